Context: an optimization exercise on an open-source flow, tuned for small area, a short achievable clock period and few clock cycles per item. The choices shown serve that exercise and are no tape-out recipe. At most, simulation tests tie the RTL to the original design; equivalence was not proved. The runs stand in the order in which they began. Some may have run side by side, so a run need not build on the results above it, and the first need not be the original design. The series may have gaps, and a smaller design here may also do less where the tests do not look. The RTL of runs 1, 7 and 11 was laid out without a check of its function. No activity file was given, so power comes from the tool's default toggle rates.

==> flow/design.v <==
module alu_top (
    input wire clk,
    input wire rst,
    input wire in_valid,
    output wire in_ready,
    input wire [2:0] opcode,
    input wire [31:0] a,
    input wire [31:0] b,
    output reg out_valid,
    output reg [31:0] result
);
    localparam K = 4;           
    localparam NCH = 32 / K;    
    localparam ADD = 3'd0, MUL = 3'd1, SUB = 3'd2, DIV = 3'd3,
               SHR = 3'd4, SHL = 3'd5, NOR = 3'd6, XOR = 3'd7;
    reg [31:0] A, B;
    reg [2:0]  op;
    reg        full;        
    reg        first;       
    reg        ready_q;     
    reg [3:0]  cnt;         
    assign in_ready = ready_q;
    function [3:0] nchunks(input [31:0] v);
        integer j;
        begin
            nchunks = 4'd0;
            for (j = 0; j < NCH; j = j + 1)
                if (|v[K*j +: K]) nchunks = j + 1;
        end
    endfunction
    wire is_mul = (op == MUL);
    wire is_div = (op == DIV);
    wire is_md  = is_mul | is_div;
    wire [3:0] cha = nchunks(A);
    wire [3:0] chb = nchunks(B);
    wire       b_zero = (chb == 4'd0);
    wire       swp   = first & is_mul & (chb < cha);
    wire [3:0] n_mul = swp ? chb : cha;
    wire [4:0] n_div = {1'b0, cha} - {1'b0, chb} + 5'd1;
    wire       div_short = n_div[4] | (n_div == 5'd0);    
    wire [3:0] n = is_mul ? n_mul : n_div[3:0];
    wire md_zero = is_mul ? (n_mul == 4'd0) : (is_div & ~b_zero & div_short);
    wire md_ones = is_div & b_zero;
    wire md_const = md_zero | md_ones;
    wire [5:0] r = is_md ? (n * K) :
                   (op == SHL) ? (6'd32 - {1'b0, B[4:0]}) : {1'b0, B[4:0]};
    wire [5:0] m = 6'd32 - r;
    wire [31:0] rin = swp ? B : A;
    wire [63:0] rr = {rin, rin} >> r[4:0];
    wire [31:0] rot = rr[31:0];
    reg  [31:0] low;
    integer i;
    always @(*) begin
        for (i = 0; i < 32; i = i + 1)
            low[i] = (i < m);
    end
    wire big = |B[31:5];
    wire [31:0] rot_lo = rot & low;
    wire [31:0] rot_hi = rot & ~low;
    wire [31:0] R0 = first ? rot_lo : result;
    wire [31:0] Q0 = first ? rot_hi : A;
    wire [31:0] D  = swp ? A : B;
    reg  [31:0] Rs, Qs;
    reg  [32:0] r2, y;
    reg  [33:0] s;
    integer k;
    always @(*) begin
        Rs = R0;
        Qs = Q0;
        for (k = 0; k < K; k = k + 1) begin
            r2 = {Rs, is_div & Qs[31]};
            y  = is_div ? {1'b1, ~D} : (Qs[31] ? {1'b0, D} : 33'd0);
            s  = {1'b0, r2} + {1'b0, y} + {33'd0, is_div};
            if (is_div) begin
                Rs = s[33] ? s[31:0] : r2[31:0];
                Qs = {Qs[30:0], s[33]};
            end else begin
                Rs = s[31:0];
                Qs = {Qs[30:0], 1'b0};
            end
        end
    end
    reg [31:0] simple;
    always @(*) begin
        case (op)
            ADD: simple = A + B;
            SUB: simple = A - B;
            SHR: simple = big ? 32'd0 : rot_lo;
            SHL: simple = big ? 32'd0 : rot_hi;
            NOR: simple = ~(A | B);
            default: simple = A ^ B;
        endcase
    end
    wire fin_first = ~is_md | md_const | (n == 4'd1);
    wire fin = full & (first ? fin_first : (cnt == 4'd0));
    wire fin_next = first ? (n == 4'd2) : (cnt == 4'd1);
    always @(posedge clk) begin
        if (ready_q) begin
            A  <= a;
            B  <= b;
            op <= opcode;
        end else begin
            A <= Qs;
            if (first & swp) B <= A;
        end
        if (full & ~first & is_md | full & first & is_md & ~md_const)
            result <= (fin & is_div) ? Qs : Rs;
        if (full & first & ~is_md)
            result <= simple;
        if (full & first & md_const)
            result <= md_ones ? 32'hFFFFFFFF : 32'd0;
        if (first) cnt <= n - 4'd2;
        else       cnt <= cnt - 4'd1;
        if (rst) begin
            full <= 1'b0;
            first <= 1'b0;
            ready_q <= 1'b1;
            out_valid <= 1'b0;
        end else begin
            out_valid <= fin;
            if (ready_q) begin
                full <= in_valid;
                first <= in_valid;
                ready_q <= ~in_valid | (opcode != MUL && opcode != DIV);
            end else begin
                full <= ~fin;
                first <= 1'b0;
                ready_q <= fin | fin_next;
            end
        end
    end
endmodule
==> flow/run.sh <==
#!/bin/bash
# synth_recipe.tcl (not shown) runs the flow's synth.tcl, then flattens the netlist and writes it again
# the make line also repeats each setting of config.mk as NAME=value (left out here)
make -C /OpenROAD-flow-scripts/flow DESIGN_CONFIG=/design/flow/config.mk WORK_HOME=/design/flow/orfs CLKGATE_MAP_FILE= SYNTH_SCRIPT=/design/flow/synth_recipe.tcl finish
==> flow/config.mk <==
export PLATFORM = sky130hd
export DESIGN_NAME = alu_top
export DESIGN_NICKNAME = alu_top
export VERILOG_FILES = /design/flow/design.v
export SDC_FILE = /design/flow/constraint.sdc
export NUM_CORES = 4
export LEC_CHECK = 0
export CAP_MARGIN = 20
export CORE_MARGIN = 2
export CORE_UTILIZATION = 40
export SLEW_MARGIN = 20
==> flow/constraint.sdc <==
create_clock -name core_clock -period 100.0 [get_ports {clk}]
set_input_delay 20.0000 -clock core_clock [delete_from_list [all_inputs] [get_ports {clk}]]
set_output_delay 20.0000 -clock core_clock [all_outputs]
set_load 0.01 [all_outputs]
==> results.cfg, run 1 <==
[cells_and_area]
syn2layout_area_growth_pct = 8.80
final_net_count = 3453
drive_gt1_frac = 0.0682
fillers = 5905
fin_cells = 3930
utilization = 0.439
mostFrequentLayoutCells = o21ai_0 (330), nand2_1 (287), a21oi_1 (282), nor2_1 (248), ha_1 (209)
mostFrequentLayoutCell = o21ai_0

[setup_path]
cp-startpoint = A[18]
cp_max_fo = 25
crit_slowest_cell = nor4_2
end_kind = register
path_common_cell = a21oi_1
start_kind = register
worstReg2RegStart = A[18]
required_ns = 100.14
worstPathArrival_ns = 23.57
crit_type = reg -> reg
crit_path_max_incr_delay_ns = 0.83

[clock_tree]
clk-insertion-delay-late_ns = 0.40
cts_root_buf = clkbuf_16
ctsHoldBuffers = 0
cts.sinks = 107
cts_resized = 0
htreeDepth = 3
cts.clk_slew.worst_paths_ns = 0.08
numCtsBuffers = 9
post_cts_buffers = 0
clock_path_buffers = 2
cts_tree = yes

[synth]
synthArstFlopShare = 0
ys_warn_count = 1
netlist_instances = 3192
ys_seq_elements = 107
syn_area_um2 = 22600
syn-num-nets = 3481
ys_seq_area_frac = 0.124
ys_types = 111
synth_enable_flop_cells = 67
synth_top_flop_cell = edfxtp_1
synth_area_per_cell_um2 = 7.09

[sta]
clock.fmax_mhz = 42.7
holdWs_ns = 0.516
tns_ns = 0
period_share = 0.234
rsz0062_at_grt = no
relSlewSlack = 0.108
skew_ns = 0.0121
worst_pin_slew_ns = 1.33
fin_ws_ns = 76.57
maxSlewViolCount = 0
min_period_ns = 23.43
setup_viol = 0
hold_viol = 0

[placed_design]
port-buffer-count = 103
dp_slack_ns = 77.34
place_hpwl_um = 87700
place_congestion = 1.03
dpl.cell_count = 3908

[grt]
grt_pass1_wl_um = 161000
grt_use_total = 0.363
overflow = 0
grt_pass1_vias = 24500
grt_max_degree = 68
grt_antenna_before_repair = 3

[flow_run]
maxCapViolCount = 0

[worst_hold_path]
min_path_type = reg -> reg
hold_start = cnt[0]

[die]
core_um2 = 56200
rows = 87
die_area_um2 = 58500
io_pins = 104
die_w_um = 242
die_h_um = 242
initial_core_util = 0.403

[power_and_ir_drop]
p_per_area_nw_per_um2 = 43.3
leakagePower_nw = 10.6
ir_drop_mv = 0.0432

[detailed_routing]
wl_per_cell_um = 28.0
vias_per_cell = 6.60
drtIter0Drc = 3347
vias = 25900
dr.pass1.iters = 6
drt_wl_total_um = 110000
route.detailed.drc = 0
antenna_left = 0

[outcome]
status = timing/DRC/antenna clean
==> report_power, final <==
group | leakage [nW] | switching [W] | total, W | internal [W]
Sequential | 0.999 | 0.0000185 | 0.0000941 | 0.0000756
Clock | 0.146 | 0.0000204 | 0.0000383 | 0.0000179
Combinational | 9.43 | 0.000549 | 0.000934 | 0.000385
==> synthesized netlist by cell type, drive strengths merged, types with 46 or more instances <==
cell,n,share of area
a31oi,46,0.014
edfxtp,67,0.089
nand2,290,0.049
inv,208,0.034
xnor2,138,0.053
buf,60,0.013
nor3,108,0.025
ha,209,0.12
nand3,62,0.014
mux2,46,0.023
mux2i,145,0.065
o21ai,354,0.079
clkbuf,145,0.024
a21oi,286,0.064
nor2,251,0.042
nand2b,48,0.013
a21o,75,0.025
o22ai,70,0.020
==> path summary, 6_finish.rpt <==
check	slack [ns]	endpoint	cells past startpoint
setup / recovery	76.57	result[19]	83
hold / removal	0.52	cnt[0]	1
setup reg to reg	76.57	result[19]	83
hold reg to reg	0.52	cnt[0]	1
==> worst max-delay path, delay by kind of cell, from the launching register on <==
| family | cells | cell delay, ns |
|---|---|---|
| compound gates | 49 | 13.40 |
| simple gates | 17 | 4.41 |
| fa+ha+maj | 6 | 2.01 |
| buf+inv | 8 | 1.80 |
| mux | 2 | 0.79 |
| flops | 1 | 0.47 |
| xor+xnor | 1 | 0.22 |
==> cells by family (layout without fill, tap and decap cells) <==
group,after synthesis,in the layout,share of synthesized area
AO/OA/AOI/OAI,1139,1139,0.314
flip-flops,107,107,0.124
AND/OR/NAND/NOR,927,927,0.193
multiplexers,206,206,0.103
adder cells (fa/ha/maj),221,221,0.125
buffers and inverters,414,391,0.0713
other,0,5,0
XOR/XNOR,178,178,0.0688
==> per-layer routing <==
metal  GRT usage  part of all wire  vias up
met3      0.0724              0.10      330
met4       0.200             0.063        2
li1            -                 -    11600
met1       0.481              0.41    12300
met2       0.554              0.43     1695
met5           0           0.00016        -
==> cell type report <==
class | instances | area [um^2] | share of cell area
diodes | 5 | 12.5 | 0.000508
inverters | 209 | 785 | 0.0318
multi-input cells | 2671 | 18300 | 0.742
clock buffers | 10 | 239 | 0.00970
well taps | 756 | 946 | 0.0384
clock inverters | 6 | 45.0 | 0.00183
flip-flops and latches | 107 | 2820 | 0.114
repair buffers | 166 | 1500 | 0.0609
==> per-stage QoR <==
stage	total power (W)	cell area [um^2]
final	0.00107	24600
after global routing	0.00115	24600
after CTS	0.00105	24600
after detailed placement	0.00100	24300
after global placement	0.000992	24300
after floorplan	0.000766	22600
==> registers in the layout (all words and copies together), names as in the netlist <==
register   count
A             32
B             32
cnt            4
first          1
full           1
op             3
out_valid      1
ready_q        1
result        32
==> inputs of run 2 (changes only) <==
--- a/flow/design.v
+++ b/flow/design.v
@@ -18,12 +18,12 @@
     reg        full;        
     reg        first;       
     reg        ready_q;     
-    reg [3:0]  cnt;         
+    reg [5:0]  cnt;         
     assign in_ready = ready_q;
-    function [3:0] nchunks(input [31:0] v);
+    function [5:0] nchunks(input [31:0] v);
         integer j;
         begin
-            nchunks = 4'd0;
+            nchunks = 6'd0;
             for (j = 0; j < NCH; j = j + 1)
                 if (|v[K*j +: K]) nchunks = j + 1;
         end
@@ -31,15 +31,15 @@
     wire is_mul = (op == MUL);
     wire is_div = (op == DIV);
     wire is_md  = is_mul | is_div;
-    wire [3:0] cha = nchunks(A);
-    wire [3:0] chb = nchunks(B);
-    wire       b_zero = (chb == 4'd0);
+    wire [5:0] cha = nchunks(A);
+    wire [5:0] chb = nchunks(B);
+    wire       b_zero = (chb == 6'd0);
     wire       swp   = first & is_mul & (chb < cha);
-    wire [3:0] n_mul = swp ? chb : cha;
-    wire [4:0] n_div = {1'b0, cha} - {1'b0, chb} + 5'd1;
-    wire       div_short = n_div[4] | (n_div == 5'd0);    
-    wire [3:0] n = is_mul ? n_mul : n_div[3:0];
-    wire md_zero = is_mul ? (n_mul == 4'd0) : (is_div & ~b_zero & div_short);
+    wire [5:0] n_mul = swp ? chb : cha;
+    wire [6:0] n_div = {1'b0, cha} - {1'b0, chb} + 7'd1;
+    wire       div_short = n_div[6] | (n_div == 7'd0);    
+    wire [5:0] n = is_mul ? n_mul : n_div[5:0];
+    wire md_zero = is_mul ? (n_mul == 6'd0) : (is_div & ~b_zero & div_short);
     wire md_ones = is_div & b_zero;
     wire md_const = md_zero | md_ones;
     wire [5:0] r = is_md ? (n * K) :
@@ -91,9 +91,9 @@
             default: simple = A ^ B;
         endcase
     end
-    wire fin_first = ~is_md | md_const | (n == 4'd1);
-    wire fin = full & (first ? fin_first : (cnt == 4'd0));
-    wire fin_next = first ? (n == 4'd2) : (cnt == 4'd1);
+    wire fin_first = ~is_md | md_const | (n == 6'd1);
+    wire fin = full & (first ? fin_first : (cnt == 6'd0));
+    wire fin_next = first ? (n == 6'd2) : (cnt == 6'd1);
     always @(posedge clk) begin
         if (ready_q) begin
             A  <= a;
@@ -109,8 +109,8 @@
             result <= simple;
         if (full & first & md_const)
             result <= md_ones ? 32'hFFFFFFFF : 32'd0;
-        if (first) cnt <= n - 4'd2;
-        else       cnt <= cnt - 4'd1;
+        if (first) cnt <= n - 6'd2;
+        else       cnt <= cnt - 6'd1;
         if (rst) begin
             full <= 1'b0;
             first <= 1'b0;
==> results.cfg, run 2 <==
[outcome]
status = timing/DRC/antenna clean

[cells_and_area]
final_net_count = 3461
mostFrequentLayoutCells = o21ai_0 (340), nand2_1 (336), nor2_1 (250), a21oi_1 (244), ha_1 (209)
antenna_cells = 0
fillers = 5924
multi_input_area_um2 = 18900
final_cell_area_um2 = 25100
largestRegisters = A: 32 flops, B: 32 flops, result: 32 flops
syn2layout_area_growth_pct = 8.82
drive_gt1_frac = 0.0866
regArea_um2 = 2860
mostFrequentLayoutCell = o21ai_0

[grt]
grt_pass1_vias = 25200
grt_pass1_wl_um = 170000
grt_antenna_before_repair = 2
overflow = 0
grt_use_total = 0.382
grt_max_degree = 68

[clock_tree]
numCtsBuffers = 9
cts_resized = 0
cts_tree = yes
htreeDepth = 3
post_cts_buffers = 0
ctsHoldBuffers = 0
cts_root_buf = clkbuf_16
cts.sinks = 109
clock_path_buffers = 2
cts.clk_slew.worst_paths_ns = 0.09
clk-insertion-delay-late_ns = 0.41

[synth]
synth_area_leader_cell = ha_1
ys_warn_count = 1
synth_enable_flop_cells = 67
synth_area_per_cell_um2 = 7.25
netlist_instances = 3186
synth_top_flop_cell = edfxtp_1
syn-num-nets = 3476
ys_seq_elements = 109
ys_types = 112
ys_seq_area_frac = 0.124
synth_most_common_cell = o21ai_0
synth_top_area_share = 0.113
synthTopCellsByCount = o21ai_0 (340), nand2_1 (338), nor2_1 (254), a21oi_1 (244), ha_1 (209)
synthTopCellsByArea = ha_1 (11%), edfxtp_1 (8.7%), o21ai_0 (7.4%)
synthArstFlopShare = 0
syn_area_um2 = 23100

[setup_path]
worstReg2RegStart = B[0]
rrSetupSlack_ns = 76.10
crit_path_max_incr_delay_ns = 0.82
timing.rr.end = result[22]
worstPathArrival_ns = 24.17
required_ns = 100.28
start_kind = register
end_kind = register
crit_slowest_cell = nor2_1
rr_worst_depth = 89
crit_type = reg -> reg
cp_max_fo = 62

[die]
io_pins = 104
initial_core_util = 0.403
die_w_um = 244
die_area_um2 = 59700
core_um2 = 57400
die_h_um = 244
rows = 88

[detailed_routing]
antenna_left = 0
vias = 26700
dr.pass1.iters = 8
wl_per_cell_um = 29.8
route.detailed.drc = 0
vias_per_cell = 6.77
drtIter0Drc = 3868
drt_wl_total_um = 117000

[worst_hold_path]
min_path_type = reg -> reg
min_delay_path_depth = 1
hold_start = cnt[0]
min_to = cnt[0]

[sta]
rsz0062_at_grt = no
min_period_ns = 23.90
period_share = 0.239
maxSlewViolCount = 0
clock.fmax_mhz = 41.8
relSlewSlack = 0.214
hold_viol = 0
worst_pin_slew_ns = 1.16
tns_ns = 0
setup_viol = 0
skew_ns = 0.0150

[power_and_ir_drop]
leakagePower_nw = 10.6
p_per_area_nw_per_um2 = 47.3
ir_drop_mv = 0.0359

[flow_run]
maxCapViolCount = 0

[placed_design]
place_hpwl_um = 92000
place_congestion = 1.06
port-buffer-count = 103
placed_cell_area_um2 = 24900
==> run 2: cell types whose count changed after synthesis, sizes merged, moves of 11 or more <==
cell	before	now
mux4	15	27
mux2i	145	104
a21oi	286	246
o21a	26	39
a22oi	24	13
nand2	290	339
xor2	40	56
a221o	13	0
or3	13	24
inv	208	144
mux2	46	61
a31oi	46	35
==> run 2: area by class of cell <==
class | count | share of cell area
inverters | 149 | 0.0223
well taps | 765 | 0.0381
clock inverters | 7 | 0.00189
flip-flops and latches | 109 | 0.114
repair buffers | 173 | 0.0619
clock buffers | 9 | 0.00896
multi-input cells | 2729 | 0.753
==> run 2: metal layers <==
layer  GRT usage  wire length (um)  vias up  part of all wire
li1            -                 -    11700                 -
met1       0.507             47600    12700              0.41
met2       0.567             48700     1880              0.41
met3      0.0953             13900      337              0.12
met4       0.202              7200        2             0.061
met5           0                11        -          0.000094
==> run 2: power by group <==
group	switching [W]	internal, W	total (W)
clock	0.0000215	0.0000171	0.0000386
combinational	0.000635	0.000418	0.00105
sequential	0.0000184	0.0000771	0.0000955
total	0.000675	0.000513	0.00119
==> run 2: cell families after synthesis <==
family,Yosys count,synth area share
AOI/OAI and AO/OA,1115,0.310
xor gates and xnor gates,195,0.0749
adders and majority gates,224,0.124
buffers and inverters,348,0.0597
DFF,109,0.124
muxes,192,0.103
and+or+nand+nor,1003,0.204
==> run 2: how the worst max path moves through the flow <==
stage	startpoint	cells after the start	end	slack, ns
after floorplan	rst	2	ready_q	79.48
after global placement	B[0]	87	result[15]	77.47
after detailed placement	B[0]	87	result[23]	77.08
after CTS	B[0]	89	result[22]	76.96
after global routing	B[0]	89	result[23]	74.52
final	B[0]	89	result[22]	76.10
==> run 2: stage by stage <==
step           hold WS, ns  instances  worst slack, ns  utilization  total power [W]
6_report             0.521       3941            76.10        0.438          0.00119
5_1_grt              0.539       3941            74.52        0.438          0.00126
4_1_cts              0.516       3941            76.96        0.438          0.00115
3_5_place_dp         0.487       3925            77.08        0.433          0.00111
3_3_place_gp         0.467       3925            77.47        0.433          0.00110
2_1_floorplan        0.453       3186            79.48            -         0.000819
==> run 2: worst max-delay path: cells and delay by family, from the launching register on <==
| family | cells | cell delay, ns |
|---|---|---|
| AO/OA/AOI/OAI | 53 | 13.26 |
| buffers and inverters | 9 | 1.97 |
| multiplexers | 4 | 1.07 |
| XOR/XNOR | 1 | 0.16 |
| adder cells (fa/ha/maj) | 8 | 2.82 |
| AND/OR/NAND/NOR | 14 | 3.90 |
| flip-flops | 1 | 0.52 |
Testbench counts for the RTL of run 2, summed over its fixed seeds: cycles 98,907, ops 64,000.
==> inputs of run 3 (changes only) <==
==> flow/design.v (replaced) <==
module alu_top (
    input wire clk,
    input wire rst,
    input wire in_valid,
    output wire in_ready,
    input wire [2:0] opcode,
    input wire [31:0] a,
    input wire [31:0] b,
    output reg out_valid,
    output reg [31:0] result
);
    localparam K = 4;           
    localparam NCH = 32 / K;    
    localparam ADD = 3'd0, MUL = 3'd1, SUB = 3'd2, DIV = 3'd3,
               SHR = 3'd4, SHL = 3'd5, NOR = 3'd6, XOR = 3'd7;
    reg [31:0] A, B;
    reg [2:0]  op;
    reg        full;        
    reg        first;       
    reg        ready_q;     
    reg [5:0]  cnt;         
    assign in_ready = ready_q;
    function [5:0] nchunks(input [31:0] v);
        integer j;
        begin
            nchunks = 6'd0;
            for (j = 0; j < NCH; j = j + 1)
                if (|v[K*j +: K]) nchunks = j + 1;
        end
    endfunction
    function [33:0] add33(input [32:0] x, input [32:0] y, input ci);
        integer i, l;
        reg [33:0] g, p, g2, p2;
        begin
            g = {x & y, ci};
            p = {x ^ y, 1'b0};
            for (l = 1; l < 34; l = l * 2) begin
                g2 = g;
                p2 = p;
                for (i = 0; i < 34; i = i + 1)
                    if ((i / l) % 2 == 1) begin
                        g2[i] = g[i] | (p[i] & g[(i / l) * l - 1]);
                        p2[i] = p[i] & p[(i / l) * l - 1];
                    end
                g = g2;
                p = p2;
            end
            add33 = {g[33], (x ^ y) ^ g[32:0]};
        end
    endfunction
    wire is_mul = (op == MUL);
    wire is_div = (op == DIV);
    wire is_md  = is_mul | is_div;
    wire is_as  = (op == ADD) | (op == SUB);
    wire [5:0] cha = nchunks(A);
    wire [5:0] chb = nchunks(B);
    wire       b_zero = (chb == 6'd0);
    wire       swp   = first & is_mul & (chb < cha);
    wire [5:0] n_mul = swp ? chb : cha;
    wire [6:0] n_dd  = {1'b0, cha} - {1'b0, chb};
    wire [5:0] n_div = b_zero ? NCH : (n_dd[6] ? 6'd1 : n_dd[5:0] + 6'd1);
    wire [5:0] n = is_mul ? n_mul : n_div;
    wire [5:0] r = is_md ? (n * K) :
                   (op == SHL) ? (6'd32 - {1'b0, B[4:0]}) :
                   (op == SHR) ? {1'b0, B[4:0]} : K;
    wire [5:0] m = 6'd32 - r;
    wire [31:0] rin = swp ? B : A;
    wire [63:0] rr = {rin, rin} >> r[4:0];
    wire [31:0] rot = rr[31:0];
    reg  [31:0] low;
    integer i;
    always @(*) begin
        for (i = 0; i < 32; i = i + 1)
            low[i] = (i < m);
    end
    wire [31:0] rot_lo = rot & low;
    wire [31:0] rot_hi = rot & ~low;
    wire inv = is_div | (op == SUB);
    wire [31:0] R0 = first ? rot_lo : result;
    wire [31:0] Q0 = first ? rot_hi : A;
    wire [31:0] D  = swp ? A : B;
    reg  [31:0] Rs, Qs;
    reg  [32:0] r2, y;
    reg  [33:0] s;
    reg         en;
    integer k;
    always @(*) begin
        Rs = R0;
        Qs = Q0;
        for (k = 0; k < K; k = k + 1) begin
            en = is_mul ? Qs[31] : (is_div | (k == K - 1));
            r2 = {Rs, ~is_mul & Qs[31]};
            y  = en ? ({1'b0, D} ^ {33{inv}}) : 33'd0;
            s  = add33(r2, y, inv & en);
            Rs = (is_div & ~s[33]) ? r2[31:0] : s[31:0];
            Qs = {Qs[30:0], is_div & s[33]};
        end
    end
    wire fin_first = ~is_md | (n <= 6'd1);
    wire fin = full & (first ? fin_first : (cnt == 6'd0));
    wire fin_next = first ? (n == 6'd2) : (cnt == 6'd1);
    wire big = |B[31:5];
    reg [31:0] misc;
    always @(*) begin
        case (op[1:0])
            2'b00: misc = big ? 32'd0 : rot_lo;     
            2'b01: misc = big ? 32'd0 : rot_hi;     
            2'b10: misc = ~(A | B);                 
            default: misc = A ^ B;                  
        endcase
    end
    always @(posedge clk) begin
        if (ready_q) begin
            A  <= a;
            B  <= b;
            op <= opcode;
        end else begin
            A <= Qs;
            if (swp) B <= A;
        end
        result <= (is_div & fin) ? Qs : (op[2] ? misc : Rs);
        if (first) cnt <= n - 6'd2;
        else       cnt <= cnt - 6'd1;
        if (rst) begin
            full <= 1'b0;
            first <= 1'b0;
            ready_q <= 1'b1;
            out_valid <= 1'b0;
        end else begin
            out_valid <= fin;
            if (ready_q) begin
                full <= in_valid;
                first <= in_valid;
                ready_q <= ~in_valid | (opcode != MUL && opcode != DIV) |
                           (opcode == MUL && (~|a[31:K] || ~|b[31:K]));
            end else begin
                full <= ~fin;
                first <= 1'b0;
                ready_q <= fin | fin_next;
            end
        end
    end
endmodule
--- a/flow/config.mk
+++ b/flow/config.mk
@@ -5,6 +5,7 @@
 export SDC_FILE = /design/flow/constraint.sdc
 export NUM_CORES = 4
 export LEC_CHECK = 0
+export ABC_AREA = 1
 export CAP_MARGIN = 20
 export CORE_MARGIN = 2
 export CORE_UTILIZATION = 40
==> results.cfg, run 3 <==
[outcome]
status = timing/DRC/antenna clean

[cells_and_area]
final_net_count = 3487
syn2layout_area_growth_pct = 8.48
fin_cells = 3828
final_cell_area_um2 = 20100
largestRegisters = A: 32 flops, B: 32 flops, result: 32 flops
antenna_cells = 0
drive_gt1_frac = 0.0579
mostFrequentLayoutCell = nand2_1
mostFrequentLayoutCells = nand2_1 (975), inv_1 (351), nand3_1 (270), nor2_1 (265), o21ai_0 (200)
fillers = 5095
utilization = 0.441

[sta]
maxSlewViolCount = 0
skew_ns = 0.0177
setup_viol = 0
hold_viol = 0
holdWs_ns = 0.533
tns_ns = 0
min_period_ns = 21.73
clock.fmax_mhz = 46.0
worst_pin_slew_ns = 1.05
rsz0062_at_grt = no
period_share = 0.217
relSlewSlack = 0.293

[power_and_ir_drop]
ir_drop_mv = 0.0213
p_per_area_nw_per_um2 = 25.6
leakagePower_nw = 10.5

[setup_path]
crit_path_max_incr_delay_ns = 0.63
cp_max_fo = 2
worstPathArrival_ns = 22.04
crit_slowest_cell = nor4_1
worstSetupEndpoint = ready_q
worstReg2RegStart = A[9]
cp-startpoint = b[18]
rr_worst_depth = 119
crit_cells = 6
rrSetupSlack_ns = 78.51
cp_num_buf_inv = 1
timing.rr.end = result[15]
end_kind = register
start_kind = input pin
path_cells = clkdlybuf4s50_1 > nor4_1 > nand4_1 > o22ai_1 > a21oi_1 > a41oi_1
required_ns = 100.32
cpLargestDelayFamily = simple AND/OR/NAND/NOR gates
crit_type = in -> reg

[die]
io_pins = 104
die_h_um = 219
die_w_um = 219
core_um2 = 45600
rows = 78
initial_core_util = 0.407
die_area_um2 = 48100

[clock_tree]
cts.sinks = 109
cts_tree = yes
htreeDepth = 3
cts_resized = 0
numCtsBuffers = 9
cts_root_buf = clkbuf_16
ctsHoldBuffers = 0
clk-insertion-delay-late_ns = 0.41
clock_path_buffers = 2
post_cts_buffers = 0
cts.clk_slew.worst_paths_ns = 0.07

[grt]
grt_use_total = 0.330
grt_pass1_wl_um = 120000
grt_max_degree = 99
overflow = 0
grt_antenna_before_repair = 1
grt_pass1_vias = 20000

[detailed_routing]
wl_per_cell_um = 20.8
vias = 21300
vias_per_cell = 5.56
route.detailed.drc = 0
dr.pass1.iters = 8
antenna_left = 0
drt_wl_total_um = 79600
drtIter0Drc = 2161

[synth]
syn_area_um2 = 18500
ys_types = 58
synth_most_common_cell = nand2_1
ys_warn_count = 1
synth_enable_flop_cells = 3
ys_seq_elements = 109
synth_top_area_share = 0.198
netlist_instances = 3230
synthArstFlopShare = 0
synth_top_flop_cell = dfxtp_1
ys_seq_area_frac = 0.119
synth_area_per_cell_um2 = 5.74
synth_area_leader_cell = nand2_1
synthTopCellsByCount = nand2_1 (976), inv_1 (353), nand3_1 (270), nor2_1 (268), o21ai_0 (200)
synthTopCellsByArea = nand2_1 (20%), ha_1 (12%), dfxtp_1 (11%)
syn-num-nets = 3493

[worst_hold_path]
min_path_type = reg -> reg

[placed_design]
dpl.cell_count = 3812
port-buffer-count = 103
placed_cell_area_um2 = 19800
place_hpwl_um = 63700
place_congestion = 0.972

[flow_run]
maxCapViolCount = 0
run 3: changes by cell type in the layout (fill, tap and decap cells not counted), moves of 99 or more:
cell	previous run	this run
o21ai_0	340	200
nand2_1	336	975
xnor2_1	137	35
o21ai_1	10	109
inv_1	141	351
nand3_1	66	270
run 3: kinds of logic (layout without fill, tap and decap cells):
group	count (synthesis)	count (layout)	synth area share
mux	3	3	0.00162
flops	109	109	0.119
compound gates	591	591	0.177
simple gates	1681	1681	0.387
buf+inv	536	534	0.121
fa+ha+maj	193	193	0.139
xor+xnor	117	117	0.0553
run 3: worst min path at each step:
stage / start / end / depth (start not counted)
2_1_floorplan: full / out_valid / 2
3_3_place_gp: cnt[3] / cnt[3] / 2
3_5_place_dp: cnt[3] / cnt[3] / 2
4_1_cts: cnt[3] / cnt[3] / 2
5_1_grt: cnt[3] / cnt[3] / 2
6_report: cnt[3] / cnt[3] / 2
run 3: per-stage QoR:
step | worst slack [ns] | total power, W
after floorplan | 79.21 | 0.000357
after global placement | 78.03 | 0.000463
after detailed placement | 78.01 | 0.000469
after CTS | 78.42 | 0.000511
after global routing | 76.81 | 0.000566
final | 78.27 | 0.000514
run 3: per-layer routing:
layer | wire, um | part of all wire | vias to the layer above | global-route usage
li1 | - | - | 10500 | -
met1 | 35700 | 0.45 | 9817 | 0.451
met2 | 34600 | 0.44 | 826 | 0.520
met3 | 5380 | 0.068 | 157 | 0.0373
met4 | 3860 | 0.049 | 0 | 0.147
met5 | 0 | 0 | - | 0
run 3: worst reg2reg max path: cells and delay by family (launching register included):
family,cells,cell delay [ns]
fa+ha+maj,6,1.83
compound gates,25,5.60
simple gates,73,8.79
flops,1,0.35
buf+inv,15,4.83
run 3: final cells by class:
| cell class | count | area [um^2] | area share |
|---|---|---|---|
| tap | 600 | 751 | 0.0373 |
| clock buffer | 11 | 243 | 0.0121 |
| multi-input combinational | 2585 | 14100 | 0.701 |
| inverter | 381 | 1440 | 0.0714 |
| clock inverter | 4 | 48.8 | 0.00243 |
| sequential | 109 | 2210 | 0.110 |
| timing repair buffer | 138 | 1310 | 0.0653 |
run 3: report_power, final:
group,total (W),internal (W),leakage [nW],switching (W)
clock network,0.0000397,0.0000200,0.146,0.0000197
registers,0.0000634,0.0000548,0.923,0.00000860
logic,0.000411,0.000152,9.44,0.000259
Testbench counts for the RTL of run 3, summed over its fixed seeds: cycles 97,820, ops 64,000.
==> inputs of run 4 (changes only) <==
--- a/flow/design.v
+++ b/flow/design.v
@@ -28,11 +28,11 @@
                 if (|v[K*j +: K]) nchunks = j + 1;
         end
     endfunction
-    function [33:0] add33(input [32:0] x, input [32:0] y, input ci);
+    function [33:0] add33(input [32:0] x, input [32:0] y, input ci, input kill);
         integer i, l;
         reg [33:0] g, p, g2, p2;
         begin
-            g = {x & y, ci};
+            g = {x & y & {33{~kill}}, ci & ~kill};
             p = {x ^ y, 1'b0};
             for (l = 1; l < 34; l = l * 2) begin
                 g2 = g;
@@ -62,7 +62,7 @@
     wire [5:0] n = is_mul ? n_mul : n_div;
     wire [5:0] r = is_md ? (n * K) :
                    (op == SHL) ? (6'd32 - {1'b0, B[4:0]}) :
-                   (op == SHR) ? {1'b0, B[4:0]} : K;
+                   (op == SHR) ? {1'b0, B[4:0]} : K;    
     wire [5:0] m = 6'd32 - r;
     wire [31:0] rin = swp ? B : A;
     wire [63:0] rr = {rin, rin} >> r[4:0];
@@ -82,16 +82,18 @@
     reg  [31:0] Rs, Qs;
     reg  [32:0] r2, y;
     reg  [33:0] s;
-    reg         en;
+    reg         en, kl;
+    wire is_xor = (op == XOR);
     integer k;
     always @(*) begin
         Rs = R0;
         Qs = Q0;
         for (k = 0; k < K; k = k + 1) begin
             en = is_mul ? Qs[31] : (is_div | (k == K - 1));
+            kl = is_xor & (k == K - 1);
             r2 = {Rs, ~is_mul & Qs[31]};
             y  = en ? ({1'b0, D} ^ {33{inv}}) : 33'd0;
-            s  = add33(r2, y, inv & en);
+            s  = add33(r2, y, inv & en, kl);
             Rs = (is_div & ~s[33]) ? r2[31:0] : s[31:0];
             Qs = {Qs[30:0], is_div & s[33]};
         end
@@ -106,9 +108,18 @@
             2'b00: misc = big ? 32'd0 : rot_lo;     
             2'b01: misc = big ? 32'd0 : rot_hi;     
             2'b10: misc = ~(A | B);                 
-            default: misc = A ^ B;                  
+            default: misc = ~(A | B);               
         endcase
     end
+    reg [NCH-1:0] anz, tb;
+    integer j;
+    always @(*) begin
+        for (j = 0; j < NCH; j = j + 1)
+            anz[j] = |a[K*j +: K];
+        for (j = 0; j < NCH; j = j + 1)
+            tb[j] = |(b >> (K*j));
+    end
+    wire div_fast = tb[0] & &(~anz | tb);
     always @(posedge clk) begin
         if (ready_q) begin
             A  <= a;
@@ -118,7 +129,7 @@
             A <= Qs;
             if (swp) B <= A;
         end
-        result <= (is_div & fin) ? Qs : (op[2] ? misc : Rs);
+        result <= (is_div & fin) ? Qs : ((op[2] & ~is_xor) ? misc : Rs);
         if (first) cnt <= n - 6'd2;
         else       cnt <= cnt - 6'd1;
         if (rst) begin
@@ -132,7 +143,8 @@
                 full <= in_valid;
                 first <= in_valid;
                 ready_q <= ~in_valid | (opcode != MUL && opcode != DIV) |
-                           (opcode == MUL && (~|a[31:K] || ~|b[31:K]));
+                           (opcode == MUL && (~|a[31:K] || ~|b[31:K])) |
+                           (opcode == DIV && div_fast);
             end else begin
                 full <= ~fin;
                 first <= 1'b0;
==> results.cfg, run 4 <==
[setup_path]
timing.rr.end = result[27]
cp_max_fo = 2
path_common_cell = inv_1
required_ns = 100.33
rrSetupSlack_ns = 78.23
path_cells = clkdlybuf4s50_1 > nor4_1 > inv_1 > o2111ai_1 > a31oi_1 > o41ai_1 > o21ai_0 > inv_1
worstReg2RegStart = A[29]
start_kind = input pin
end_kind = register
crit_slowest_cell = nor4_1
rr_worst_depth = 110
crit_type = in -> reg
worstPathArrival_ns = 22.35
crit_path_max_incr_delay_ns = 0.90

[synth]
synthTopCellsByArea = nand2_1 (20%), dfxtp_1 (12%), ha_1 (10%)
synth_top_family_by_area = simple AND/OR/NAND/NOR gates
synth_top_flop_cell = dfxtp_1
ys_seq_elements = 109
synthAdderAreaFrac = 0.121
synth_mux_area_frac = 0.00168
synth_xor_area_frac = 0.0583
synth_top_area_share = 0.199
synth_enable_flop_cells = 3
netlist_instances = 3149
syn-num-nets = 3381
synthSimpleGateAreaFrac = 0.411
ys_seq_area_frac = 0.124
syn_area_um2 = 17900
ys_types = 65
synth_most_common_cell = nand2_1
synth_area_leader_cell = nand2_1
synthArstFlopShare = 0
synthTopCellsByCount = nand2_1 (949), nand3_1 (350), inv_1 (339), nor2_1 (209), o21ai_0 (175)
synth_compound_area_frac = 0.169
ys_warn_count = 1
synth_area_per_cell_um2 = 5.68

[detailed_routing]
wl_per_cell_um = 20.9
vias_per_cell = 5.61
antenna_left = 0
drt_wl_total_um = 78300
route.detailed.drc = 0
dr.pass1.iters = 8
drtIter0Drc = 2029
vias = 21000

[clock_tree]
numCtsBuffers = 9
cts_tree = yes
htreeDepth = 3
ctsHoldBuffers = 0
cts_resized = 0
post_cts_buffers = 0
clk-insertion-delay-late_ns = 0.40
cts_root_buf = clkbuf_16
cts.sinks = 109
clock_path_buffers = 2
cts.clk_slew.worst_paths_ns = 0.08

[sta]
fin_ws_ns = 77.98
tns_ns = 0
maxSlewViolCount = 0
min_period_ns = 22.02
skew_ns = 0.0248
clock.fmax_mhz = 45.4
relSlewSlack = 0.301
period_share = 0.220
rsz0062_at_grt = no
hold_viol = 0
setup_viol = 0
worst_pin_slew_ns = 1.04

[power_and_ir_drop]
p_total_w = 0.000528
leakagePower_nw = 10.1
ir_drop_mv = 0.0154
p_per_area_nw_per_um2 = 27.1

[grt]
overflow = 0
grt_antenna_before_repair = 0
grt_use_total = 0.330
grt_max_degree = 106
grt_pass1_wl_um = 117000
grt_pass1_vias = 19700

[flow_run]
maxCapViolCount = 0

[die]
die_area_um2 = 46400
die_h_um = 215
rows = 77
initial_core_util = 0.405
io_pins = 104
die_w_um = 215
core_um2 = 44100

[cells_and_area]
mostFrequentLayoutCell = nand2_1
largestRegisters = A: 32 flops, B: 32 flops, result: 32 flops
final_cell_area_um2 = 19500
syn2layout_area_growth_pct = 8.89
mostFrequentLayoutCells = nand2_1 (949), nand3_1 (350), inv_1 (338), nor2_1 (206), o21ai_0 (175)
final_net_count = 3378
drive_gt1_frac = 0.0514

[worst_hold_path]
min_delay_path_depth = 1
min_to = cnt[0]
min_path_type = reg -> reg
hold_start = cnt[0]

[placed_design]
placed_cell_area_um2 = 19200
dp_slack_ns = 77.53
place_congestion = 0.979
port-buffer-count = 103
place_hpwl_um = 63200

[outcome]
status = timing/DRC/antenna clean
-- run 4: cell type report --
type,count,area (um^2)
sequential,109,2220
fill,4901,24700
inverter,367,1380
multi-input combinational,2529,13600
tap,592,741
timing repair buffer,130,1230
clock inverter,4,31.3
clock buffer,12,236
antenna,3,7.51
-- run 4: cells by family after synthesis --
kind of cell,Yosys count
mux,3
compound gates,548
xor+xnor,119
buf+inv,511
simple gates,1697
flops,109
fa+ha+maj,162
-- run 4: per-stage QoR --
step	util	hold slack [ns]	cells
2_1_floorplan	-	0.440	3149
3_3_place_gp	0.435	0.474	3727
3_5_place_dp	0.435	0.471	3727
4_1_cts	0.441	0.489	3743
5_1_grt	0.441	0.509	3743
6_report	0.441	0.484	3746
-- run 4: layer usage --
| layer | GRT usage | up-vias | wire [um] |
|---|---|---|---|
| met5 | 0 | - | 0 |
| met3 | 0.0468 | 145 | 5690 |
| li1 | - | 10300 | - |
| met1 | 0.422 | 9712 | 33200 |
| met4 | 0.154 | 0 | 4090 |
| met2 | 0.549 | 849 | 35400 |
-- run 4: worst max path at each step --
stage | start | to | slack (ns) | cells past startpoint
6_report | a[11] | ready_q | 77.98 | 8
5_1_grt | A[29] | result[25] | 76.46 | 110
4_1_cts | a[7] | ready_q | 77.92 | 8
3_5_place_dp | a[7] | ready_q | 77.53 | 8
3_3_place_gp | a[7] | ready_q | 77.60 | 8
2_1_floorplan | b[1] | ready_q | 78.83 | 7
-- run 4: critical path, delay by kind of cell --
family | cells | cell delay [ns]
AND/OR/NAND/NOR | 1 | 0.90
AO/OA/AOI/OAI | 4 | 0.83
buffers and inverters | 3 | 0.62
-- run 4: report_power, final --
part	switching, W	internal (W)
registers	0.0000122	0.0000552
logic	0.000263	0.000161
clock network	0.0000191	0.0000172
Testbench counts for the RTL of run 4, summed over its fixed seeds: cycles 93,116, ops 64,000.
==> inputs of run 5 (changes only) <==
--- a/flow/design.v
+++ b/flow/design.v
@@ -17,8 +17,11 @@
     reg [2:0]  op;
     reg        full;        
     reg        first;       
-    reg        ready_q;     
+    reg        ready_c;     
+    reg        ready_f;     
+    wire       ready_q = ready_c | ready_f;
     reg [5:0]  cnt;         
+    reg        swp_q;       
     assign in_ready = ready_q;
     function [5:0] nchunks(input [31:0] v);
         integer j;
@@ -55,7 +58,7 @@
     wire [5:0] cha = nchunks(A);
     wire [5:0] chb = nchunks(B);
     wire       b_zero = (chb == 6'd0);
-    wire       swp   = first & is_mul & (chb < cha);
+    wire       swp   = first & is_mul & swp_q;
     wire [5:0] n_mul = swp ? chb : cha;
     wire [6:0] n_dd  = {1'b0, cha} - {1'b0, chb};
     wire [5:0] n_div = b_zero ? NCH : (n_dd[6] ? 6'd1 : n_dd[5:0] + 6'd1);
@@ -65,8 +68,15 @@
                    (op == SHR) ? {1'b0, B[4:0]} : K;    
     wire [5:0] m = 6'd32 - r;
     wire [31:0] rin = swp ? B : A;
-    wire [63:0] rr = {rin, rin} >> r[4:0];
-    wire [31:0] rot = rr[31:0];
+    reg  [31:0] rot;
+    always @(*) begin
+        rot = rin;
+        if (r[0]) rot = {rot[0], rot[31:1]};
+        if (r[1]) rot = {rot[1:0], rot[31:2]};
+        if (r[2]) rot = {rot[3:0], rot[31:4]};
+        if (r[3]) rot = {rot[7:0], rot[31:8]};
+        if (r[4]) rot = {rot[15:0], rot[31:16]};
+    end
     reg  [31:0] low;
     integer i;
     always @(*) begin
@@ -119,12 +129,14 @@
         for (j = 0; j < NCH; j = j + 1)
             tb[j] = |(b >> (K*j));
     end
-    wire div_fast = tb[0] & &(~anz | tb);
+    wire b_fewer = |(anz & ~tb);
+    wire div_fast = tb[0] & ~b_fewer;
     always @(posedge clk) begin
         if (ready_q) begin
             A  <= a;
             B  <= b;
             op <= opcode;
+            swp_q <= b_fewer;
         end else begin
             A <= Qs;
             if (swp) B <= A;
@@ -135,20 +147,22 @@
         if (rst) begin
             full <= 1'b0;
             first <= 1'b0;
-            ready_q <= 1'b1;
+            ready_c <= 1'b1;
+            ready_f <= 1'b0;
             out_valid <= 1'b0;
         end else begin
             out_valid <= fin;
             if (ready_q) begin
                 full <= in_valid;
                 first <= in_valid;
-                ready_q <= ~in_valid | (opcode != MUL && opcode != DIV) |
-                           (opcode == MUL && (~|a[31:K] || ~|b[31:K])) |
+                ready_c <= ~in_valid | (opcode != MUL && opcode != DIV);
+                ready_f <= (opcode == MUL && (~|a[31:K] || ~|b[31:K])) |
                            (opcode == DIV && div_fast);
             end else begin
                 full <= ~fin;
                 first <= 1'b0;
-                ready_q <= fin | fin_next;
+                ready_c <= fin | fin_next;
+                ready_f <= 1'b0;
             end
         end
     end
==> results.cfg, run 5 <==
[setup_path]
worstPathArrival_ns = 22.73
cp_max_fo = 3
crit_type = in -> reg
required_ns = 100.27
start_kind = input pin
end_kind = register

[synth]
synth_xor_area_frac = 0.0542
ys_warn_count = 1
synthTopCellsByArea = nand2_1 (21%), dfxtp_1 (12%), ha_1 (10%)
synthArstFlopShare = 0
synth_most_common_cell = nand2_1
synth_top_area_share = 0.208
ys_seq_elements = 111
synthAdderAreaFrac = 0.119
synthTopCellsByCount = nand2_1 (992), inv_1 (344), nand3_1 (312), o21ai_0 (200), nor2_1 (190)
synth_enable_flop_cells = 4
synth_top_flop_cell = dfxtp_1
synth_top_family_by_area = simple AND/OR/NAND/NOR gates
ys_types = 56
syn-num-nets = 3408
synth_area_leader_cell = nand2_1
synth_area_per_cell_um2 = 5.64
syn_area_um2 = 17900
synth_compound_area_frac = 0.174
netlist_instances = 3177
ys_seq_area_frac = 0.126
synth_mux_area_frac = 0.00726
synthSimpleGateAreaFrac = 0.409

[flow_run]
maxCapViolCount = 0

[sta]
period_share = 0.225
rsz0062_at_grt = no
maxSlewViolCount = 0
skew_ns = 0.0125
setup_viol = 0
tns_ns = 0
hold_viol = 0
worst_pin_slew_ns = 1.05
relSlewSlack = 0.297
min_period_ns = 22.46
fin_ws_ns = 77.54
clock.fmax_mhz = 44.5

[placed_design]
port-buffer-count = 103
dp_slack_ns = 77.24
dpl.cell_count = 3758
place_congestion = 1.02
place_hpwl_um = 66000

[cells_and_area]
multi_input_area_um2 = 13700
drive_gt1_frac = 0.0471
mostFrequentLayoutCell = nand2_1
utilization = 0.445
largestRegisters = A: 32 flops, B: 32 flops, result: 32 flops
regArea_um2 = 2270
fin_cells = 3774
fillers = 4930
final_net_count = 3408
syn2layout_area_growth_pct = 9.69
antenna_cells = 0
mostFrequentLayoutCells = nand2_1 (992), inv_1 (343), nand3_1 (312), o21ai_0 (200), nor2_1 (187)

[detailed_routing]
antenna_left = 0
highest_layer = met4
route.detailed.drc = 0
wl_met1_um = 34300
vias = 21300
dr_wl_met3_um = 5680
dr.pass1.iters = 5
wl_met2_um = 36200
vias_per_cell = 5.64
drt_wl_total_um = 81000
wl_per_cell_um = 21.5
drtIter0Drc = 2000

[die]
die_h_um = 216
core_um2 = 44200
die_area_um2 = 46500
die_w_um = 216
io_pins = 104
rows = 77
initial_core_util = 0.405

[clock_tree]
cts_root_buf = clkbuf_16
cts_resized = 0
cts.clk_slew.worst_paths_ns = 0.08
cts.sinks = 111
ctsHoldBuffers = 0
post_cts_buffers = 0
htreeDepth = 3
cts_tree = yes
numCtsBuffers = 9
clock_path_buffers = 2
clk-insertion-delay-late_ns = 0.39

[grt]
overflow = 0
grt_antenna_before_repair = 0
grt_max_degree = 94
grt_pass1_wl_um = 121000
grt_pass1_vias = 20200
grt_use_total = 0.344

[power_and_ir_drop]
p_per_area_nw_per_um2 = 27.3
leakagePower_nw = 10.2
ir_drop_mv = 0.0133

[worst_hold_path]
min_path_type = reg -> reg

[outcome]
status = timing/DRC/antenna clean
## run 5: cell types whose count changed in the layout (fill, tap and decap cells not counted), sizes merged, moves of 11 or more
| cell | before | now |
|---|---|---|
| o21ai | 310 | 324 |
| xor2 | 85 | 72 |
| nand2 | 964 | 998 |
| nor2 | 218 | 199 |
| or2 | 59 | 70 |
| nand3 | 353 | 315 |
## run 5: metal layers
| metal | global-route usage | up-vias |
|---|---|---|
| met1 | 0.439 | 9823 |
| met2 | 0.564 | 884 |
| li1 | - | 10400 |
| met3 | 0.0461 | 172 |
| met4 | 0.183 | 0 |
| met5 | 0 | - |
## run 5: kinds of logic (layout without fill, tap and decap cells)
| kind of cell | after synthesis | after routing |
|---|---|---|
| mux | 13 | 13 |
| compound gates | 570 | 570 |
| buf+inv | 510 | 515 |
| xor+xnor | 111 | 111 |
| simple gates | 1701 | 1701 |
| fa+ha+maj | 161 | 161 |
| flops | 111 | 111 |
## run 5: worst paths after layout
path | from | cells after the start | slack [ns] | endpoint
max | b[30] | 15 | 77.54 | ready_f
min | cnt[0] | 1 | 0.49 | cnt[0]
max reg2reg | B[0] | 111 | 79.09 | result[29]
min reg2reg | cnt[0] | 1 | 0.49 | cnt[0]
## run 5: area by class of cell
type                            instances  area share
Multi-Input combinational cell       2556       0.697
Sequential cell                       111       0.115
Inverter                              367      0.0701
Timing Repair Buffer                  132      0.0635
Tap cell                              592      0.0377
Clock buffer                           10      0.0116
Clock inverter                          6     0.00471
## run 5: critical path, stage by stage
cell and delay [ns]:
clkdlybuf4s50_1 0.42, nor4_1 0.41, nand2_1 0.08, nor3_1 0.30, nand3_1 0.18, nor3_1 0.30, nand2_1 0.14, nor2_1 0.19
nand2_1 0.07, a21oi_1 0.19, a2111oi_0 0.09, nand2_1 0.12, a21oi_1 0.05, nand3_1 0.11, a211oi_1 0.07
## run 5: metrics by stage
step | hold slack [ns] | instance area, um^2 | power, W
floorplan | 0.440 | 17900 | 0.000366
global placement | 0.465 | 19300 | 0.000483
detailed placement | 0.472 | 19300 | 0.000489
CTS | 0.484 | 19700 | 0.000533
global route | 0.515 | 19700 | 0.000590
finish | 0.492 | 19700 | 0.000537
## run 5: power by group
group	switching (W)	total [W]	leakage, nW	internal [W]
logic	0.000270	0.000429	9.05	0.000159
registers	0.00000980	0.0000657	0.945	0.0000559
clock network	0.0000204	0.0000427	0.157	0.0000223
Testbench counts for the RTL of run 5, summed over its fixed seeds: cycles 93,116, ops 64,000.
==> inputs of run 6 (changes only) <==
==> flow/flow/run.sh (new file) <==
#!/bin/bash
# Standard layout, with buf_2 cells as the port buffers (instead of the
# delay buffer buffer_ports picks by default).
cp standard.sh standard_copy.log 2>/dev/null
export BUFFER_PORTS_ARGS="-buffer_cell sky130_fd_sc_hd__buf_2"
bash standard.sh > standard.log 2>&1
==> flow/standard.sh (new file) <==
#!/bin/bash
# synth_recipe.tcl (not shown) runs the flow's synth.tcl, then flattens the netlist and writes it again
# the make line also repeats each setting of config.mk as NAME=value (left out here)
make -C /OpenROAD-flow-scripts/flow DESIGN_CONFIG=/design/flow/config.mk WORK_HOME=/design/flow/orfs CLKGATE_MAP_FILE= SYNTH_SCRIPT=/design/flow/synth_recipe.tcl "${@:-finish}"
removed: flow/run.sh
==> results.cfg, run 6 <==
[outcome]
status = timing/DRC/antenna clean

[setup_path]
worstPathArrival_ns = 22.57
crit_type = in -> reg
rr_worst_depth = 102
start_kind = input pin
rrSetupSlack_ns = 79.09
timing.rr.end = result[23]
worstSetupEndpoint = ready_f
cp_max_fo = 3
end_kind = register
worstReg2RegStart = op[1]
cp-startpoint = b[30]
required_ns = 100.27

[synth]
synthAdderAreaFrac = 0.119
synth_enable_flop_cells = 4
synthTopCellsByCount = nand2_1 (992), inv_1 (344), nand3_1 (312), o21ai_0 (200), nor2_1 (190)
syn-num-nets = 3408
ys_seq_area_frac = 0.126
synth_top_family_by_area = simple AND/OR/NAND/NOR gates
synthTopCellsByArea = nand2_1 (21%), dfxtp_1 (12%), ha_1 (10%)
ys_seq_elements = 111
ys_warn_count = 1
synthSimpleGateAreaFrac = 0.409
synth_xor_area_frac = 0.0542
synthArstFlopShare = 0
synth_top_flop_cell = dfxtp_1
syn_area_um2 = 17900
ys_types = 56
synth_mux_area_frac = 0.00726
synth_top_area_share = 0.208
synth_area_leader_cell = nand2_1
synth_compound_area_frac = 0.174
synth_most_common_cell = nand2_1
synth_area_per_cell_um2 = 5.64
netlist_instances = 3177

[sta]
tns_ns = 0
fin_ws_ns = 77.70
skew_ns = 0.0175
maxSlewViolCount = 0
hold_viol = 0
rsz0062_at_grt = no
worst_pin_slew_ns = 1.10
min_period_ns = 22.30
relSlewSlack = 0.267
setup_viol = 0
clock.fmax_mhz = 44.8
period_share = 0.223

[die]
initial_core_util = 0.405
io_pins = 104
die_h_um = 216
core_um2 = 44200
die_w_um = 216
die_area_um2 = 46500
rows = 77

[detailed_routing]
vias_per_cell = 5.62
vias = 21200
drtIter0Drc = 2125
drt_wl_total_um = 81800
dr.pass1.iters = 8
wl_per_cell_um = 21.7
route.detailed.drc = 0
antenna_left = 0

[clock_tree]
cts_root_buf = clkbuf_16
cts.sinks = 111
cts_tree = yes
ctsHoldBuffers = 0
post_cts_buffers = 0
cts_resized = 0
clk-insertion-delay-late_ns = 0.40
htreeDepth = 3
cts.clk_slew.worst_paths_ns = 0.09
numCtsBuffers = 9
clock_path_buffers = 2

[power_and_ir_drop]
leakagePower_nw = 10.1
p_per_area_nw_per_um2 = 27.5
ir_drop_mv = 0.0124

[placed_design]
place_congestion = 0.978
place_hpwl_um = 66600
port-buffer-count = 103
dp_slack_ns = 77.44

[worst_hold_path]
min_path_type = reg -> reg

[grt]
grt_pass1_vias = 19900
grt_antenna_before_repair = 0
overflow = 0
grt_use_total = 0.348
grt_pass1_wl_um = 122000
grt_max_degree = 96

[cells_and_area]
mostFrequentLayoutCells = nand2_1 (992), inv_1 (342), nand3_1 (312), o21ai_0 (200), nor2_1 (187)
final_net_count = 3407
largestRegisters = A: 32 flops, B: 32 flops, result: 32 flops
utilization = 0.432
mostFrequentLayoutCell = nand2_1
syn2layout_area_growth_pct = 6.59
antenna_cells = 0
drive_gt1_frac = 0.0798
fillers = 4992

[flow_run]
maxCapViolCount = 0
==> run 6: routing by layer <==
metal  part of all wire  wire (um)  vias up  global-route usage
li1                   -          -    10400                   -
met1               0.43      34900     9778               0.450
met2               0.46      37400      863               0.583
met3              0.066       5390      173              0.0427
met4              0.050       4090        0               0.149
met5                  0          0        -                   0
==> run 6: report_power, final <==
group | switching (W) | internal, W
clock network | 0.0000216 | 0.0000175
logic | 0.000268 | 0.000151
registers | 0.0000108 | 0.0000559
total | 0.000300 | 0.000225
==> run 6: cell families (layout without fill, tap and decap cells) <==
logic type / after synthesis / count (layout)
AO/OA/AOI/OAI: 570 / 570
AND/OR/NAND/NOR: 1701 / 1701
multiplexers: 13 / 13
flip-flops: 111 / 111
XOR/XNOR: 111 / 111
buffers and inverters: 510 / 514
adder cells (fa/ha/maj): 161 / 161
==> run 6: metrics by stage <==
stage	hold slack, ns	instances	total power [W]	cell area (um^2)
final	0.489	3773	0.000525	19100
after global routing	0.514	3773	0.000576	19100
after CTS	0.497	3773	0.000520	19100
after detailed placement	0.482	3757	0.000480	18800
after global placement	0.465	3757	0.000474	18800
after floorplan	0.440	3177	0.000366	17900
==> run 6: worst max-delay path: stages <==
cell       delay [ns]
buf_2            0.11
nor4_1           0.48
nand2_1          0.09
nor3_1           0.39
nand3_1          0.17
nor3_1           0.28
nand2_1          0.13
nor2_1           0.19
nand2_1          0.09
a21oi_1          0.22
a2111oi_0        0.09
nand2_1          0.11
a21oi_1          0.05
nand3_1          0.12
a211oi_1         0.06
==> run 6: layout make-up <==
cell class | instances | area [um^2] | share of cell area
multi-input combinational | 2556 | 13700 | 0.717
tap | 592 | 741 | 0.0388
timing repair buffer | 131 | 726 | 0.0380
sequential | 111 | 2270 | 0.119
inverter | 367 | 1380 | 0.0721
clock buffer | 9 | 225 | 0.0118
clock inverter | 7 | 63.8 | 0.00334
==> run 6: worst min-delay path by stage <==
| stage | slack, ns | endpoint | start | depth (start not counted) |
|---|---|---|---|---|
| 6_report | 0.49 | cnt[0] | cnt[0] | 1 |
| 5_1_grt | 0.51 | cnt[0] | cnt[0] | 1 |
| 4_1_cts | 0.50 | cnt[0] | cnt[0] | 1 |
| 3_5_place_dp | 0.48 | cnt[0] | cnt[0] | 1 |
| 3_3_place_gp | 0.47 | cnt[0] | cnt[0] | 1 |
| 2_1_floorplan | 0.44 | cnt[0] | cnt[0] | 1 |
==> inputs of run 7 (changes only) <==
--- a/flow/design.v
+++ b/flow/design.v
@@ -17,12 +17,11 @@
     reg [2:0]  op;
     reg        full;        
     reg        first;       
-    reg        ready_c;     
-    reg        ready_f;     
-    wire       ready_q = ready_c | ready_f;
+    reg        ready_q;     
     reg [5:0]  cnt;         
     reg        swp_q;       
-    assign in_ready = ready_q;
+    reg        nready_o;
+    assign in_ready = ~nready_o;
     function [5:0] nchunks(input [31:0] v);
         integer j;
         begin
@@ -147,22 +146,25 @@
         if (rst) begin
             full <= 1'b0;
             first <= 1'b0;
-            ready_c <= 1'b1;
-            ready_f <= 1'b0;
+            ready_q <= 1'b1;
+            nready_o <= 1'b0;
             out_valid <= 1'b0;
         end else begin
             out_valid <= fin;
             if (ready_q) begin
                 full <= in_valid;
                 first <= in_valid;
-                ready_c <= ~in_valid | (opcode != MUL && opcode != DIV);
-                ready_f <= (opcode == MUL && (~|a[31:K] || ~|b[31:K])) |
+                ready_q <= ~in_valid | (opcode != MUL && opcode != DIV) |
+                           (opcode == MUL && (~|a[31:K] || ~|b[31:K])) |
                            (opcode == DIV && div_fast);
+                nready_o <= in_valid & (opcode == MUL || opcode == DIV) &
+                            ~(opcode == MUL && (~|a[31:K] || ~|b[31:K])) &
+                            ~(opcode == DIV && div_fast);
             end else begin
                 full <= ~fin;
                 first <= 1'b0;
-                ready_c <= fin | fin_next;
-                ready_f <= 1'b0;
+                ready_q <= fin | fin_next;
+                nready_o <= ~(fin | fin_next);
             end
         end
     end
==> results.cfg, run 7 <==
[sta]
period_share = 0.229
holdWs_ns = 0.479
relSlewSlack = 0.140
skew_ns = 0.0187
tns_ns = 0
clock.fmax_mhz = 43.6
min_period_ns = 22.94
setup_viol = 0
maxSlewViolCount = 0
rsz0062_at_grt = no
worst_pin_slew_ns = 1.29
hold_viol = 0

[power_and_ir_drop]
switching_share = 0.566
pwr-share-seq = 0.127
p_per_area_nw_per_um2 = 27.1
p_total_w = 0.000520
internal_power_w = 0.000226
clock_power_share = 0.074
leakagePower_nw = 9.95
p_comb_frac = 0.799
p_switching_w = 0.000294
ir_drop_mv = 0.0109

[synth]
ys_types = 66
synth_xor_area_frac = 0.0540
synthTopCellsByCount = nand2_1 (943), inv_1 (339), nand3_1 (296), o21ai_0 (211), nor2_1 (202)
synth_top_area_share = 0.195
ys_warn_count = 1
synth_most_common_cell = nand2_1
syn_area_um2 = 18200
synth_compound_area_frac = 0.172
synth_mux_area_frac = 0.00220
synthTopCellsByArea = nand2_1 (19%), dfxtp_1 (12%), ha_1 (10%)
synth_top_family_by_area = simple AND/OR/NAND/NOR gates
synth_area_leader_cell = nand2_1
synth_area_per_cell_um2 = 5.75
synth_enable_flop_cells = 4
synth_top_flop_cell = dfxtp_1
synthAdderAreaFrac = 0.117
syn-num-nets = 3392
ys_seq_area_frac = 0.124
netlist_instances = 3161
synthArstFlopShare = 0
ys_seq_elements = 111
synthSimpleGateAreaFrac = 0.416

[setup_path]
worstSetupEndpoint = nready_o
crit_slowest_cell = a221oi_1
worstReg2RegStart = B[20]
worstPathArrival_ns = 23.23
cpLargestDelayFamily = compound AO/OA/AOI/OAI gates
path_cells = buf_2 > nor4_2 > o22ai_1 > a221oi_1 > nor3b_1 > o221ai_1 > o2111ai_1 > o21ai_0 > nand2_1 > inv_1
end_kind = register
cp_max_fo = 2
rrSetupSlack_ns = 79.40
cp-startpoint = a[19]
crit_cells = 10
timing.rr.end = result[25]
crit_type = in -> reg
start_kind = input pin
cp_num_buf_inv = 2
crit_path_max_incr_delay_ns = 1.03
rr_worst_depth = 117
required_ns = 100.29

[die]
core_um2 = 45100
die_w_um = 217
initial_core_util = 0.403
rows = 78
die_h_um = 217
io_pins = 104
die_area_um2 = 47200

[detailed_routing]
drtIter0Drc = 2236
dr.pass1.iters = 6
wl_per_cell_um = 20.2
antenna_left = 0
route.detailed.drc = 0
drt_wl_total_um = 75800
vias_per_cell = 5.67
vias = 21300

[cells_and_area]
antenna_cells = 0
final_net_count = 3385
mostFrequentLayoutCells = nand2_1 (942), inv_1 (339), nand3_1 (296), o21ai_0 (211), nor2_1 (198)
regArea_um2 = 2270
syn2layout_area_growth_pct = 5.72
mostFrequentLayoutCell = nand2_1
utilization = 0.426
largestRegisters = A: 32 flops, B: 32 flops, result: 32 flops
drive_gt1_frac = 0.0940
fillers = 5073
multi_input_area_um2 = 13900

[flow_run]
maxCapViolCount = 0

[outcome]
status = timing/DRC/antenna clean

[clock_tree]
post_cts_buffers = 0
cts.sinks = 111
clk-insertion-delay-late_ns = 0.39
htreeDepth = 3
cts_resized = 0
ctsHoldBuffers = 0
clock_path_buffers = 2
cts_tree = yes
cts_root_buf = clkbuf_16
cts.clk_slew.worst_paths_ns = 0.08
numCtsBuffers = 9

[worst_hold_path]
min_path_type = reg -> reg

[placed_design]
place_hpwl_um = 60900
port-buffer-count = 103
place_congestion = 1.01

[grt]
grt_use_total = 0.315
grt_antenna_before_repair = 1
grt_pass1_wl_um = 115000
overflow = 0
grt_pass1_vias = 19900
grt_max_degree = 82
run 7: how the worst min path moves through the flow:
stage                     startpoint     end  slack, ns  depth (start not counted)
final                         cnt[0]  cnt[0]       0.48                          1
after global routing          cnt[0]  cnt[0]       0.53                          1
after floorplan               cnt[0]  cnt[0]       0.44                          1
after CTS                     cnt[0]  cnt[0]       0.48                          1
after global placement        cnt[0]  cnt[0]       0.46                          1
after detailed placement      cnt[0]  cnt[0]       0.47                          1
run 7: per-stage QoR:
| step | setup WS, ns | instances | cell area [um^2] |
|---|---|---|---|
| after floorplan | 78.38 | 3161 | 18200 |
| after global placement | 76.64 | 3743 | 18900 |
| after detailed placement | 77.06 | 3743 | 18900 |
| after CTS | 77.47 | 3759 | 19200 |
| after global routing | 77.29 | 3759 | 19200 |
| final | 77.06 | 3759 | 19200 |
run 7: layout make-up:
class / count / share of cell area
multi-input cells: 2543 / 0.722
flip-flops and latches: 111 / 0.118
inverters: 367 / 0.0721
well taps: 600 / 0.0391
repair buffers: 122 / 0.0342
clock buffers: 9 / 0.0117
clock inverters: 7 / 0.00326
run 7: per-layer routing:
metal	track usage	share of wire	vias to the layer above
met3	0.0505	0.081	160
met1	0.416	0.43	9874
met4	0.132	0.047	0
li1	-	-	10300
met5	0	0	-
met2	0.507	0.44	942
run 7: cell families (layout without fill, tap and decap cells):
| kind of cell | after synthesis | after routing |
|---|---|---|
| flops | 111 | 111 |
| xor+xnor | 112 | 112 |
| fa+ha+maj | 161 | 161 |
| mux | 4 | 4 |
| simple gates | 1700 | 1700 |
| compound gates | 566 | 566 |
| buf+inv | 507 | 505 |
run 7: worst reg2reg max path, delay by kind of cell, from the launching register on:
family	cells	cell delay [ns]
buffers and inverters	13	3.75
DFF	1	0.40
and+or+nand+nor	89	12.39
adders and majority gates	7	2.22
AOI/OAI and AO/OA	8	1.80
run 7: power groups by stage:
stage                     Combinational [W]  Sequential (W)   Clock, W
after floorplan                    0.000305       0.0000651          0
after global placement             0.000401       0.0000668          0
after detailed placement           0.000408       0.0000669          0
after CTS                          0.000411       0.0000659  0.0000384
after global routing               0.000463       0.0000670  0.0000398
final                              0.000416       0.0000663  0.0000383
==> inputs of run 8 (changes only) <==
--- a/flow/design.v
+++ b/flow/design.v
@@ -17,11 +17,12 @@
     reg [2:0]  op;
     reg        full;        
     reg        first;       
-    reg        ready_q;     
+    reg        ready_c;     
+    reg        ready_f;     
+    wire       ready_q = ready_c | ready_f;
     reg [5:0]  cnt;         
     reg        swp_q;       
-    reg        nready_o;
-    assign in_ready = ~nready_o;
+    assign in_ready = ready_q;
     function [5:0] nchunks(input [31:0] v);
         integer j;
         begin
@@ -146,25 +147,22 @@
         if (rst) begin
             full <= 1'b0;
             first <= 1'b0;
-            ready_q <= 1'b1;
-            nready_o <= 1'b0;
+            ready_c <= 1'b1;
+            ready_f <= 1'b0;
             out_valid <= 1'b0;
         end else begin
             out_valid <= fin;
             if (ready_q) begin
                 full <= in_valid;
                 first <= in_valid;
-                ready_q <= ~in_valid | (opcode != MUL && opcode != DIV) |
-                           (opcode == MUL && (~|a[31:K] || ~|b[31:K])) |
+                ready_c <= ~in_valid | (opcode != MUL && opcode != DIV);
+                ready_f <= (opcode == MUL && (~|a[31:K] || ~|b[31:K])) |
                            (opcode == DIV && div_fast);
-                nready_o <= in_valid & (opcode == MUL || opcode == DIV) &
-                            ~(opcode == MUL && (~|a[31:K] || ~|b[31:K])) &
-                            ~(opcode == DIV && div_fast);
             end else begin
                 full <= ~fin;
                 first <= 1'b0;
-                ready_q <= fin | fin_next;
-                nready_o <= ~(fin | fin_next);
+                ready_c <= fin | fin_next;
+                ready_f <= 1'b0;
             end
         end
     end
--- a/flow/config.mk
+++ b/flow/config.mk
@@ -8,5 +8,5 @@
 export ABC_AREA = 1
 export CAP_MARGIN = 20
 export CORE_MARGIN = 2
-export CORE_UTILIZATION = 40
+export CORE_UTILIZATION = 30
 export SLEW_MARGIN = 20
==> results.cfg, run 8 <==
[sta]
hold_viol = 0
skew_ns = 0.0148
clock.fmax_mhz = 45.1
holdWs_ns = 0.485
relSlewSlack = 0.241
tns_ns = 0
period_share = 0.222
min_period_ns = 22.16
worst_pin_slew_ns = 1.14
setup_viol = 0
maxSlewViolCount = 0
rsz0062_at_grt = no

[power_and_ir_drop]
p_per_area_nw_per_um2 = 26.6
leakagePower_nw = 10.2
p_total_w = 0.000516
ir_drop_mv = 0.0121

[placed_design]
dpl.cell_count = 3939
port-buffer-count = 103
place_congestion = 1.04
place_hpwl_um = 60400

[setup_path]
crit_cells = 15
crit_slowest_cell = nor4_1
cp_num_buf_inv = 1
rrSetupSlack_ns = 79.21
start_kind = input pin
crit_type = in -> reg
required_ns = 100.28
crit_path_max_incr_delay_ns = 0.40
rr_worst_depth = 117
cpLargestDelayFamily = simple AND/OR/NAND/NOR gates
end_kind = register
path_common_cell = nand2_1
cp_max_fo = 3
worstReg2RegStart = B[0]
path_cells = buf_2 > nor4_1 > nand2_1 > nor3_1 > nand3_1 > nor3_1 > nand2_1 > nor2_1 > nand2_1 > a21oi_1 > a2111oi_0 > nand2_1 > a21oi_1 > nand3_1 > a211oi_1
timing.rr.end = result[19]
worstPathArrival_ns = 22.44

[synth]
synthTopCellsByArea = nand2_1 (21%), dfxtp_1 (12%), ha_1 (10%)
synthTopCellsByCount = nand2_1 (992), inv_1 (344), nand3_1 (312), o21ai_0 (200), nor2_1 (190)
syn_area_um2 = 17900
ys_types = 56
ys_seq_elements = 111
synth_top_flop_cell = dfxtp_1
ys_warn_count = 1
netlist_instances = 3177
synth_top_area_share = 0.208
synth_area_leader_cell = nand2_1
synth_enable_flop_cells = 4
ys_seq_area_frac = 0.126
synthArstFlopShare = 0
synth_most_common_cell = nand2_1
synth_area_per_cell_um2 = 5.64
syn-num-nets = 3408

[die]
die_w_um = 248
initial_core_util = 0.304
io_pins = 104
core_um2 = 59000
die_h_um = 248
die_area_um2 = 61700
rows = 89

[cells_and_area]
fin_cells = 3955
mostFrequentLayoutCell = nand2_1
final_net_count = 3408
antenna_cells = 0
largestRegisters = A: 32 flops, B: 32 flops, result: 32 flops
syn2layout_area_growth_pct = 8.14
mostFrequentLayoutCells = nand2_1 (992), inv_1 (343), nand3_1 (312), o21ai_0 (200), nor2_1 (187)
drive_gt1_frac = 0.0801

[clock_tree]
clk-insertion-delay-late_ns = 0.40
ctsHoldBuffers = 0
clock_path_buffers = 2
cts.sinks = 111
cts_root_buf = clkbuf_16
post_cts_buffers = 0
cts.clk_slew.worst_paths_ns = 0.08
cts_resized = 0
cts_tree = yes
htreeDepth = 3
numCtsBuffers = 9

[detailed_routing]
vias_per_cell = 5.27
dr.pass1.iters = 8
vias = 20900
wl_per_cell_um = 18.9
route.detailed.drc = 0
drtIter0Drc = 2058
drt_wl_total_um = 74700
antenna_left = 0

[grt]
grt_pass1_vias = 19400
grt_antenna_before_repair = 0
grt_max_degree = 121
grt_use_total = 0.236
overflow = 0
grt_pass1_wl_um = 114000

[outcome]
status = timing/DRC/antenna clean

[worst_hold_path]
hold_start = cnt[0]
min_to = cnt[0]
min_delay_path_depth = 1
min_path_type = reg -> reg

[flow_run]
maxCapViolCount = 0
[run 8: changes by cell type after synthesis, sizes merged, moves of 6 or more]
cell / previous run / this run
o211ai: 7 / 14
nand4: 55 / 46
or2: 76 / 70
mux2i: 4 / 13
clkbuf: 58 / 86
o21ai: 337 / 324
buf: 82 / 57
nor3: 29 / 22
a21oi: 144 / 138
a31oi: 11 / 22
nor2: 213 / 199
nand2: 968 / 998
[run 8: power breakdown]
part	switching, W	internal [W]	leakage, nW	total (W)
clock	0.0000202	0.0000223	0.154	0.0000425
sequential	0.0000122	0.0000559	0.945	0.0000682
combinational	0.000254	0.000151	9.06	0.000405
[run 8: logic make-up after synthesis]
group,after synthesis,synth area share
buffers and inverters,510,0.110
AND/OR/NAND/NOR,1701,0.409
flip-flops,111,0.126
AO/OA/AOI/OAI,570,0.174
XOR/XNOR,111,0.0542
multiplexers,13,0.00726
adder cells (fa/ha/maj),161,0.119
[run 8: per-stage QoR]
stage               utilization  area [um^2]  setup slack [ns]
global route              0.329        19400             77.51
CTS                       0.329        19400             77.91
floorplan                     -        17900             78.26
finish                    0.329        19400             77.84
detailed placement        0.323        19100             77.49
global placement          0.323        19100             77.56
[run 8: layer usage]
metal	routed length, um	vias up	GRT usage	share of wire
met5	0	-	0	0
met1	32700	9447	0.315	0.44
met2	31800	844	0.370	0.43
met3	5950	159	0.0351	0.080
li1	-	10400	-	-
met4	4270	0	0.117	0.057
[run 8: worst max-delay path by stage]
| stage | start | endpoint | slack [ns] |
|---|---|---|---|
| floorplan | b[30] | ready_f | 78.26 |
| global placement | b[30] | ready_f | 77.56 |
| detailed placement | b[30] | ready_f | 77.49 |
| CTS | b[30] | ready_f | 77.91 |
| global route | b[30] | ready_f | 77.51 |
| finish | b[30] | ready_f | 77.84 |
[run 8: area by class of cell]
type	count	area (um^2)
flip-flops and latches	111	2270
well taps	773	967
clock buffers	9	225
inverters	367	1380
clock inverters	7	104
fillers	6816	39600
repair buffers	132	733
multi-input cells	2556	13700
Testbench counts for the RTL of run 8, summed over its fixed seeds: cycles 93,116, ops 64,000.
==> inputs of run 9 (changes only) <==
--- a/flow/config.mk
+++ b/flow/config.mk
@@ -8,5 +8,5 @@
 export ABC_AREA = 1
 export CAP_MARGIN = 20
 export CORE_MARGIN = 2
-export CORE_UTILIZATION = 30
+export CORE_UTILIZATION = 55
 export SLEW_MARGIN = 20
==> results.cfg, run 9 <==
[power_and_ir_drop]
p_total_w = 0.000526
ir_drop_mv = 0.0168
p_per_area_nw_per_um2 = 27.7
leakagePower_nw = 10.2

[synth]
synth_top_flop_cell = dfxtp_1
synth_most_common_cell = nand2_1
ys_seq_elements = 111
synth_area_leader_cell = nand2_1
synthArstFlopShare = 0
synthTopCellsByArea = nand2_1 (21%), dfxtp_1 (12%), ha_1 (10%)
synth_top_area_share = 0.208
syn-num-nets = 3408
synth_enable_flop_cells = 4
ys_warn_count = 1
synthTopCellsByCount = nand2_1 (992), inv_1 (344), nand3_1 (312), o21ai_0 (200), nor2_1 (190)
ys_types = 56
netlist_instances = 3177
synth_area_per_cell_um2 = 5.64
syn_area_um2 = 17900
ys_seq_area_frac = 0.126

[outcome]
status = timing/DRC/antenna clean

[sta]
clock.fmax_mhz = 43.9
relSlewSlack = 0.206
min_period_ns = 22.76
skew_ns = 0.0198
hold_viol = 0
maxSlewViolCount = 0
worst_pin_slew_ns = 1.18
setup_viol = 0
tns_ns = 0
rsz0062_at_grt = no
period_share = 0.228

[setup_path]
crit_cells = 3
rrSetupSlack_ns = 78.75
worstReg2RegStart = op[1]
cp_num_buf_inv = 2
crit_path_max_incr_delay_ns = 0.96
timing.rr.end = result[26]
crit_slowest_cell = clkinv_2
end_kind = output pin
required_ns = 80.00
path_cells = nor2_1 > clkinv_2 > buf_2
cpLargestDelayFamily = buffers and inverters
crit_type = reg -> out
cp_max_fo = 68
rr_worst_depth = 102
worstPathArrival_ns = 2.76
start_kind = register

[cells_and_area]
drive_gt1_frac = 0.0789
syn2layout_area_growth_pct = 5.68
fillers = 3334
antenna_cells = 0
mostFrequentLayoutCell = nand2_1
largestRegisters = A: 32 flops, B: 32 flops, result: 32 flops
mostFrequentLayoutCells = nand2_1 (992), inv_1 (343), nand3_1 (312), o21ai_0 (200), nor2_1 (187)
final_net_count = 3406
utilization = 0.587

[placed_design]
place_congestion = 1.08
port-buffer-count = 103
place_hpwl_um = 59200

[detailed_routing]
antenna_left = 0
vias = 22000
dr.pass1.iters = 8
vias_per_cell = 6.08
drtIter0Drc = 2620
wl_per_cell_um = 20.7
route.detailed.drc = 0
drt_wl_total_um = 74900

[grt]
grt_max_degree = 123
grt_use_met1 = 0.543
grt_pass1_vias = 20100
grtUsageMet2 = 0.674
top_usage_layer = met2
overflow = 0
gr-usage-met3 = 0.0729
grt_antenna_before_repair = 1
grt_pass1_wl_um = 113000
grt_use_total = 0.437

[die]
die_w_um = 185
die_h_um = 185
die_area_um2 = 34100
core_um2 = 32300
io_pins = 104
rows = 66
initial_core_util = 0.555

[clock_tree]
clk-insertion-delay-late_ns = 0.39
clock_path_buffers = 2
cts.sinks = 111
htreeDepth = 3
cts.clk_slew.worst_paths_ns = 0.07
post_cts_buffers = 0
cts_resized = 0
ctsHoldBuffers = 0
cts_root_buf = clkbuf_16
cts_tree = yes
numCtsBuffers = 9

[worst_hold_path]
min_path_type = reg -> reg
min_to = cnt[0]
hold_start = cnt[0]
min_delay_path_depth = 1

[flow_run]
maxCapViolCount = 0
## run 9: worst max path at each step
stage          startpoint        to  slack [ns]
2_1_floorplan       b[30]   ready_f       78.26
3_3_place_gp        b[30]   ready_f       77.64
3_5_place_dp        b[30]   ready_f       77.52
4_1_cts           ready_f  in_ready       77.30
5_1_grt           ready_f  in_ready       77.10
6_report          ready_f  in_ready       77.24
## run 9: final cells by class
| type | count | area (um^2) | share of cell area |
|---|---|---|---|
| multi-input cells | 2556 | 13700 | 0.724 |
| flip-flops and latches | 111 | 2270 | 0.120 |
| inverters | 367 | 1380 | 0.0728 |
| repair buffers | 130 | 718 | 0.0379 |
| well taps | 442 | 553 | 0.0292 |
| clock buffers | 9 | 225 | 0.0119 |
| clock inverters | 7 | 96.3 | 0.00508 |
## run 9: kinds of logic after synthesis
group | after synthesis | share of synthesized area
AOI/OAI and AO/OA | 570 | 0.174
xor gates and xnor gates | 111 | 0.0542
adders and majority gates | 161 | 0.119
and+or+nand+nor | 1701 | 0.409
DFF | 111 | 0.126
muxes | 13 | 0.00726
buffers and inverters | 510 | 0.110
## run 9: stage by stage
stage	instances	setup slack [ns]	hold WS, ns	area [um^2]
after CTS	3622	77.30	0.503	18900
after global routing	3622	77.10	0.540	18900
after detailed placement	3606	77.52	0.493	18600
final	3622	77.24	0.497	18900
after global placement	3606	77.64	0.469	18600
after floorplan	3177	78.26	0.440	17900
## run 9: routing by layer
metal	part of all wire	vias up	wire length [um]
met5	0	-	0
met1	0.38	9968	28800
met3	0.11	299	7880
met2	0.42	1346	31600
li1	-	10400	-
met4	0.088	0	6610
## run 9: where the power goes
part | internal, W | switching (W) | total (W)
Combinational | 0.000151 | 0.000268 | 0.000419
Sequential | 0.0000559 | 0.00000942 | 0.0000653
Clock | 0.0000221 | 0.0000193 | 0.0000414
Total | 0.000229 | 0.000296 | 0.000526
## run 9: worst register-to-register path, delay by kind of cell, from the launching register on
family	cells	cell delay, ns
buffers and inverters	17	6.06
flip-flops	1	0.32
AND/OR/NAND/NOR	64	8.84
adder cells (fa/ha/maj)	4	1.27
AO/OA/AOI/OAI	17	4.71
==> inputs of run 10 (changes only) <==
==> flow/flow/run.sh (replaced) <==
#!/bin/bash
# Standard layout, with buf_2 cells as the port buffers (instead of the
# delay buffer buffer_ports picks by default), and the operand pins (a[i]
# next to b[i]) and the result pins each kept together on the die edge.
export BUFFER_PORTS_ARGS="-buffer_cell sky130_fd_sc_hd__buf_2"
export PLACE_PINS_ARGS="-group_pins {in_valid opcode[0] opcode[1] opcode[2] a[0] b[0] a[1] b[1] a[2] b[2] a[3] b[3] a[4] b[4] a[5] b[5] a[6] b[6] a[7] b[7] a[8] b[8] a[9] b[9] a[10] b[10] a[11] b[11] a[12] b[12] a[13] b[13] a[14] b[14] a[15] b[15] a[16] b[16] a[17] b[17] a[18] b[18] a[19] b[19] a[20] b[20] a[21] b[21] a[22] b[22] a[23] b[23] a[24] b[24] a[25] b[25] a[26] b[26] a[27] b[27] a[28] b[28] a[29] b[29] a[30] b[30] a[31] b[31]} -group_pins {in_ready out_valid result[0] result[1] result[2] result[3] result[4] result[5] result[6] result[7] result[8] result[9] result[10] result[11] result[12] result[13] result[14] result[15] result[16] result[17] result[18] result[19] result[20] result[21] result[22] result[23] result[24] result[25] result[26] result[27] result[28] result[29] result[30] result[31]}"
bash standard.sh > standard.log 2>&1
--- a/flow/config.mk
+++ b/flow/config.mk
@@ -8,5 +8,5 @@
 export ABC_AREA = 1
 export CAP_MARGIN = 20
 export CORE_MARGIN = 2
-export CORE_UTILIZATION = 55
+export CORE_UTILIZATION = 40
 export SLEW_MARGIN = 20
==> results.cfg, run 10 <==
[outcome]
status = timing/DRC/antenna clean

[detailed_routing]
drtIter0Drc = 2502
dr.pass1.iters = 6
antenna_left = 0
route.detailed.drc = 0
drt_wl_total_um = 84500
vias_per_cell = 5.76
wl_per_cell_um = 22.3
vias = 21800

[placed_design]
dp_slack_ns = 77.66
place_congestion = 1.05
port-buffer-count = 103
placed_cell_area_um2 = 18800
place_hpwl_um = 69000

[cells_and_area]
drive_gt1_frac = 0.0801
fillers = 4986
mostFrequentLayoutCells = nand2_1 (992), inv_1 (343), nand3_1 (312), o21ai_0 (200), nor2_1 (187)
largestRegisters = A: 32 flops, B: 32 flops, result: 32 flops
syn2layout_area_growth_pct = 6.83
final_cell_area_um2 = 19200
final_net_count = 3409
mostFrequentLayoutCell = nand2_1

[power_and_ir_drop]
pwr-share-seq = 0.134
p_per_area_nw_per_um2 = 27.9
internal_power_w = 0.000226
p_comb_frac = 0.795
ir_drop_mv = 0.0131
leakagePower_nw = 10.2
switching_share = 0.578
clock_power_share = 0.071
p_switching_w = 0.000309

[clock_tree]
ctsHoldBuffers = 0
numCtsBuffers = 9
clk-insertion-delay-late_ns = 0.37
cts_root_buf = clkbuf_16
htreeDepth = 3
post_cts_buffers = 0
clock_path_buffers = 2
cts_resized = 0
cts_tree = yes
cts.sinks = 111
cts.clk_slew.worst_paths_ns = 0.08

[grt]
overflow = 0
grt_antenna_before_repair = 2
grt_use_total = 0.355
grt_pass1_vias = 20400
grt_max_degree = 127
grt_pass1_wl_um = 124000

[die]
die_w_um = 216
io_pins = 104
die_h_um = 216
initial_core_util = 0.405
rows = 77
die_area_um2 = 46500
core_um2 = 44200

[synth]
ys_seq_area_frac = 0.126
synth_xor_area_frac = 0.0542
synth_top_flop_cell = dfxtp_1
syn-num-nets = 3408
synth_enable_flop_cells = 4
ys_types = 56
synth_compound_area_frac = 0.174
synth_top_area_share = 0.208
synth_area_leader_cell = nand2_1
synthTopCellsByCount = nand2_1 (992), inv_1 (344), nand3_1 (312), o21ai_0 (200), nor2_1 (190)
synthTopCellsByArea = nand2_1 (21%), dfxtp_1 (12%), ha_1 (10%)
synth_area_per_cell_um2 = 5.64
ys_warn_count = 1
synth_top_family_by_area = simple AND/OR/NAND/NOR gates
synth_most_common_cell = nand2_1
syn_area_um2 = 17900
synthSimpleGateAreaFrac = 0.409
synthArstFlopShare = 0
synth_mux_area_frac = 0.00726
ys_seq_elements = 111
synthAdderAreaFrac = 0.119
netlist_instances = 3177

[setup_path]
end_kind = register
required_ns = 100.24
cp_max_fo = 3
rr_worst_depth = 106
crit_type = in -> reg
worstPathArrival_ns = 22.25
start_kind = input pin
cp-startpoint = b[30]
worstReg2RegStart = op[1]

[flow_run]
maxCapViolCount = 0

[sta]
skew_ns = 0.0119
maxSlewViolCount = 0
hold_viol = 0
clock.fmax_mhz = 45.4
relSlewSlack = 0.234
min_period_ns = 22.01
tns_ns = 0
setup_viol = 0
fin_ws_ns = 77.99
period_share = 0.220
rsz0062_at_grt = no
worst_pin_slew_ns = 1.15

[worst_hold_path]
min_delay_path_depth = 1
min_path_type = reg -> reg
hold_start = cnt[0]
[run 10: through the flow]
step / hold slack (ns) / std cells / power (W) / util
final: 0.480 / 3779 / 0.000535 / 0.433
after global routing: 0.504 / 3775 / 0.000582 / 0.433
after CTS: 0.487 / 3775 / 0.000528 / 0.433
after detailed placement: 0.476 / 3759 / 0.000488 / 0.426
after global placement: 0.463 / 3759 / 0.000481 / 0.426
after floorplan: 0.440 / 3177 / 0.000366 / -
[run 10: layout make-up]
type | count | area, um^2 | area share
repair buffers | 133 | 744 | 0.0389
diodes | 4 | 10.0 | 0.000523
clock buffers | 11 | 254 | 0.0133
flip-flops and latches | 111 | 2270 | 0.118
well taps | 592 | 741 | 0.0387
inverters | 367 | 1380 | 0.0720
multi-input cells | 2556 | 13700 | 0.716
clock inverters | 5 | 41.3 | 0.00216
[run 10: logic make-up after synthesis]
logic type	Yosys count
and+or+nand+nor	1701
muxes	13
buffers and inverters	510
xor gates and xnor gates	111
AOI/OAI and AO/OA	570
adders and majority gates	161
DFF	111
[run 10: metal layers]
metal	global-route usage	share of wire
met5	0	0
met4	0.174	0.058
met3	0.0560	0.088
met2	0.579	0.44
met1	0.456	0.41
[run 10: worst max-delay path, stage by stage]
cell and delay, ns:
buf_2 0.11, nor4_1 0.44, nand2_1 0.10, nor3_1 0.29, nand3_1 0.17, nor3_1 0.25, nand2_1 0.12, nor2_1 0.18
nand2_1 0.07, a21oi_1 0.14, a2111oi_0 0.07, nand2_1 0.10, a21oi_1 0.05, nand3_1 0.09, a211oi_1 0.06
[run 10: final timing paths]
kind                                   end  slack, ns
worst max-delay path               ready_f      77.99
worst min-delay path                cnt[0]       0.48
worst max register to register  result[26]      79.45
worst min register to register      cnt[0]       0.48
[run 10: power by group through the flow]
stage	logic, W	clock network (W)	registers (W)
CTS	0.000420	0.0000381	0.0000697
floorplan	0.000301	0	0.0000649
finish	0.000425	0.0000382	0.0000716
global route	0.000471	0.0000393	0.0000714
detailed placement	0.000417	0	0.0000706
global placement	0.000410	0	0.0000708
==> inputs of run 11 (changes only) <==
--- a/flow/design.v
+++ b/flow/design.v
@@ -156,8 +156,7 @@
                 full <= in_valid;
                 first <= in_valid;
                 ready_c <= ~in_valid | (opcode != MUL && opcode != DIV);
-                ready_f <= (opcode == MUL && (~|a[31:K] || ~|b[31:K])) |
-                           (opcode == DIV && div_fast);
+                ready_f <= opcode[1] ? div_fast : (~|a[31:K] | ~|b[31:K]);
             end else begin
                 full <= ~fin;
                 first <= 1'b0;
==> results.cfg, run 11 <==
[outcome]
status = timing/DRC/antenna clean

[synth]
synth_top_flop_cell = dfxtp_1
ys_seq_elements = 111
ys_seq_area_frac = 0.125
ys_warn_count = 1
synthTopCellsByArea = nand2_1 (20%), dfxtp_1 (12%), ha_1 (10%)
synth_area_per_cell_um2 = 5.71
synth_area_leader_cell = nand2_1
syn-num-nets = 3392
synth_most_common_cell = nand2_1
netlist_instances = 3161
synthArstFlopShare = 0
ys_types = 65
synthTopCellsByCount = nand2_1 (969), nand3_1 (342), inv_1 (327), o21ai_0 (247), nor2_1 (188)
synth_enable_flop_cells = 4
syn_area_um2 = 18100
synth_top_area_share = 0.201

[worst_hold_path]
min_path_type = reg -> reg

[grt]
grt_pass1_vias = 19900
grt_max_degree = 77
grt_use_total = 0.372
grt_antenna_before_repair = 4
grt_pass1_wl_um = 129000
overflow = 0

[cells_and_area]
drive_gt1_frac = 0.0850
final_net_count = 3390
largestRegisters = A: 32 flops, B: 32 flops, result: 32 flops
fillers = 4958
utilization = 0.431
syn2layout_area_growth_pct = 6.02
mostFrequentLayoutCell = nand2_1
antenna_cells = 0
mostFrequentLayoutCells = nand2_1 (969), nand3_1 (342), inv_1 (326), o21ai_0 (247), nor2_1 (186)

[clock_tree]
cts_tree = yes
cts.clk_slew.worst_paths_ns = 0.08
post_cts_buffers = 0
cts_resized = 0
numCtsBuffers = 9
ctsHoldBuffers = 0
clk-insertion-delay-late_ns = 0.40
cts_root_buf = clkbuf_16
htreeDepth = 3
cts.sinks = 111
clock_path_buffers = 2

[setup_path]
end_kind = output pin
crit_type = reg -> out
required_ns = 80.00
rrSetupSlack_ns = 79.21
cp_max_fo = 48
worstPathArrival_ns = 2.78
start_kind = register

[placed_design]
place_congestion = 1.00
place_hpwl_um = 73600
port-buffer-count = 103

[sta]
rsz0062_at_grt = no
skew_ns = 0.0149
relSlewSlack = 0.227
hold_viol = 0
period_share = 0.228
setup_viol = 0
worst_pin_slew_ns = 1.16
clock.fmax_mhz = 43.9
tns_ns = 0
min_period_ns = 22.78
maxSlewViolCount = 0

[detailed_routing]
vias = 21700
vias_per_cell = 5.79
drtIter0Drc = 2454
drt_wl_total_um = 89100
antenna_left = 0
wl_per_cell_um = 23.7
route.detailed.drc = 0
dr.pass1.iters = 7

[die]
rows = 77
core_um2 = 44400
die_area_um2 = 46900
die_w_um = 216
initial_core_util = 0.407
die_h_um = 216
io_pins = 104

[power_and_ir_drop]
ir_drop_mv = 0.0110
p_per_area_nw_per_um2 = 27.3
leakagePower_nw = 9.97

[flow_run]
maxCapViolCount = 0
-- run 11: cells by family (layout without fill, tap and decap cells) --
| group | Yosys count | in the layout | share of synthesized area |
|---|---|---|---|
| xor gates and xnor gates | 116 | 116 | 0.0563 |
| AOI/OAI and AO/OA | 547 | 547 | 0.167 |
| muxes | 5 | 5 | 0.00277 |
| adders and majority gates | 161 | 161 | 0.118 |
| DFF | 111 | 111 | 0.125 |
| and+or+nand+nor | 1731 | 1731 | 0.421 |
| buffers and inverters | 490 | 493 | 0.109 |
-- run 11: final timing paths --
check	cells past startpoint	from	endpoint
setup / recovery	3	ready_f	in_ready
hold reg to reg	1	cnt[0]	cnt[0]
hold / removal	1	cnt[0]	cnt[0]
setup reg to reg	94	op[1]	result[15]
-- run 11: per-layer routing --
layer | vias to the layer above | wire [um] | global-route usage
li1 | 10400 | - | -
met4 | 4 | 4490 | 0.171
met1 | 10200 | 39000 | 0.510
met5 | - | 56 | 0
met3 | 137 | 7720 | 0.0512
met2 | 1083 | 37800 | 0.577
-- run 11: area by class of cell --
class	instances	area, um^2	share of cell area
Multi-Input combinational cell	2560	13800	0.722
Timing Repair Buffer	129	711	0.0371
Tap cell	592	741	0.0387
Clock inverter	7	65.1	0.00340
Clock buffer	9	225	0.0118
Sequential cell	111	2270	0.118
Inverter	348	1310	0.0684
-- run 11: power breakdown --
part | total, W | leakage [nW] | switching (W) | internal, W
Clock | 0.0000385 | 0.139 | 0.0000210 | 0.0000175
Combinational | 0.000414 | 8.88 | 0.000266 | 0.000148
Sequential | 0.0000691 | 0.946 | 0.0000135 | 0.0000557
-- run 11: through the flow --
step / hold WS, ns / instance area [um^2] / setup slack, ns / std cells / total power, W
2_1_floorplan: 0.440 / 18100 / 78.34 / 3161 / 0.000358
3_3_place_gp: 0.464 / 18900 / 77.75 / 3740 / 0.000466
3_5_place_dp: 0.488 / 18900 / 77.71 / 3740 / 0.000472
4_1_cts: 0.500 / 19100 / 77.28 / 3756 / 0.000512
5_1_grt: 0.546 / 19100 / 77.06 / 3756 / 0.000568
6_report: 0.500 / 19100 / 77.22 / 3756 / 0.000522
-- run 11: critical path, cell delays in order, from the launching register on --
cell,delay [ns]
dfxtp_1,0.30
nor2_1,0.73
clkinv_2,0.88
buf_2,0.44
==> inputs of run 12 (changes only) <==
--- a/flow/design.v
+++ b/flow/design.v
@@ -22,7 +22,8 @@
     wire       ready_q = ready_c | ready_f;
     reg [5:0]  cnt;         
     reg        swp_q;       
-    assign in_ready = ready_q;
+    reg        nready_c_o, nready_f_o;
+    assign in_ready = ~(nready_c_o & nready_f_o);
     function [5:0] nchunks(input [31:0] v);
         integer j;
         begin
@@ -131,6 +132,8 @@
     end
     wire b_fewer = |(anz & ~tb);
     wire div_fast = tb[0] & ~b_fewer;
+    wire rc_next = ~in_valid | (opcode != MUL && opcode != DIV);
+    wire rf_next = opcode[1] ? div_fast : (~|a[31:K] | ~|b[31:K]);
     always @(posedge clk) begin
         if (ready_q) begin
             A  <= a;
@@ -149,19 +152,25 @@
             first <= 1'b0;
             ready_c <= 1'b1;
             ready_f <= 1'b0;
+            nready_c_o <= 1'b0;
+            nready_f_o <= 1'b1;
             out_valid <= 1'b0;
         end else begin
             out_valid <= fin;
             if (ready_q) begin
                 full <= in_valid;
                 first <= in_valid;
-                ready_c <= ~in_valid | (opcode != MUL && opcode != DIV);
-                ready_f <= opcode[1] ? div_fast : (~|a[31:K] | ~|b[31:K]);
+                ready_c <= rc_next;
+                ready_f <= rf_next;
+                nready_c_o <= ~rc_next;
+                nready_f_o <= ~rf_next;
             end else begin
                 full <= ~fin;
                 first <= 1'b0;
                 ready_c <= fin | fin_next;
                 ready_f <= 1'b0;
+                nready_c_o <= ~(fin | fin_next);
+                nready_f_o <= 1'b1;
             end
         end
     end
==> results.cfg, run 12 <==
[outcome]
status = timing/DRC/antenna clean

[synth]
syn_area_um2 = 18100
synth_area_per_cell_um2 = 5.71
ys_warn_count = 1
synthTopCellsByArea = nand2_1 (20%), dfxtp_1 (12%), ha_1 (10%)
netlist_instances = 3172
synth_top_flop_cell = dfxtp_1
synth_most_common_cell = nand2_1
ys_types = 67
ys_seq_elements = 113
synth_enable_flop_cells = 4
synth_area_leader_cell = nand2_1
synthTopCellsByCount = nand2_1 (987), nand3_1 (332), inv_1 (315), nor2_1 (198), o21ai_0 (170)
synth_top_area_share = 0.204
ys_seq_area_frac = 0.127
syn-num-nets = 3403
synthArstFlopShare = 0

[sta]
holdWs_ns = 0.471
period_share = 0.215
hold_viol = 0
min_period_ns = 21.48
worst_pin_slew_ns = 0.988
tns_ns = 0
clock.fmax_mhz = 46.5
relSlewSlack = 0.335
setup_viol = 0
maxSlewViolCount = 0
rsz0062_at_grt = no
skew_ns = 0.0155

[setup_path]
cp_num_buf_inv = 4
worstPathArrival_ns = 21.82
end_kind = register
cpLargestDelayFamily = simple AND/OR/NAND/NOR gates
crit_slowest_cell = nor4_1
crit_type = in -> reg
crit_path_max_incr_delay_ns = 0.41
path_common_cell = nand2_1
start_kind = input pin
path_cells = buf_2 > nor4_1 > nand2_1 > inv_1 > nand4_1 > nor3_1 > nand2_1 > inv_1 > nand2_1 > o22ai_1 > nor3_1 > nand3_1 > a21oi_1 > nand2_1 > inv_1
cp_max_fo = 4
required_ns = 100.34

[die]
initial_core_util = 0.407
io_pins = 104
die_area_um2 = 47000
die_h_um = 217
core_um2 = 44500
die_w_um = 217
rows = 77

[detailed_routing]
antenna_left = 0
drt_wl_total_um = 86000
wl_per_cell_um = 22.7
vias_per_cell = 5.75
dr.pass1.iters = 6
vias = 21700
drtIter0Drc = 2423
route.detailed.drc = 0

[cells_and_area]
drive_gt1_frac = 0.0900
mostFrequentLayoutCells = nand2_1 (987), nand3_1 (332), inv_1 (314), nor2_1 (195), o21ai_0 (170)
final_net_count = 3408
syn2layout_area_growth_pct = 7.70
fin_cells = 3784
fillers = 4918
utilization = 0.439
final_cell_area_um2 = 19500
largestRegisters = A: 32 flops, B: 32 flops, result: 32 flops
mostFrequentLayoutCell = nand2_1

[clock_tree]
cts_root_buf = clkbuf_16
htreeDepth = 4
clk-insertion-delay-late_ns = 0.45
numCtsBuffers = 17
cts_tree = yes
cts.clk_slew.worst_paths_ns = 0.06
cts.sinks = 113
post_cts_buffers = 0
clock_path_buffers = 2
cts_resized = 0
ctsHoldBuffers = 0

[grt]
grt_max_degree = 105
grt_use_total = 0.362
grt_pass1_vias = 20200
grt_pass1_wl_um = 127000
grt_antenna_before_repair = 4
overflow = 0

[power_and_ir_drop]
switching_share = 0.557
p_per_area_nw_per_um2 = 27.8
internal_power_w = 0.000240
p_switching_w = 0.000302
ir_drop_mv = 0.0168
pwr-share-seq = 0.131
p_comb_frac = 0.751
leakagePower_nw = 10.3
clock_power_share = 0.118

[flow_run]
maxCapViolCount = 0

[placed_design]
place_congestion = 1.04
place_hpwl_um = 69900
dpl.cell_count = 3750
port-buffer-count = 103
placed_cell_area_um2 = 18900

[worst_hold_path]
min_path_type = reg -> reg
run 12: final timing paths:
| kind | slack, ns | startpoint | cells after the start | to |
|---|---|---|---|---|
| hold / removal | 0.47 | cnt[5] | 2 | cnt[5] |
| hold reg to reg | 0.47 | cnt[5] | 2 | cnt[5] |
| setup reg to reg | 80.13 | op[1] | 106 | result[30] |
| setup / recovery | 78.52 | b[29] | 15 | ready_f |
run 12: logic make-up (layout without fill, tap and decap cells):
family                   Yosys count  after routing  synth area share
AND/OR/NAND/NOR                 1754           1754             0.425
adder cells (fa/ha/maj)          161            161             0.118
AO/OA/AOI/OAI                    543            543             0.166
multiplexers                      10             10           0.00552
XOR/XNOR                         103            103            0.0498
other                              0              2                 0
flip-flops                       113            113             0.127
buffers and inverters            488            506             0.109
run 12: area by class of cell:
type | instances | area [um^2] | share of cell area
Clock inverter | 12 | 133 | 0.00679
Inverter | 347 | 1310 | 0.0669
Tap cell | 592 | 741 | 0.0379
Multi-Input combinational cell | 2571 | 13900 | 0.711
Timing Repair Buffer | 127 | 696 | 0.0356
Sequential cell | 113 | 2310 | 0.118
Clock buffer | 20 | 457 | 0.0234
Antenna cell | 2 | 5.00 | 0.000256
run 12: power groups by stage:
stage	registers (W)	logic, W	clock network, W
floorplan	0.0000655	0.000289	0
global placement	0.0000704	0.000392	0
detailed placement	0.0000704	0.000399	0
CTS	0.0000695	0.000401	0.0000631
global route	0.0000712	0.000452	0.0000658
finish	0.0000713	0.000407	0.0000639
run 12: metal layers:
layer  wire length, um  track usage  vias up
met3              7090       0.0697      227
met2             36900        0.567      939
met5                17            0        -
met4              5470        0.197        2
li1                  -            -    10400
met1             36500        0.467    10200
run 12: metrics by stage:
step	power [W]	worst slack (ns)
final	0.000543	78.52
after global routing	0.000590	78.22
after CTS	0.000534	78.52
after detailed placement	0.000469	78.08
after global placement	0.000463	78.11
after floorplan	0.000355	78.56
run 12: worst register-to-register path, delay by kind of cell (launching register included):
kind / cells / cell delay, ns
AO/OA/AOI/OAI: 11 / 2.54
adder cells (fa/ha/maj): 4 / 1.33
flip-flops: 1 / 0.32
AND/OR/NAND/NOR: 76 / 10.28
buffers and inverters: 15 / 5.34
Testbench counts for the RTL of run 12, summed over its fixed seeds: cycles 93,116, ops 64,000.
==> inputs of run 13 (changes only) <==
--- a/flow/config.mk
+++ b/flow/config.mk
@@ -8,5 +8,5 @@
 export ABC_AREA = 1
 export CAP_MARGIN = 20
 export CORE_MARGIN = 2
-export CORE_UTILIZATION = 40
+export CORE_UTILIZATION = 30
 export SLEW_MARGIN = 20
==> results.cfg, run 13 <==
[outcome]
status = timing/DRC/antenna clean

[clock_tree]
cts.sinks = 113
clk-insertion-delay-late_ns = 0.44
cts_root_buf = clkbuf_16
post_cts_buffers = 0
numCtsBuffers = 17
cts_tree = yes
cts_resized = 0
cts.clk_slew.worst_paths_ns = 0.06
clock_path_buffers = 2
ctsHoldBuffers = 0
htreeDepth = 4

[synth]
synth_area_per_cell_um2 = 5.71
synthArstFlopShare = 0
synth_most_common_cell = nand2_1
synth_area_leader_cell = nand2_1
syn-num-nets = 3403
netlist_instances = 3172
synth_top_area_share = 0.204
ys_warn_count = 1
synthTopCellsByCount = nand2_1 (987), nand3_1 (332), inv_1 (315), nor2_1 (198), o21ai_0 (170)
synth_top_flop_cell = dfxtp_1
syn_area_um2 = 18100
ys_seq_elements = 113
ys_types = 67
synthTopCellsByArea = nand2_1 (20%), dfxtp_1 (12%), ha_1 (10%)
ys_seq_area_frac = 0.127
synth_enable_flop_cells = 4

[cells_and_area]
largestRegisters = A: 32 flops, B: 32 flops, result: 32 flops
mostFrequentLayoutCells = nand2_1 (987), nand3_1 (332), inv_1 (314), nor2_1 (196), o21ai_0 (170)
regArea_um2 = 2310
final_net_count = 3406
antenna_cells = 0
multi_input_area_um2 = 13900
syn2layout_area_growth_pct = 8.86
drive_gt1_frac = 0.0894
mostFrequentLayoutCell = nand2_1
fillers = 6783
utilization = 0.329

[setup_path]
cp-startpoint = b[29]
cp_max_fo = 4
required_ns = 100.34
worstPathArrival_ns = 21.85
crit_type = in -> reg
path_common_cell = nand2_1
crit_cells = 15
path_cells = buf_2 > nor4_1 > nand2_1 > inv_1 > nand4_1 > nor3_1 > nand2_1 > inv_1 > nand2_1 > o22ai_1 > nor3_1 > nand3_1 > a21oi_1 > nand2_1 > inv_1
worstSetupEndpoint = ready_f
rr_worst_depth = 113
cp_num_buf_inv = 4
timing.rr.end = result[7]
start_kind = input pin
rrSetupSlack_ns = 80.53
end_kind = register
worstReg2RegStart = B[0]
crit_path_max_incr_delay_ns = 0.43
crit_slowest_cell = nor4_1
cpLargestDelayFamily = simple AND/OR/NAND/NOR gates

[grt]
grt_pass1_vias = 19300
grt_pass1_wl_um = 116000
overflow = 0
grt_antenna_before_repair = 1
grt_max_degree = 91
grt_use_total = 0.242

[power_and_ir_drop]
p_total_w = 0.000528
ir_drop_mv = 0.0131
leakagePower_nw = 10.3
p_per_area_nw_per_um2 = 26.8

[detailed_routing]
dr.pass1.iters = 6
wl_per_cell_um = 19.6
drtIter0Drc = 2587
vias_per_cell = 5.34
vias = 21200
route.detailed.drc = 0
drt_wl_total_um = 77600
antenna_left = 0

[sta]
rsz0062_at_grt = no
skew_ns = 0.0123
clock.fmax_mhz = 46.5
period_share = 0.215
worst_pin_slew_ns = 1.19
maxSlewViolCount = 0
min_period_ns = 21.51
setup_viol = 0
hold_viol = 0
tns_ns = 0
relSlewSlack = 0.204

[worst_hold_path]
min_delay_path_depth = 2
min_path_type = reg -> reg

[placed_design]
place_congestion = 1.04
port-buffer-count = 103
place_hpwl_um = 63300

[die]
initial_core_util = 0.302
core_um2 = 60000
io_pins = 104
die_w_um = 250
rows = 90
die_h_um = 250
die_area_um2 = 62400

[flow_run]
maxCapViolCount = 0
## run 13: cell counts after synthesis
Identical to the previous run, type by type.
## run 13: area by class of cell
class,instances,share of cell area
Multi-Input combinational cell,2571,0.703
Sequential cell,113,0.117
Inverter,347,0.0661
Tap cell,782,0.0496
Timing Repair Buffer,125,0.0345
Clock buffer,19,0.0235
Clock inverter,13,0.00634
## run 13: worst register-to-register path, delay by kind of cell, from the launching register on
family,cells,cell delay [ns]
DFF,1,0.35
adders and majority gates,8,2.53
buffers and inverters,13,3.62
AOI/OAI and AO/OA,11,2.70
and+or+nand+nor,81,10.17
## run 13: worst min path at each step
stage,startpoint,slack (ns),to
after detailed placement,cnt[5],0.47,cnt[5]
after global placement,cnt[5],0.46,cnt[5]
after global routing,cnt[0],0.52,cnt[0]
after floorplan,cnt[0],0.44,cnt[0]
final,cnt[5],0.48,cnt[5]
after CTS,cnt[5],0.48,cnt[5]
## run 13: cell families (layout without fill, tap and decap cells)
kind of cell | Yosys count | after routing | share of synthesized area
compound gates | 543 | 543 | 0.166
xor+xnor | 103 | 103 | 0.0498
fa+ha+maj | 161 | 161 | 0.118
buf+inv | 488 | 504 | 0.109
flops | 113 | 113 | 0.127
mux | 10 | 10 | 0.00552
simple gates | 1754 | 1754 | 0.425
## run 13: routing by layer
layer  up-vias  share of wire  global-route usage
met4         0          0.058               0.122
met2       918           0.43               0.380
met3       172          0.093              0.0428
li1      10400              -                   -
met5         -              0                   0
met1      9716           0.42               0.319
## run 13: where the power goes
part	leakage, nW	internal, W	switching [W]
clock	0.285	0.0000366	0.0000264
sequential	0.962	0.0000565	0.0000150
combinational	9.07	0.000145	0.000248
total	10.3	0.000238	0.000290
## run 13: metrics by stage
stage / instances / hold WS [ns] / setup WS, ns / instance area (um^2)
floorplan: 3172 / 0.440 / 78.56 / 18100
global placement: 3938 / 0.460 / 78.13 / 19100
detailed placement: 3938 / 0.474 / 78.10 / 19100
CTS: 3970 / 0.482 / 78.53 / 19700
global route: 3970 / 0.518 / 78.30 / 19700
finish: 3970 / 0.476 / 78.49 / 19700

## re-timing with driven ports
In the flow no input, the clock included, has a driving cell. The finished layouts below were timed again as built, in two steps. Step 1 sets driving cells, clkbuf_16 on the clock port and buf_2 on the other inputs (assumed; they add their load-dependent delay and slew). Step 2 times the ports against the registers' clock, not the clock port: input delays grow and output delays shrink by t, the midpoint of the rising clock arrivals with the driver on. Slacks: no drivers / after step 1 / after step 2; pairs: no drivers / after step 1.
run | shift t [ns] | setup WS [ns] | latest minus earliest clock arrival (ns) | worst slew at a driven data input, ns
run 1 | 0.442 | 76.571 / 76.571 / 76.571 | 0.012 / 0.012 | 0.04
run 2 | 0.455 | 76.104 / 76.104 / 76.104 | 0.015 / 0.015 | 0.05
run 3 | 0.451 | 78.272 / 78.292 / 77.841 | 0.018 / 0.018 | 0.05
run 4 | 0.433 | 77.984 / 78.000 / 77.567 | 0.024 / 0.024 | 0.04
run 5 | 0.435 | 77.537 / 77.556 / 77.120 | 0.013 / 0.013 | 0.05
run 6 | 0.436 | 77.702 / 77.731 / 77.294 | 0.018 / 0.017 | 0.04
run 7 | 0.434 | 77.061 / 77.089 / 76.655 | 0.018 / 0.019 | 0.03
run 8 | 0.436 | 77.843 / 77.869 / 77.433 | 0.015 / 0.014 | 0.03
run 9 | 0.431 | 77.236 / 77.187 / 77.345 | 0.020 / 0.020 | 0.04
run 10 | 0.415 | 77.987 / 78.012 / 77.597 | 0.012 / 0.012 | 0.04
run 11 | 0.449 | 77.223 / 77.169 / 77.617 | 0.015 / 0.015 | 0.03
run 12 | 0.492 | 78.516 / 78.550 / 78.058 | 0.016 / 0.016 | 0.05
run 13 | 0.473 | 78.490 / 78.503 / 78.031 | 0.012 / 0.013 | 0.04
After both steps every run listed still meets setup and hold. The setup slack of run 13, which loses most, moves by +0.013 ns with the drivers and by -0.459 ns with both steps.
